From an optimization exercise on the open Yosys and OpenROAD flow, aimed at small area, a short achievable clock period and few clock cycles; shortcuts taken in it are not production practice.
Only simulation tests tie the RTL to the original design; equivalence was not proved.
Runs are listed by start time; runs that overlapped did not see each other's results, and the first one shown may already differ from the original design.
The series may have gaps, and a smaller design here may also do less where the tests do not look.
Power and IR drop assume default switching activity.

--- design/flow/design.v ---
module alu(	input wire [31:0] A, B,
			input wire [2:0] ALU_operation,
			output reg [31:0] res,
			output wire zero, overflow,
			output reg C
		);
wire sign_xor;
parameter one = 32'h00000001, zero_0 = 32'h00000000;
assign zero = (res == zero_0)? 1'b1 : 1'b0;
assign sign_xor = A[31] ^ B[31];
assign overflow = (~sign_xor) & (A[31] ^ res[31]); 
always @(A, B, ALU_operation) begin
	C = 1'b0;
	case (ALU_operation)
		3'b000: res = A & B;
		3'b001: res = A | B;
		3'b010: {C, res} = A + B ;
		3'b011: res = A ^ B;
		3'b100: res = ~(A | B);
		3'b101: res = A >> B[10:6];
		3'b110: begin res = A - B; C = (A < B)? 1'b1 : 1'b0; end
		3'b111: res = (A < B) ? one : zero_0;
		default: res = {32{1'bx}};
	endcase
end
endmodule
`timescale 1ns / 1ps
module regs(
	input wire clk, rst, WE,
	input wire [4:0] R_addr_A, R_addr_B, W_addr,
	input wire [31:0] W_data,
	output wire [31:0] rdata_A, rdata_B
    );
reg [31:0] R_array [31:0];
integer i;
assign rdata_A = R_array[R_addr_A];
assign rdata_B = R_array[R_addr_B];
always @ (posedge clk) begin
	if (rst) begin
		for (i = 0; i < 32; i = i+1) begin
			R_array[i] <= 32'h00000000;
		end
	end
	else if (WE) begin
		R_array[W_addr] <= W_data;
	end
end
endmodule
`timescale 1ns / 1ps
module REG_32(
	input wire clk, rst, EN,
	input wire [31:0] D,
	output reg [31:0] Q
    );
always @ (posedge clk) begin
	if (rst) begin
		Q <= 32'h00000000;
	end
	else if (EN) begin
		Q <= D;
	end
end
endmodule
`timescale 1ns / 1ps
module Ext_32(
	imm_16, SorZ, imm_32
    );
input wire [15:0] imm_16;
input wire SorZ;  
output reg [31:0] imm_32;
always @* begin
	case (SorZ)
		1'b0: begin  
			imm_32 <= {{16'd0}, {imm_16}};
		end
		1'b1: begin  
			imm_32 <= {{16{imm_16[15]}}, {imm_16}};
		end
	endcase
end
endmodule
`timescale 1ns / 1ps
module ctrl(	input  clk,
				input  reset,
				input  [31:0] Inst_in,
				input  zero,
				input  overflow,
				input  MIO_ready,
				output reg MemRead,
				output reg MemWrite,
				output reg[2:0]ALU_operation,
				output [4:0]state_out,				
				output reg CPU_MIO,
				output reg IorD,
				output reg IRWrite,
				output reg [1:0]RegDst,
				output reg RegWrite,
				output reg [1:0]MemtoReg,
				output reg ALUSrcA,
				output reg [1:0]ALUSrcB,
				output reg [1:0]PCSource,
				output reg PCWrite,
				output reg [1:0] Branch,
				output reg SorZ
				);
parameter ST_IF = 5'd0;  
parameter ST_ID = 5'd1;  
parameter ST_ERR = 5'd31;  
parameter ST_JP = 5'd2;  
parameter ST_JAL_WB = 5'd10;  
parameter ST_JAL_CPL = 5'd11;  
parameter ST_BEQ = 5'd3;  
parameter ST_BNE = 5'd12;  
parameter ST_R_EXE = 5'd4;  
parameter ST_R_CPL = 5'd5;  
parameter ST_R_JR = 5'd13;  
parameter ST_R_JALR = 5'd14;  
parameter ST_R_SRL = 5'd18;  
parameter ST_I_EXE = 5'd15;  
parameter ST_I_CPL = 5'd16;  
parameter ST_LUI = 5'd17;  
parameter ST_M_ADDR = 5'd6;  
parameter ST_M_SW_ACS = 5'd7;  
parameter ST_M_LW_ACS = 5'd8;  
parameter ST_M_LW_WB = 5'd9;  
parameter ALU_AND = 3'b000;
parameter ALU_OR = 3'b001;
parameter ALU_ADD = 3'b010;
parameter ALU_XOR = 3'b011;
parameter ALU_NOR = 3'b100;
parameter ALU_SRL = 3'b101;
parameter ALU_SUB = 3'b110;
parameter ALU_SLT = 3'b111;
parameter JUMP_INS_OPCD = 6'b000010;
parameter BEQ_INS_OPCD = 6'b000100;
parameter BNE_INS_OPCD = 6'b000101;  
parameter LW_INS_OPCD = 6'b100011;
parameter SW_INS_OPCD = 6'b101011;
parameter R_TYPE_OPCD = 6'b000000;
parameter JAL_INS_OPCD = 6'b000011;
parameter ADDI_INS_OPCD = 6'b001000;  
parameter ANDI_INS_OPCD = 6'b001100;  
parameter ORI_INS_OPCD = 6'b001101;  
parameter XORI_INS_OPCD = 6'b001110;  
parameter SLTI_INS_OPCD = 6'b001010;  
parameter LUI_INS_OPCD = 6'b001111;  
parameter AND_INS_FUNC = 6'b100100;  
parameter OR_INS_FUNC = 6'b100101;  
parameter ADD_INS_FUNC = 6'b100000;  
parameter XOR_INS_FUNC = 6'b100110;  
parameter NOR_INS_FUNC = 6'b100111;  
parameter SUB_INS_FUNC = 6'b100010;  
parameter SLT_INS_FUNC = 6'b101010;  
parameter SRL_INS_FUNC = 6'b000010;  
parameter JR_INS_FUNC = 6'b001000;  
parameter JALR_INS_FUNC = 6'b001001;  
reg [4:0] State;
assign state_out = State;
always @(posedge clk) begin
	if (reset == 1'b1) begin
		State <= ST_IF;
	end
	else begin
		case (State)
			ST_IF: begin
				if (MIO_ready == 1'b1) begin
					State <= ST_ID;
				end
				else begin
					State <= ST_IF;
				end;
			end
			ST_LUI: begin
				State <= ST_IF;
			end
			ST_ID: begin  
				case (Inst_in[31:26])
					LUI_INS_OPCD: begin
						State <= ST_LUI;
					end
					ANDI_INS_OPCD: begin
						State <= ST_I_EXE;
					end
					ADDI_INS_OPCD: begin
						State <= ST_I_EXE;
					end
					ORI_INS_OPCD: begin
						State <= ST_I_EXE;
					end
					XORI_INS_OPCD: begin
						State <= ST_I_EXE;
					end
					SLTI_INS_OPCD: begin
						State <= ST_I_EXE;
					end
					R_TYPE_OPCD: begin
						State <= ST_R_EXE;
					end
					JUMP_INS_OPCD: begin
						State <= ST_JP;
					end
					JAL_INS_OPCD: begin
						State <= ST_JAL_WB;
					end
					BEQ_INS_OPCD: begin
						State <= ST_BEQ;
					end
					BNE_INS_OPCD: begin
						State <= ST_BNE;
					end
					SW_INS_OPCD: begin
						State <= ST_M_ADDR;
					end
					LW_INS_OPCD: begin
						State <= ST_M_ADDR;
					end
				endcase
			end
			ST_JP: begin
				State <= ST_IF;
			end
			ST_JAL_WB: begin
				State <= ST_JAL_CPL;
			end
			ST_JAL_CPL: begin
				State <= ST_IF;
			end
			ST_BEQ: begin
				State <= ST_IF;
			end
			ST_BNE: begin
				State <= ST_IF;
			end
			ST_I_EXE: begin
				State <= ST_I_CPL;
			end
			ST_I_CPL: begin
				State <= ST_IF;
			end
			ST_R_EXE: begin
				if (Inst_in[5:0] == JR_INS_FUNC)
					State <= ST_R_JR;
				else if (Inst_in[5:0] == JALR_INS_FUNC)
					State <= ST_R_JALR;
				else
					State <= ST_R_CPL;
			end
			ST_R_JR: begin
				State <= ST_IF;
			end
			ST_R_JALR: begin
				State <= ST_IF;
			end
			ST_R_CPL: begin
				State <= ST_IF;
			end
			ST_M_ADDR: begin
				if (Inst_in[31:26] == SW_INS_OPCD) begin
					State <= ST_M_SW_ACS;
				end
				else begin  
					State <= ST_M_LW_ACS;
				end;
			end
			ST_M_SW_ACS: begin
				State <= ST_IF;
			end
			ST_M_LW_ACS: begin
				State <= ST_M_LW_WB;
			end
			ST_M_LW_WB: begin
				State <= ST_IF;
			end
			default: State <= ST_ERR;
		endcase
	end;
end;
always @* begin
	ALU_operation <= ALU_ADD;  
	if (State == ST_BEQ || State == ST_BNE) begin
		ALU_operation <= ALU_SUB;
	end
	else if (State == ST_R_EXE) begin
		case (Inst_in[5:0])  
			AND_INS_FUNC: begin
				ALU_operation <= ALU_AND;
			end
			ADD_INS_FUNC: begin
				ALU_operation <= ALU_ADD;
			end
			SUB_INS_FUNC: begin
				ALU_operation <= ALU_SUB;
			end
			OR_INS_FUNC: begin
				ALU_operation <= ALU_OR;
			end
			SLT_INS_FUNC: begin
				ALU_operation <= ALU_SLT;
			end
			NOR_INS_FUNC: begin
				ALU_operation <= ALU_NOR;
			end
		endcase
	end
	else if (State == ST_I_EXE) begin
		case (Inst_in[31:26])
			ADDI_INS_OPCD: begin
				ALU_operation <= ALU_ADD;	
			end
			ANDI_INS_OPCD: begin
				ALU_operation <= ALU_AND;
			end
			ORI_INS_OPCD: begin
				ALU_operation <= ALU_OR;
			end
			XORI_INS_OPCD: begin
				ALU_operation <= ALU_XOR;
			end
			SLTI_INS_OPCD: begin  
				ALU_operation <= ALU_SLT;
			end
		endcase
	end
end
always @* begin
	RegDst <= 2'b00;
	if (State == ST_R_CPL)
		RegDst <= 2'b01;
	else if (State == ST_JAL_WB || State == ST_R_JALR)
		RegDst <= 2'b10;
end
always @* begin
	MemtoReg <= 2'b00;
	if (State == ST_M_LW_WB)
		MemtoReg <= 2'b01;
	else if (State == ST_JAL_WB || State == ST_R_JALR)
		MemtoReg <= 2'b11;
	else if (State == ST_LUI) 
		MemtoReg <= 2'b10;
end
always @* begin
	ALUSrcB <= 2'b00;
	if (State == ST_IF)
		ALUSrcB <= 2'b01;
	else if (State == ST_ID)  
		ALUSrcB <= 2'b11;
	else if (State == ST_M_ADDR || State == ST_I_EXE)  
		ALUSrcB <= 2'b10;
end
always @* begin
	PCSource <= 2'b00;
	if (State == ST_BEQ || State == ST_BNE)
		PCSource <= 2'b01;
	else if (State == ST_JP || State == ST_JAL_CPL)
		PCSource <= 2'b10;
	else if (State == ST_R_JR || State == ST_R_JALR)
		PCSource <= 2'b11;
end
always @* begin
	SorZ <= 1'b1;	 
	if (State == ST_I_EXE) begin
		case (Inst_in[31:26])
			ANDI_INS_OPCD: begin
				SorZ <= 1'b0;
			end
			ORI_INS_OPCD: begin
				SorZ <= 1'b0;
			end
			XORI_INS_OPCD: begin
				SorZ <= 1'b0;
			end
		endcase
	end
end
always @* begin
	MemRead <= (State == ST_IF) || (State == ST_M_LW_ACS);
	MemWrite <= (State == ST_M_SW_ACS);
	CPU_MIO <= 1'b0;
	IorD <= (State == ST_M_LW_ACS) || (State == ST_M_SW_ACS);
	IRWrite <= (State == ST_IF);
	RegWrite <= (State == ST_R_CPL) || (State == ST_M_LW_WB) || (State == ST_JAL_WB) || (State == ST_R_JALR) || (State == ST_LUI) || (State == ST_I_CPL);
	PCWrite <= (State == ST_IF) || (State == ST_JP) || (State == ST_JAL_CPL) || (State == ST_R_JR) || (State == ST_R_JALR);  
	ALUSrcA <= (State == ST_R_EXE) || (State == ST_M_ADDR) || (State == ST_BEQ) || (State == ST_BNE) || (State == ST_I_EXE);
	Branch[0] <= (State == ST_BEQ);
	Branch[1] <= (State == ST_BNE);
end
endmodule
`timescale 1ns / 1ps
module M_datapath(	   input clk,
					   input reset,
					   input MIO_ready,		 
					   input IorD,
					   input IRWrite,
					   input[1:0] RegDst,
					   input RegWrite,
					   input[1:0]MemtoReg,
					   input ALUSrcA,
					   input[1:0]ALUSrcB,
					   input[1:0]PCSource,
					   input PCWrite,
					   input [1:0] Branch,
					   input[2:0]ALU_operation,
					   input[31:0]data2CPU,
					   input wire SorZ,
					   output[31:0]PC_Current,  
					   output[31:0]Inst,  
					   output[31:0]data_out,  
					   output[31:0]M_addr,  
					   output zero,
					   output overflow
					  );	
wire [31:0] 
	alu_O_result,
	rf_O_A, rf_O_B,
	alu_reg_O,
	IR_O,
	DR_O,
	ext_O, ext_O_sl2,
	lui,
	jump_addr;
wire [4:0]
	rf_I_addrA, rf_I_addrB;
wire 
	alu_O_zero, alu_O_overflow, alu_O_carry;
reg 
	_PCWrite;
reg [4:0]
	rf_I_addrW;
reg [31:0]
	alu_I_opA, alu_I_opB, rf_I_data, PC_I;
assign rf_I_addrA = Inst[25:21];  
assign rf_I_addrB = Inst[20:16];  
assign ext_O_sl2 = {ext_O[29:0], 2'b00};
assign lui = {Inst[15:0], 16'h0000};
assign jump_addr = {PC_Current[31:28], Inst[25:0], 2'b00};
assign zero = alu_O_zero;
assign Inst = IR_O; 
assign overflow = alu_O_overflow;
assign data_out = rf_O_B;
assign M_addr = (IorD == 1'b0)? PC_Current : alu_reg_O;
REG_32
IR(	
	.clk(clk), .rst(reset), .EN(IRWrite), 
	.D(data2CPU), 
	.Q(IR_O)
	);
REG_32
DR(	
	.clk(clk), .rst(reset), .EN(1'b1),
	.D(data2CPU), 
	.Q(DR_O)
	);
REG_32
ALUOut(	
	.clk(clk), .rst(reset), .EN(1'b1),
	.D(alu_O_result),
	.Q(alu_reg_O)
	);
REG_32 
PC(	
	.clk(clk), .rst(reset), .EN(_PCWrite),
	.D(PC_I), 
	.Q(PC_Current)
	);
alu
alu_unit(
	.ALU_operation(ALU_operation),
	.A(alu_I_opA), .B(alu_I_opB), 
	.res(alu_O_result), .zero(alu_O_zero), .overflow(alu_O_overflow), .C(alu_O_carry)
	);
regs
register_file(
	.clk(clk), .rst(reset), .WE(RegWrite),
	.R_addr_A(rf_I_addrA), .R_addr_B(rf_I_addrB), .W_addr(rf_I_addrW), .W_data(rf_I_data),
	.rdata_A(rf_O_A), .rdata_B(rf_O_B)
	);
Ext_32
ext(
	.imm_16(Inst[15:0]), .SorZ(SorZ),
	.imm_32(ext_O)
		);
always @* begin
	if (MIO_ready == 1'b0) begin
		_PCWrite <= 1'b0;
	end
	else if (PCWrite == 1'b1) begin
		_PCWrite <= 1'b1;
	end
	else begin
		_PCWrite <= (Branch[0] && alu_O_zero) || (Branch[1] && (!alu_O_zero));  
	end
end
always @* begin
	case (PCSource)
		2'b00: begin
			PC_I <= alu_O_result;
		end
		2'b01: begin
			PC_I <= alu_reg_O;
		end
		2'b10: begin
			PC_I <= jump_addr;
		end
		2'b11: begin
			PC_I <= alu_reg_O;
		end
	endcase
end
always @* begin
	case (ALUSrcA) 
		1'b0: begin
			alu_I_opA <= PC_Current;
		end
		1'b1: begin
			alu_I_opA <= rf_O_A;
		end
	endcase
end
always @* begin
	case (ALUSrcB) 
		2'b00: begin
			alu_I_opB <= rf_O_B;
		end
		2'b01: begin
			alu_I_opB <= 32'd4;
		end
		2'b10: begin
			alu_I_opB <= ext_O;
		end
		2'b11: begin
			alu_I_opB <= ext_O_sl2;
		end
	endcase
end
always @* begin
	case (RegDst)
		2'b00: begin  
			rf_I_addrW <= Inst[20:16];
		end
		2'b01: begin  
			rf_I_addrW <= Inst[15:11];
		end
		2'b10: begin  
			rf_I_addrW <= 5'b11111;
		end
		2'b11: begin  
			rf_I_addrW <= 5'd0;
		end
	endcase
end
always @* begin 
	case(MemtoReg)
		2'b00: begin  
			rf_I_data <= alu_reg_O;
		end
		2'b01: begin  
			rf_I_data <= DR_O;
		end
		2'b10: begin  
			rf_I_data <= lui; 
		end
		2'b11: begin  
			rf_I_data <= PC_Current;
		end
	endcase
end
endmodule
`timescale 1ns / 1ps
module Multi_CPU(
	input wire clk, reset,
	input wire [31:0] Data_in, 
	output wire mem_w,
	output wire [31:0] Data_out, Addr_out
    );
wire MIO_ready = 1'b1;
wire CPU_MIO;
wire [31:0] PC_out, inst_out;
wire [4:0] state;
wire zero, overflow, MemRead, MemWrite, IorD, IRWrite, RegWrite, ALUSrcA, PCWrite, SorZ;
wire [1:0] RegDst, MemtoReg, ALUSrcB, PCSource, Branch;
wire [2:0] ALU_operation;
assign mem_w = MemWrite & (~MemRead);
ctrl
ctrl_multi_cycle(.clk(clk), .reset(reset), .zero(zero), .overflow(overflow), .MIO_ready(MIO_ready), .Inst_in(inst_out),
				.MemRead(MemRead), .MemWrite(MemWrite), .CPU_MIO(CPU_MIO), .IorD(IorD), .IRWrite(IRWrite), .RegWrite(RegWrite), .ALUSrcA(ALUSrcA),
				.PCWrite(PCWrite), .Branch(Branch), .RegDst(RegDst), .MemtoReg(MemtoReg), .ALUSrcB(ALUSrcB), .PCSource(PCSource), .SorZ(SorZ),
				.ALU_operation(ALU_operation), .state_out(state));
M_datapath
M_datapath_multi_cycle(.clk(clk), .reset(reset), .MIO_ready(MIO_ready), .IorD(IorD), .IRWrite(IRWrite), .RegWrite(RegWrite), .ALUSrcA(ALUSrcA),
				.PCWrite(PCWrite), .Branch(Branch), .RegDst(RegDst), .MemtoReg(MemtoReg) , .ALUSrcB(ALUSrcB), .PCSource(PCSource),
				.ALU_operation(ALU_operation), .data2CPU(Data_in), .SorZ(SorZ),
				.zero(zero), .overflow(overflow), .PC_Current(PC_out), .Inst(inst_out), .data_out(Data_out) , .M_addr(Addr_out)) ;
endmodule
--- design/flow/run.sh ---
#!/bin/bash
# synth_recipe.tcl (not shown) runs the flow's synth.tcl, then flattens the netlist and writes it again
# the make line also repeats each setting of config.mk as NAME=value (left out here)
make -C /OpenROAD-flow-scripts/flow DESIGN_CONFIG=/design/flow/config.mk WORK_HOME=/design/flow/orfs CLKGATE_MAP_FILE= SYNTH_SCRIPT=/design/flow/synth_recipe.tcl finish
--- design/flow/config.mk ---
export PLATFORM = sky130hd
export DESIGN_NAME = Multi_CPU
export DESIGN_NICKNAME = Multi_CPU
export VERILOG_FILES = /design/flow/design.v
export SDC_FILE = /design/flow/constraint.sdc
export NUM_CORES = 4
export LEC_CHECK = 0
export CAP_MARGIN = 20
export CORE_MARGIN = 2
export CORE_UTILIZATION = 40
export SLEW_MARGIN = 20
--- design/flow/constraint.sdc ---
create_clock -name core_clock -period 9.0 [get_ports {clk}]
set_input_delay 1.8000 -clock core_clock [delete_from_list [all_inputs] [get_ports {clk}]]
set_output_delay 1.8000 -clock core_clock [all_outputs]
set_load 0.01 [all_outputs]
==> results.py, run 1 <==
metrics = {
    "die": {
        "die_y_um": 406,
        "core-area_sq_mm": 0.161,
        "row_count": 147,
        "ios": 99,
        "die_w_um": 406,
        "die_area_sq_mm": 0.165,
        "start_util_pct": 40.3,
    },
    "cells_and_area": {
        "nets": 5052,
        "syn_to_final_growth_pct": 12.1,
        "drive_gt1_share_pct": 25.0,
        "instances_no_fill": 7187,
        "nFillCells": 14200,
    },
    "timing": {
        "rsz0062_at_grt": "no",
        "tightestPinTransition_ps": 1210,
        "fin_skew_ps": 70.1,
        "hold_viol": 0,
        "min_period_over_period_pct": 97.2,
        "relSlewSlack_pct": 19.1,
        "finalSetupViolCount": 0,
        "period_minus_slack_ps": 8750,
        "tns_ps": 0,
        "drv_slew": 0,
        "fmax_mhz": 114,
    },
    "logic_synthesis": {
        "synth_edf_count": 1024,
        "yosysTopAreaCell": "edfxtp_1",
        "synth_area_sq_mm": 0.0647,
        "yosysSeqAreaShare_pct": 51.9,
        "ys_warn_count": 6,
        "ys_ff_latch": 1167,
        "synth-main-ff-cell": "edfxtp_1",
        "synth_cell_types": 95,
        "synthTopCellsByArea": "edfxtp_1 48%, mux4_2 22%, nor2_1 6.9%",
        "yosysMostFrequentCell": "nor2_1",
        "async_reset_ff_share_pct": 0,
        "syn_avg_cell_area_sq_um": 13.0,
        "synth_top_area_share_pct": 47.5,
        "synth_nets": 5112,
        "synth.top_cells.by_count": "1195 x nor2_1, 1024 x edfxtp_1, 640 x mux4_2",
        "synth_cells": 4976,
    },
    "cts": {
        "worstSkewPairLatency_ps": 790,
        "cts-buffers-inserted": 121,
        "htreeDepth": 3,
        "post_cts_buffers": 0,
        "cts_tree": "yes",
        "clock_path_buffers": 3,
        "ctsRootBufferMaster": "clkbuf_16",
        "hold_buffers": 0,
        "cts.sinks": 1167,
        "cts.clk_slew.worst_paths_ps": 60,
    },
    "run_status": {
        "outcome": "timing/DRC/antenna clean",
    },
    "placement": {
        "portBuffers": 98,
        "gp_congestion": 0.995,
        "place_hpwl_mm": 160,
        "dp.cells": 6953,
    },
    "min_path": {
        "holdCritPathClass": "register to register",
    },
    "pwr": {
        "max-vdd-ir-drop_mv": 0.226,
        "p_per_area_mw_per_mm2": 363,
        "p_leak_nw": 24.1,
    },
    "drt": {
        "vias_per_cell": 6.66,
        "initialDrtViolationCount": 8146,
        "wire_per_inst_um": 35.6,
        "vias": 47900,
        "ant_nets": 0,
        "dr.pass1.iters": 12,
        "drcViolationCount": 0,
        "wl_mm": 256,
    },
    "worst_setup_path": {
        "start_kind": "register",
        "worstSetupEndpointType": "register",
        "crit_required_ps": 9560,
        "worstSetupPathType": "register to register",
        "critPathMaxFanout": 28,
        "critPathArrivalTime_ps": 9310,
    },
    "grt": {
        "gr-total-overflow": 0,
        "grtUsageMet1_pct": 41.1,
        "met3_usage_pct": 8.03,
        "grt_pass1_vias": 46500,
        "antenna_found_initial": 6,
        "grt_max_degree": 72,
        "busiest_layer": "met2",
        "grt_pass1_wl_mm": 357,
        "grtUsageTotal_pct": 30.8,
        "grt_util_met2_pct": 46.9,
    },
    "job": {
        "maxCapViolations": 0,
    },
}
cell usage in the layout, fill, tap and decap left out, drive strengths merged, types with 12 or more instances in the layout:
cell type / synthesis / final
nor2: 1195 / 1195
o211ai: 25 / 25
edfxtp: 1024 / 1024
nand4: 16 / 16
dfxtp: 143 / 143
a222oi: 35 / 35
mux2: 71 / 71
nand3: 49 / 49
o21ai: 78 / 78
clkdlybuf4s50: 0 / 97
o31ai: 20 / 20
and2: 22 / 22
a311oi: 13 / 13
clkinv: 1 / 63
mux4: 640 / 640
a221oi: 26 / 26
buf: 110 / 213
nor2b: 54 / 54
inv: 97 / 99
nor3: 38 / 38
or3: 12 / 12
nand2: 228 / 228
a31oi: 22 / 22
nor4: 20 / 20
clkbuf: 383 / 154
ha: 100 / 100
o21a: 17 / 17
a21oi: 197 / 197
and3: 12 / 12
nand2b: 13 / 13
a21o: 23 / 23
a211oi: 45 / 45
a22oi: 14 / 14
mux2i: 57 / 57
stage by stage:
stage | hold slack [ps] | power, W | cell area, sq um | setup slack [ps] | utilization [%]
after floorplan | 451 | 0.0158 | 64700 | 1880 | -
after global placement | 526 | 0.0210 | 68600 | 466 | 42.7
after detailed placement | 528 | 0.0210 | 68600 | 364 | 42.7
after CTS | 541 | 0.0260 | 72500 | 332 | 45.2
after global routing | 580 | 0.0272 | 72500 | 67.3 | 45.2
final | 540 | 0.0264 | 72500 | 254 | 45.2
worst paths after layout:
path	start	to	slack (ps)	cells after the start
worst max-delay path	register	M_datapath_multi_cycle.PC.Q[19]	250	23
worst min-delay path	M_datapath_multi_cycle.IR.Q[30]	M_datapath_multi_cycle.IR.Q[30]	540	2
worst max register to register	register	M_datapath_multi_cycle.PC.Q[19]	250	23
worst min register to register	M_datapath_multi_cycle.IR.Q[30]	M_datapath_multi_cycle.IR.Q[30]	540	2
critical path, stage by stage, from the launching register on:
cell and delay, ps:
dfxtp_4 770, buf_4 430, mux4_2 560, mux4_2 500, mux2_2 310, and2_1 160
a221oi_1 410, ha_1 410, a211oi_1 170, o21ai_1 360, a31oi_2 250, o211ai_1 740
a2111oi_0 250, a211oi_1 440, nand3_1 210, or4_1 550, nor4_1 370, o2111ai_1 220
nor4b_2 460, buf_4 210, a21o_1 190, and2_1 220, buf_12 190, a311oi_1 100
area by class of cell:
| class | count | area, sq um | share of cell area, % |
|---|---|---|---|
| clock buffers | 154 | 3290 | 4.53 |
| clock inverters | 73 | 598 | 0.825 |
| flip-flops and latches | 1167 | 33600 | 46.4 |
| well taps | 2160 | 2700 | 3.73 |
| inverters | 98 | 368 | 0.507 |
| repair buffers | 310 | 2770 | 3.82 |
| diodes | 7 | 17.5 | 0.0242 |
| multi-input cells | 3218 | 29100 | 40.2 |
report_power, final:
group	switching [W]	leakage, nW	internal (W)
registers	0.000689	11.8	0.00630
logic	0.00892	10.4	0.00542
clock network	0.00225	1.92	0.00277
total	0.0119	24.1	0.0145
flip-flops by register name, indices dropped and copies added (netlist names), named ones only:
signal	cells
M_datapath_multi_cycle.DR.Q	32
M_datapath_multi_cycle.register_file.R_array	1024
M_datapath_multi_cycle.ALUOut.Q	32
ctrl_multi_cycle.State	5
M_datapath_multi_cycle.IR.Q	32
M_datapath_multi_cycle.PC.Q	32
per-layer routing:
layer | part of all wire [%] | vias up | routed length (um)
li1 | - | 18900 | -
met1 | 36 | 24500 | 92700
met2 | 45 | 3659 | 115000
met3 | 13 | 732 | 33500
met4 | 5.8 | 2 | 14900
met5 | 0.0051 | - | 13
timing repair:
action	in CTS	in global routing
setup endpoints to repair	0	14
hold endpoints to repair	0	0
resized for setup	0	2
kinds of logic after synthesis:
logic type | after synthesis | share of synthesized area [%]
buffers and inverters | 591 | 3.60
adder cells (fa/ha/maj) | 102 | 2.00
AO/OA/AOI/OAI | 641 | 7.03
AND/OR/NAND/NOR | 1697 | 10.9
flip-flops | 1167 | 51.9
multiplexers | 768 | 24.4
XOR/XNOR | 10 | 0.135
Testbench counts, summed over its fixed seeds: cycles 253,570.
==> run 2, diff against run 1 <==
==> design/flow/design.v (replaced) <==
`timescale 1ns / 1ps
module regs(
	input wire clk, rst, WE,
	input wire [4:0] R_addr_A, R_addr_B, W_addr,
	input wire [31:0] W_data,
	output wire [31:0] rdata_A, rdata_B
    );
wire [31:0] wd = W_data & {32{~rst}};
wire [31:0] wsel = 32'd1 << W_addr;
wire [31:0] asel = 32'd1 << R_addr_A;
wire [31:0] bsel = 32'd1 << R_addr_B;
reg [31:0] R [0:31];
wire [31:0] ta [0:32];
wire [31:0] tb [0:32];
assign ta[0] = 32'd0;
assign tb[0] = 32'd0;
genvar i;
generate for (i = 0; i < 32; i = i + 1) begin : g
	always @(posedge clk)
		if (rst | (WE & wsel[i])) R[i] <= wd;
	assign ta[i+1] = ta[i] | (R[i] & {32{asel[i]}});
	assign tb[i+1] = tb[i] | (R[i] & {32{bsel[i]}});
end endgenerate
assign rdata_A = ta[32];
assign rdata_B = tb[32];
endmodule
`timescale 1ns / 1ps
module Multi_CPU(
	input wire clk, reset,
	input wire [31:0] Data_in,
	output wire mem_w,
	output wire [31:0] Data_out, Addr_out
    );
reg  [31:0] PC, IR, maddr, sd;
reg         irv, memph, mst;
reg  [4:0]  mrt;
wire [5:0]  op = IR[31:26];
wire [5:0]  fn = IR[5:0];
wire [4:0]  rs = IR[25:21];
wire [4:0]  rt = IR[20:16];
wire [4:0]  rd = IR[15:11];
wire [15:0] imm = IR[15:0];
wire [31:0] A, B;
wire rtype = (op == 6'h00);
wire f_jr   = rtype & (fn[5:1] == 5'b00100);    
wire f_jalr = f_jr & fn[0];
wire f_alu  = rtype & fn[5];                    
wire i_alu  = (op[5:3] == 3'b001);              
wire o_j    = (op[5:1] == 5'b00001);            
wire o_jal  = o_j & op[0];
wire o_br   = (op[5:1] == 5'b00010);            
wire o_mem  = op[5];                            
wire o_sw   = op[5] & op[3];
wire is_sub = rtype ? (fn[1]) : (op[2:0] == 3'b010);
wire is_slt = rtype ? fn[3] : (op[2:0] == 3'b010);
wire [31:0] immx = (op[2] & ~o_mem) ? {16'd0, imm} : {{16{imm[15]}}, imm};
wire [31:0] opB = (rtype | o_br) ? B : immx;
wire [31:0] opBx = opB ^ {32{is_sub}};
wire [32:0] sum = {1'b0, A} + {1'b0, opBx} + {32'd0, is_sub};
reg [31:0] res;
always @* begin
	if (is_slt) res = {31'd0, ~sum[32]};
	else if (rtype ? ~fn[2] : (op[2:0] == 3'b000)) res = sum[31:0];
	else case (rtype ? fn[1:0] : op[1:0])
		2'b00: res = A & opB;
		2'b01: res = A | opB;
		2'b10: res = A ^ opB;
		default: res = rtype ? ~(A | opB) : {imm, 16'd0};
	endcase
end
wire eq = (A == B);
wire taken = o_br & (eq ^ op[0]);
wire [31:0] brt = PC + {{14{imm[15]}}, imm, 2'b00};
wire [31:0] jt = {PC[31:28], IR[25:0], 2'b00};
wire ex_we = irv & (f_alu | i_alu | f_jalr | o_jal);
wire [4:0] ex_wa = (f_jalr | o_jal) ? 5'd31 : (rtype ? rd : rt);
wire [31:0] ex_wd = (f_jalr | o_jal) ? PC : res;
wire ld_we = memph & ~mst;
wire rf_we = memph ? ld_we : ex_we;
wire [4:0] rf_wa = memph ? mrt : ex_wa;
wire [31:0] rf_wd = memph ? Data_in : ex_wd;
regs register_file(
	.clk(clk), .rst(reset), .WE(rf_we),
	.R_addr_A(rs), .R_addr_B(rt), .W_addr(rf_wa), .W_data(rf_wd),
	.rdata_A(A), .rdata_B(B)
	);
wire redirect = irv & (taken | o_j | f_jr);
always @(posedge clk) begin
	maddr <= sum[31:0];
	sd <= B;
	mrt <= rt;
	mst <= o_sw;
	if (reset) begin
		PC <= 32'd0;
		irv <= 1'b0;
		memph <= 1'b0;
	end else if (memph) begin
		memph <= 1'b0;
	end else begin
		IR <= Data_in;
		irv <= ~redirect;
		memph <= irv & o_mem;
		if (irv & taken) PC <= brt;
		else if (irv & o_j) PC <= jt;
		else if (irv & f_jr) PC <= sum[31:0];
		else PC <= PC + 32'd4;
	end
end
assign Addr_out = memph ? maddr : PC;
assign mem_w = memph & mst;
assign Data_out = sd;
endmodule
==> run 2 against run 1 <==
Net effect:
- global-route usage grew 11 points
- non-clock buffer count grew 40
- power shrank 42%
- hold slack lost 56 ps
- core utilization grew 1.5 points
- still clean
- critical path type unchanged
- clock-buffer cell count shrank 19
- sequential share of layout area grew 4.7 points
- highest routed layer unchanged
- largest power group is now sequential cells
==> results.py, run 2 <==
metrics = {
    "logic_synthesis": {
        "synth-main-ff-cell": "edfxtp_1",
        "synth_top_family_by_area": "compound AO/OA/AOI/OAI gates",
        "synthTopCellsByArea": "edfxtp_1 56%, a22oi_1 9.0%, and3_1 5.4%",
        "synth_edf_count": 1056,
        "synth_xor_xnor_area_share_pct": 2.12,
        "yosysMostFrequentCell": "edfxtp_1",
        "synthSimpleGateAreaFrac_pct": 14.2,
        "synth_area_sq_mm": 0.0570,
        "synth.top_cells.by_count": "1056 x edfxtp_1, 683 x a22oi_1, 488 x and3_1",
        "synth_top_area_share_pct": 55.6,
        "async_reset_ff_share_pct": 0,
        "yosysSeqAreaShare_pct": 59.3,
        "synth_compound_area_share_pct": 17.5,
        "syn_avg_cell_area_sq_um": 11.9,
        "ys_warn_count": 3,
        "synth_mux_area_share_pct": 0.939,
        "synth_cells": 4791,
        "synth_cell_types": 84,
        "yosysTopAreaCell": "edfxtp_1",
        "synth_nets": 4952,
        "ys_ff_latch": 1160,
        "synthAdderAreaFrac_pct": 2.81,
    },
    "timing": {
        "finalSetupViolCount": 0,
        "fmax_mhz": 122,
        "drv_slew": 0,
        "period_minus_slack_ps": 8190,
        "tns_ps": 0,
        "setup_ws_ps": 814,
        "rsz0062_at_grt": "no",
        "fin_skew_ps": 69.1,
        "relSlewSlack_pct": 6.00,
        "hold_viol": 0,
        "min_period_over_period_pct": 91.0,
        "tightestPinTransition_ps": 1400,
    },
    "pwr": {
        "power_frac_clock_pct": 35.6,
        "sequentialPowerShare_pct": 46.9,
        "p_leak_nw": 25.2,
        "max-vdd-ir-drop_mv": 0.176,
        "swShare_pct": 31.3,
        "pwr-share-comb_pct": 17.5,
        "p_per_area_mw_per_mm2": 230,
        "p_int_w": 0.0105,
        "p_switching_w": 0.00478,
    },
    "die": {
        "row_count": 138,
        "start_util_pct": 40.3,
        "die_area_sq_mm": 0.146,
        "die_w_um": 382,
        "ios": 99,
        "core-area_sq_mm": 0.142,
        "die_y_um": 382,
    },
    "placement": {
        "portBuffers": 98,
        "place_hpwl_mm": 190,
        "dp.cells": 6675,
        "pre_cts_ws_ps": 1030,
        "gp_congestion": 1.03,
        "dpl-instance-area_sq_mm": 0.0617,
    },
    "cells_and_area": {
        "layout_common_cells": "1056 x edfxtp_1, 683 x a22oi_1, 487 x and3_1",
        "instances_no_fill": 6944,
        "regMostFlops": "register_file.R",
        "fin_area_sq_mm": 0.0661,
        "nets": 5068,
        "nFillCells": 12700,
        "drive_gt1_share_pct": 13.3,
        "final_common_cell": "edfxtp_1",
        "largest_reg_flops": 1024,
        "syn_to_final_growth_pct": 15.9,
        "final_util_pct": 46.7,
    },
    "drt": {
        "dr_wl_met3_mm": 56.9,
        "ant_nets": 0,
        "initialDrtViolationCount": 12200,
        "dr.pass1.iters": 13,
        "drcViolationCount": 0,
        "met2_length_mm": 122,
        "vias_per_cell": 7.73,
        "vias": 53700,
        "wl_mm": 316,
        "wire_per_inst_um": 45.5,
        "met1Wirelength_mm": 104,
        "highest_layer": "met5",
    },
    "grt": {
        "gr-total-overflow": 0,
        "grtUsageTotal_pct": 41.7,
        "grt_max_degree": 73,
        "grt_pass1_vias": 48500,
        "grt_pass1_wl_mm": 417,
        "antenna_found_initial": 34,
    },
    "worst_setup_path": {
        "start_kind": "register",
        "r2r_setup_slack_ps": 810,
        "worstSetupEndpointType": "register",
        "crit_required_ps": 9560,
        "worstSetupPathType": "register to register",
        "critPathMaxFanout": 32,
        "critPathArrivalTime_ps": 8750,
    },
    "cts": {
        "cts-buffers-inserted": 118,
        "cts_tree": "yes",
        "worstSkewPairLatency_ps": 810,
        "hold_buffers": 0,
        "cts_resized": 0,
        "clock_path_buffers": 3,
        "cts.clk_slew.worst_paths_ps": 70,
        "post_cts_buffers": 0,
        "htreeDepth": 3,
        "ctsRootBufferMaster": "clkbuf_16",
        "cts.sinks": 1160,
    },
    "run_status": {
        "outcome": "timing/DRC/antenna clean",
    },
    "min_path": {
        "holdCritPathClass": "register to register",
    },
    "job": {
        "maxCapViolations": 0,
    },
}
-- run 2: cell families (layout without fill, tap and decap cells) --
group           after synthesis  in the layout
compound gates             1362           1362
xor+xnor                    138            138
fa+ha+maj                   127            127
buf+inv                     466            688
flops                      1160           1160
mux                          50             50
other cells                   0             41
simple gates               1488           1488
-- run 2: worst max-delay path: stages (launching register included) --
cell and delay [ps]:
edfxtp_1 1010, nand2_1 740, nor2_4 1140, buf_4 390, a32oi_1 80, nand4_1 110
or3_1 550, nand2_1 110, nand2_1 160, xnor2_1 90, ha_1 430, and3_1 220
nand4_1 140, nor4bb_1 530, o31ai_1 200, a21oi_1 340, a211oi_1 130, nor3_1 350
a21o_1 190, a21oi_1 100, xnor2_1 240, a21oi_1 120, o21ai_2 180, buf_4 340
-- run 2: power by group through the flow --
| stage | sequential (W) | clock (W) | combinational (W) |
|---|---|---|---|
| after detailed placement | 0.00720 | 0 | 0.00248 |
| after global placement | 0.00722 | 0 | 0.00246 |
| after global routing | 0.00716 | 0.00559 | 0.00268 |
| after floorplan | 0.00700 | 0 | 0.00122 |
| after CTS | 0.00710 | 0.00539 | 0.00249 |
| final | 0.00715 | 0.00542 | 0.00267 |
-- run 2: final timing paths --
check                             to   start  depth (start not counted)
min reg2reg                    PC[1]   PC[1]                          2
min                            PC[1]   PC[1]                          2
max          register_file.R[26][30]  IR[16]                         23
max reg2reg  register_file.R[26][30]  IR[16]                         23
-- run 2: metal layers --
layer,up-vias,track usage (%)
li1,19500,-
met1,25800,50.2
met2,6185,57.0
met3,2122,20.9
met4,32,30.8
met5,-,0.562
-- run 2: area by class of cell --
class,count,area (sq um),area share [%]
Multi-Input combinational cell,3165,22200,33.6
Sequential cell,1160,33800,51.1
Clock buffer,135,3180,4.81
Timing Repair Buffer,350,2970,4.50
Clock inverter,91,1040,1.57
Tap cell,1890,2360,3.58
Antenna cell,41,103,0.155
Inverter,112,420,0.636
-- run 2: through the flow --
step,hold WS (ps),power [W]
2_1_floorplan,343,0.00821
3_3_place_gp,466,0.00968
3_5_place_dp,474,0.00968
4_1_cts,483,0.0150
5_1_grt,516,0.0154
6_report,484,0.0152
Testbench counts for the RTL of run 2, summed over its fixed seeds: cycles 85,724.
==> run 3, diff against run 2 <==
==> design/flow/design.v (replaced) <==
`timescale 1ns / 1ps
module adder32(
	input wire [31:0] a, b,
	input wire cin,
	output wire [31:0] s,
	output wire cout
    );
wire [31:0] p0 = a ^ b;
wire [31:0] g0 = a & b;
wire [31:0] g [0:5];
wire [31:0] p [0:5];
assign g[0] = {g0[31:1], g0[0] | (p0[0] & cin)};
assign p[0] = p0;
genvar l, i;
generate for (l = 0; l < 5; l = l + 1) begin : lv
	for (i = 0; i < 32; i = i + 1) begin : bt
		if (((i >> l) & 1) == 1) begin : m
			localparam integer j = ((i >> l) << l) - 1;
			assign g[l+1][i] = g[l][i] | (p[l][i] & g[l][j]);
			assign p[l+1][i] = p[l][i] & p[l][j];
		end else begin : k
			assign g[l+1][i] = g[l][i];
			assign p[l+1][i] = p[l][i];
		end
	end
end endgenerate
assign s = p0 ^ {g[5][30:0], cin};
assign cout = g[5][31];
endmodule
`timescale 1ns / 1ps
module regs(
	input wire clk, rst, WE,
	input wire [31:0] asel, bsel,
	input wire [4:0] W_addr,
	input wire [31:0] W_data,
	output wire [31:0] rdata_A, rdata_B
    );
wire [31:0] wd = W_data & {32{~rst}};
wire [31:0] wsel = 32'd1 << W_addr;
reg [31:0] R [0:31];
wire [31:0] ta [0:32];
wire [31:0] tb [0:32];
assign ta[0] = 32'd0;
assign tb[0] = 32'd0;
genvar i;
generate for (i = 0; i < 32; i = i + 1) begin : g
	always @(posedge clk)
		if (rst | (WE & wsel[i])) R[i] <= wd;
	assign ta[i+1] = ta[i] | (R[i] & {32{asel[i]}});
	assign tb[i+1] = tb[i] | (R[i] & {32{bsel[i]}});
end endgenerate
assign rdata_A = ta[32];
assign rdata_B = tb[32];
endmodule
`timescale 1ns / 1ps
module Multi_CPU(
	input wire clk, reset,
	input wire [31:0] Data_in,
	output wire mem_w,
	output wire [31:0] Data_out, Addr_out
    );
reg  [31:0] PC, IR, maddr, alt;
reg  [31:0] asel, bsel;
reg         irv, memph, mst;
reg  [4:0]  mrt;
wire [5:0]  op = IR[31:26];
wire [5:0]  fn = IR[5:0];
wire [4:0]  rt = IR[20:16];
wire [4:0]  rd = IR[15:11];
wire [15:0] imm = IR[15:0];
wire [31:0] A, B;
wire rtype  = (op == 6'h00);
wire f_jr   = rtype & (fn[5:1] == 5'b00100);    
wire f_jalr = f_jr & fn[0];
wire f_alu  = rtype & fn[5];                    
wire i_alu  = (op[5:3] == 3'b001);              
wire o_j    = (op[5:1] == 5'b00001);            
wire o_jal  = o_j & op[0];
wire o_br   = (op[5:1] == 5'b00010);            
wire o_mem  = op[5];                            
wire o_sw   = op[5] & op[3];
wire o_lui  = i_alu & (op[2:0] == 3'b111);
wire is_sub = rtype ? fn[1] : (op[2:0] == 3'b010);
wire is_slt = rtype ? fn[3] : (op[2:0] == 3'b010);
wire is_add = rtype ? ~fn[2] : (op[2:0] == 3'b000) | o_mem;
wire [1:0] lop = rtype ? fn[1:0] : (o_lui ? 2'b01 : op[1:0]);    
wire [31:0] immx = o_lui ? {imm, 16'd0} :
                   (op[2] & ~o_mem) ? {16'd0, imm} : {{16{imm[15]}}, imm};
wire [31:0] opB = B | (immx & {32{~(rtype | o_br)}});
wire [31:0] sum;
wire        cout;
adder32 add_u(.a(A), .b(opB ^ {32{is_sub}}), .cin(is_sub), .s(sum), .cout(cout));
wire [31:0] lg = (lop == 2'b00) ? (A & opB) :
                 (lop == 2'b01) ? (A | opB) :
                 (lop == 2'b10) ? (A ^ opB) : ~(A | opB);
wire eq = (A == B);
wire taken = eq ^ op[0];
wire mispred = o_br & (taken ^ imm[15]);
wire ex_link = f_jalr | o_jal;
wire ex_we = irv & (f_alu | i_alu | ex_link);
wire [4:0] ex_wa = ex_link ? 5'd31 : (rtype ? rd : rt);
wire ld_we = memph & ~mst;
wire rf_we = memph ? ld_we : ex_we;
wire [4:0] rf_wa = memph ? mrt : ex_wa;
wire w_ld  = memph;
wire w_lk  = ~memph & ex_link;
wire w_sum = ~memph & ~ex_link & ~is_slt & is_add;
wire w_slt = ~memph & ~ex_link & is_slt;
wire w_lg  = ~memph & ~ex_link & ~is_slt & ~is_add;
wire [31:0] rf_wd = ({32{w_ld}} & Data_in) | ({32{w_lk}} & alt) |
                    ({32{w_sum}} & sum) | ({32{w_lg}} & lg) | {31'd0, w_slt & ~cout};
regs register_file(
	.clk(clk), .rst(reset), .WE(rf_we),
	.asel(asel), .bsel(bsel), .W_addr(rf_wa), .W_data(rf_wd),
	.rdata_A(A), .rdata_B(B)
	);
wire [31:0] pc4 = PC + 32'd4;
wire [5:0]  fop = Data_in[31:26];
wire f_j  = (fop[5:1] == 5'b00001);
wire f_br = (fop[5:1] == 5'b00010);
wire f_bt = f_br & Data_in[15];
wire [31:0] fbrt = pc4 + {{14{Data_in[15]}}, Data_in[15:0], 2'b00};
wire [31:0] fjt = {pc4[31:28], Data_in[25:0], 2'b00};
wire st_next = ~memph & irv & o_sw;
wire [31:0] nxt = memph ? IR : Data_in;
wire usesA = (nxt[31:26] != 6'h0F);                                
wire usesB = (nxt[31:26] == 6'h00) | (nxt[31:27] == 5'b00010);      
wire [31:0] adec = 32'd1 << nxt[25:21];
wire [31:0] bdec = 32'd1 << (st_next ? rt : nxt[20:16]);
wire redirect = irv & (mispred | f_jr);
always @(posedge clk) begin
	maddr <= sum;
	mrt <= rt;
	mst <= o_sw;
	asel <= adec & {32{usesA}};
	bsel <= bdec & {32{usesB | st_next}};
	if (reset) begin
		PC <= 32'd0;
		irv <= 1'b0;
		memph <= 1'b0;
	end else if (memph) begin
		memph <= 1'b0;
	end else begin
		IR <= Data_in;
		irv <= ~redirect;
		memph <= irv & o_mem;
		alt <= (f_j | f_bt | ~f_br) ? pc4 : fbrt;
		if (irv & mispred) PC <= alt;
		else if (irv & f_jr) PC <= sum;
		else if (f_j) PC <= fjt;
		else if (f_bt) PC <= fbrt;
		else PC <= pc4;
	end
end
assign Addr_out = memph ? maddr : PC;
assign mem_w = memph & mst;
assign Data_out = B;
endmodule
--- a/design/flow/config.mk
+++ b/design/flow/config.mk
@@ -10,2 +10,3 @@
 export CORE_UTILIZATION = 40
+export SETUP_SLACK_MARGIN = 4.0
 export SLEW_MARGIN = 20
==> run 3 against run 2 <==
Net effect:
- sequential power up 16%
- first-iteration DRC count up 5.1%
- cell area up 6.1%
- combinational power up 42%
- sequential cell count up 64
- largest cell class unchanged
- global-route usage down 2.9 points
- still clean on timing, DRC and antenna
- routed wire length down 6.4%
- final cell count down 1.5%
- worst setup slack better by 3100 ps
- largest power group unchanged
- synthesized area up 1.1%
==> results.py, run 3 <==
metrics = {
    "logic_synthesis": {
        "ys_warn_count": 4,
        "async_reset_ff_share_pct": 0,
        "synth-main-ff-cell": "edfxtp_1",
        "yosysTopAreaCell": "edfxtp_1",
        "yosysMostFrequentCell": "edfxtp_1",
        "synthTopCellsByArea": "edfxtp_1 57%, a22oi_1 14%, dfxtp_1 4.7%",
        "yosysSeqAreaShare_pct": 61.4,
        "synth_area_sq_mm": 0.0576,
        "synth_cells": 4485,
        "ys_ff_latch": 1224,
        "synth_cell_types": 67,
        "syn_avg_cell_area_sq_um": 12.9,
        "synth_nets": 4649,
        "synth_edf_count": 1088,
        "synth.top_cells.by_count": "1088 x edfxtp_1, 1037 x a22oi_1, 282 x nand4_1",
        "synth_top_area_share_pct": 56.7,
    },
    "drt": {
        "wire_per_inst_um": 43.3,
        "drcViolationCount": 0,
        "initialDrtViolationCount": 12800,
        "vias": 51800,
        "ant_nets": 0,
        "wl_mm": 296,
        "dr.pass1.iters": 15,
        "vias_per_cell": 7.58,
    },
    "pwr": {
        "sequentialPowerShare_pct": 46.2,
        "pwr-share-comb_pct": 21.1,
        "max-vdd-ir-drop_mv": 0.233,
        "swShare_pct": 31.7,
        "power_frac_clock_pct": 32.7,
        "p_per_area_mw_per_mm2": 255,
        "p_switching_w": 0.00567,
        "p_int_w": 0.0122,
        "p_leak_nw": 25.0,
    },
    "placement": {
        "gp_congestion": 1.02,
        "place_hpwl_mm": 172,
        "pre_cts_ws_ps": 2170,
        "portBuffers": 98,
    },
    "worst_setup_path": {
        "r2r_cells": 19,
        "worstSetupPathType": "register to register",
        "crit_required_ps": 9570,
        "cp_slowest_cell": "nor4_4",
        "r2r_start": "asel[18]",
        "critPathArrivalTime_ps": 5690,
        "critPathMaxFanout": 18,
        "worst-path-buf-inv": 5,
        "path_cells": "buf_8 -> a22oi_2 -> nand4_1 -> nor4_4 -> inv_1 -> ha_1 -> and4_4 -> nand4_1 -> a211oi_2 -> o211ai_1 -> buf_4 -> buf_12 -> a21boi_4 -> a31oi_2 -> xnor2_1 -> a21oi_2 -> o221ai_4 -> buf_12 -> and2_2",
        "reg2reg_to": "register_file.R[24][27]",
        "cp_top_family": "simple AND/OR/NAND/NOR gates",
        "r2r_setup_slack_ps": 3880,
        "worstSetupEndpointType": "register",
        "slowest_delay_ps": 510,
        "start_kind": "register",
    },
    "timing": {
        "min_period_over_period_pct": 56.9,
        "setup_ws_ps": 3880,
        "drv_slew": 0,
        "tns_ps": 0,
        "finalSetupViolCount": 0,
        "fin_skew_ps": 70.0,
        "period_minus_slack_ps": 5120,
        "hold_viol": 0,
        "rsz0062_at_grt": "yes",
        "fmax_mhz": 195,
        "tightestPinTransition_ps": 1200,
        "relSlewSlack_pct": 20.3,
    },
    "cts": {
        "cts_tree": "yes",
        "ctsRootBufferMaster": "clkbuf_16",
        "worstSkewPairLatency_ps": 840,
        "cts.sinks": 1224,
        "cts.clk_slew.worst_paths_ps": 60,
        "clock_path_buffers": 3,
        "htreeDepth": 4,
        "cts-buffers-inserted": 132,
    },
    "min_path": {
        "hold_start": "IR[20]",
        "holdPathEnd": "mrt[4]",
        "holdCritPathClass": "register to register",
        "holdPathStages": 0,
    },
    "job": {
        "maxCapViolations": 0,
    },
    "die": {
        "start_util_pct": 40.2,
        "row_count": 139,
        "die_w_um": 384,
        "ios": 99,
        "core-area_sq_mm": 0.143,
        "die_y_um": 384,
        "die_area_sq_mm": 0.147,
    },
    "grt": {
        "grtUsageTotal_pct": 38.9,
        "grt_max_degree": 66,
        "grt_pass1_vias": 46900,
        "grt_pass1_wl_mm": 392,
        "antenna_found_initial": 11,
        "gr-total-overflow": 0,
    },
    "cells_and_area": {
        "final_common_cell": "edfxtp_1",
        "syn_to_final_growth_pct": 21.6,
        "regMostFlops": "register_file.R",
        "nets": 4979,
        "layout_common_cells": "1088 x edfxtp_1, 1020 x a22oi_1, 282 x nand4_1",
        "drive_gt1_share_pct": 19.6,
        "largest_reg_flops": 1024,
        "nFillCells": 12400,
    },
    "run_status": {
        "outcome": "timing/DRC/antenna clean",
    },
}
run 3: through the flow:
| stage | util, % | hold slack [ps] | instance area (sq um) | total power (W) | instances |
|---|---|---|---|---|---|
| finish | 48.9 | 427 | 70100 | 0.0179 | 6838 |
| global route | 48.9 | 456 | 70100 | 0.0182 | 6828 |
| CTS | 47.9 | 435 | 68600 | 0.0174 | 6733 |
| detailed placement | 43.1 | 419 | 61800 | 0.0112 | 6380 |
| global placement | 43.1 | 416 | 61700 | 0.0112 | 6378 |
| floorplan | - | 392 | 57800 | 0.00957 | 4485 |
run 3: worst max path at each step:
| stage | startpoint | to | slack, ps | cells past startpoint |
|---|---|---|---|---|
| finish | asel[18] | register_file.R[24][27] | 3880 | 19 |
| global route | IR[29] | register_file.R[24][27] | 3860 | 20 |
| CTS | bsel[1] | register_file.R[11][30] | 4000 | 22 |
| detailed placement | IR[31] | register_file.R[4][27] | 2170 | 18 |
| global placement | bsel[25] | register_file.R[12][20] | 1920 | 18 |
| floorplan | IR[31] | register_file.R[22][0] | 3790 | 11 |
run 3: kinds of logic after synthesis:
family | share of synthesized area (%)
AOI/OAI and AO/OA | 18.4
xor gates and xnor gates | 2.66
adders and majority gates | 2.90
buffers and inverters | 3.42
DFF | 61.4
muxes | 1.75
and+or+nand+nor | 9.47
run 3: layer usage:
layer,vias up,GRT usage (%),part of all wire (%)
li1,18900,-,-
met1,24900,48.2,34
met2,6099,52.6,39
met3,1913,19.7,18
met4,22,25.8,9.5
met5,-,0.520,0.14
run 3: final cells by class:
cell class	instances	area (sq um)	share of cell area, %
Tap cell	1903	2380	3.40
Clock buffer	167	3580	5.11
Sequential cell	1224	35600	50.8
Multi-Input combinational cell	2823	22000	31.3
Clock inverter	77	1030	1.47
Timing Repair Buffer	483	4970	7.09
Inverter	151	579	0.826
Antenna cell	10	25.0	0.0357
run 3: power by group through the flow:
stage	clock network [W]	logic, W	registers, W
2_1_floorplan	0	0.00161	0.00795
3_3_place_gp	0	0.00283	0.00833
3_5_place_dp	0	0.00288	0.00829
4_1_cts	0.00583	0.00340	0.00817
5_1_grt	0.00604	0.00387	0.00826
6_report	0.00585	0.00378	0.00826
run 3: repair_timing:
item	in CTS	in global routing
pin swaps	60	57
setup buffers	95	90
hold buffers	0	0
gates resized for setup	233	141
setup endpoints to repair	1445	835
gates cloned	14	4
run 3: worst reg2reg max path, delay by kind of cell, from the launching register on:
family          cells  cell delay, ps
xor+xnor            1             190
compound gates      7            1390
buf+inv             5            1020
flops               1             490
simple gates        5            1420
fa+ha+maj           1             380
Testbench counts for the RTL of run 3, summed over its fixed seeds: cycles 82,021.
==> run 4, diff against run 3 <==
==> design/flow/design.v (replaced) <==
`timescale 1ns / 1ps
module adder32(input wire [31:0] a, b, input wire cin, output wire [31:0] s, output wire cout);
wire [31:0] x = a ^ b;
wire [32:0] g [0:6];
wire [32:0] p [0:6];
assign g[0] = {a & b, cin};
assign p[0] = {a | b, 1'b0};
genvar l, i;
generate for (l = 0; l < 6; l = l + 1) begin : lv
	for (i = 0; i < 33; i = i + 1) begin : bt
		if (i >= (1 << l)) begin : m
			assign g[l+1][i] = g[l][i] | (p[l][i] & g[l][i - (1 << l)]);
			assign p[l+1][i] = p[l][i] & p[l][i - (1 << l)];
		end else begin : k
			assign g[l+1][i] = g[l][i];
			assign p[l+1][i] = p[l][i];
		end
	end
end endgenerate
assign s = x ^ g[6][31:0];
assign cout = g[6][32];
endmodule
`timescale 1ns / 1ps
module regs(
	input wire clk, rst, WE,
	input wire [4:0] R_addr_A, R_addr_B, W_addr,
	input wire [31:0] W_data,
	output wire [31:0] rdata_A, rdata_B
    );
wire [31:0] wd = W_data & {32{~rst}};
wire [31:0] wsel = 32'd1 << W_addr;
wire [31:0] asel = 32'd1 << R_addr_A;
wire [31:0] bsel = 32'd1 << R_addr_B;
reg [31:0] R [0:31];
wire [31:0] ta [0:32];
wire [31:0] tb [0:32];
assign ta[0] = 32'd0;
assign tb[0] = 32'd0;
genvar i;
generate for (i = 0; i < 32; i = i + 1) begin : g
	always @(posedge clk)
		if (rst | (WE & wsel[i])) R[i] <= wd;
	assign ta[i+1] = ta[i] | (R[i] & {32{asel[i]}});
	assign tb[i+1] = tb[i] | (R[i] & {32{bsel[i]}});
end endgenerate
assign rdata_A = ta[32];
assign rdata_B = tb[32];
endmodule
`timescale 1ns / 1ps
module Multi_CPU(
	input wire clk, reset,
	input wire [31:0] Data_in,
	output wire mem_w,
	output wire [31:0] Data_out, Addr_out
    );
reg  [31:0] PC, IR, aout, alt, A_r, B_r, S_r, sd, W_r;
reg  [4:0]  W_a;
reg         W_e;
reg         irv, memph, mst;
reg  [4:0]  mrt;
wire [5:0]  op = IR[31:26];
wire [5:0]  fn = IR[5:0];
wire [4:0]  rs = IR[25:21];
wire [4:0]  rt = IR[20:16];
wire [4:0]  rd = IR[15:11];
wire [15:0] imm = IR[15:0];
reg c_rtype, c_jr, c_jalr, c_we, c_link, c_j, c_br, c_mem, c_sw, c_lui;
reg c_selB, c_sub, c_slt, c_add, c_wsum, c_wlg;
reg [1:0] c_lop;
reg [4:0] c_wa;
wire rtype = c_rtype, f_jr = c_jr, o_br = c_br, o_mem = c_mem, o_sw = c_sw, o_lui = c_lui;
wire is_sub = c_sub, is_slt = c_slt, is_add = c_add;
wire [1:0] lop = c_lop;
wire [31:0] opB = B_r;
wire [31:0] sum;
wire        cout;
adder32 add_u(.a(A_r), .b(opB ^ {32{is_sub}}), .cin(is_sub), .s(sum), .cout(cout));
wire [31:0] lg = (lop == 2'b00) ? (A_r & opB) :
                 (lop == 2'b01) ? (A_r | opB) :
                 (lop == 2'b10) ? (A_r ^ opB) : ~(A_r | opB);
wire eq = (A_r == B_r);
wire taken = eq ^ op[0];
wire mispred = o_br & (taken ^ imm[15]);
wire ex_we = irv & ~memph & c_we;
wire [4:0] ex_wa = c_wa;
wire w_lk  = c_link;
wire w_sum = c_wsum;
wire w_slt = c_slt;
wire w_lg  = c_wlg;
wire [31:0] ex_wd = ({32{w_lk}} & alt) | ({32{w_sum}} & sum) |
                    ({32{w_lg}} & lg) | {31'd0, w_slt & ~cout};
wire ld_we = memph & ~mst;
wire rf_we = memph ? ld_we : ex_we;
wire [4:0] rf_wa = memph ? mrt : ex_wa;
wire [31:0] rf_wd = memph ? Data_in : ex_wd;
wire [5:0] fop = Data_in[31:26];
wire [4:0] frs = Data_in[25:21];
wire [4:0] frt = Data_in[20:16];
wire f_usesA = (fop != 6'h0F);                                     
wire f_usesB = (fop == 6'h00) | (fop[5:1] == 5'b00010) | (fop == 6'h2B);  
wire [31:0] RA, RB;
wire [5:0] ffn = Data_in[5:0];
wire d_rtype = (fop == 6'h00);
wire d_jr    = d_rtype & (ffn[5:1] == 5'b00100);
wire d_jalr  = d_jr & ffn[0];
wire d_falu  = d_rtype & ffn[5];
wire d_ialu  = (fop[5:3] == 3'b001);
wire d_jal   = (fop == 6'h03);
wire d_br    = (fop[5:1] == 5'b00010);
wire d_mem   = fop[5];
wire d_sw    = fop[5] & fop[3];
wire d_lui   = (fop == 6'h0F);
wire d_link  = d_jalr | d_jal;
wire d_sub   = d_rtype ? ffn[1] : (fop[2:0] == 3'b010);
wire d_slt   = ~d_link & (d_rtype ? ffn[3] : (fop[2:0] == 3'b010));
wire d_add   = d_rtype ? ~ffn[2] : (fop[2:0] == 3'b000) | d_mem;
regs register_file(
	.clk(clk), .rst(reset), .WE(W_e),
	.R_addr_A(frs), .R_addr_B(frt), .W_addr(W_a), .W_data(W_r),
	.rdata_A(RA), .rdata_B(RB)
	);
wire fwdA = ex_we & (ex_wa == frs);
wire fwdB = ex_we & (ex_wa == frt);
wire wfA = W_e & (W_a == frs);
wire wfB = W_e & (W_a == frt);
wire [31:0] fA = fwdA ? ex_wd : (wfA ? W_r : RA);
wire [31:0] fB = fwdB ? ex_wd : (wfB ? W_r : RB);
wire usesA = ~c_lui;
wire ldA = ~mst & usesA & (rs == mrt);
wire ldB = ~mst & c_selB & (rt == mrt);
wire ldS = ~mst & c_sw & (rt == mrt);
wire [31:0] pc4 = PC + 32'd4;
wire f_j  = (fop[5:1] == 5'b00001);
wire f_br = (fop[5:1] == 5'b00010);
wire f_bt = f_br & Data_in[15];
wire [31:0] fbs;
adder32 add_b(.a({PC[31:2], 2'b11}), .b({{14{Data_in[15]}}, Data_in[15:0], 2'b01}), .cin(1'b0), .s(fbs), .cout());
wire [31:0] fbrt = {fbs[31:2], PC[1:0]};
wire [31:0] fjt = {pc4[31:28], Data_in[25:0], 2'b00};
wire d_zx = fop[2] & ~d_mem;
wire [15:0] fimm = Data_in[15:0];
wire [31:0] fimmx = d_lui ? {fimm, 16'd0} : d_zx ? {16'd0, fimm} : {{16{fimm[15]}}, fimm};
wire d_selB = d_rtype | d_br;
wire redirect = irv & (mispred | f_jr);
wire [31:0] pc_next = (irv & mispred) ? alt : (irv & f_jr) ? sum :
                      f_j ? fjt : f_bt ? fbrt : pc4;
always @(posedge clk) begin
	mrt <= rt;
	mst <= o_sw;
	sd <= S_r;
	W_r <= rf_wd;
	W_a <= rf_wa;
	W_e <= rf_we & ~reset;
	if (reset) begin
		PC <= 32'd0;
		aout <= 32'd0;
		irv <= 1'b0;
		memph <= 1'b0;
	end else if (memph) begin
		memph <= 1'b0;
		aout <= PC;
		if (ldA) A_r <= Data_in;
		if (ldB) B_r <= Data_in;
		if (ldS) S_r <= Data_in;
	end else begin
		IR <= Data_in;
		c_rtype <= d_rtype; c_jr <= d_jr; c_jalr <= d_jalr; c_j <= f_j;
		c_we <= d_falu | d_ialu | d_link; c_link <= d_link;
		c_br <= d_br; c_mem <= d_mem; c_sw <= d_sw; c_lui <= d_lui;
		c_selB <= d_selB;
		c_sub <= d_sub; c_slt <= d_slt; c_add <= d_add;
		c_wsum <= ~d_link & ~d_slt & d_add;
		c_wlg <= ~d_link & ~d_slt & ~d_add;
		c_lop <= d_rtype ? ffn[1:0] : (d_lui ? 2'b01 : fop[1:0]);
		c_wa <= d_link ? 5'd31 : (d_rtype ? Data_in[15:11] : Data_in[20:16]);
		A_r <= f_usesA ? fA : 32'd0;
		B_r <= d_selB ? fB : fimmx;
		S_r <= fB;
		irv <= ~redirect;
		memph <= irv & o_mem;
		alt <= (f_j | f_bt | ~f_br) ? pc4 : fbrt;
		PC <= pc_next;
		aout <= (irv & o_mem) ? sum : pc_next;
	end
end
assign Addr_out = aout;
assign mem_w = memph & mst;
assign Data_out = sd;
endmodule
--- a/design/flow/config.mk
+++ b/design/flow/config.mk
@@ -10,3 +10,3 @@
 export CORE_UTILIZATION = 40
-export SETUP_SLACK_MARGIN = 4.0
+export SETUP_SLACK_MARGIN = 5.0
 export SLEW_MARGIN = 20
==> run 4 against run 3 <==
Net effect:
- core utilization decreased by 0.062 points
- clock power increased by 1%
- via count increased by 14%
- final cell count increased by 18%
- largest power group unchanged
- worst setup slack improved by 960 ps
- first-iteration DRC count increased by 11%
- non-clock buffer count increased by 82
- synthesized cell count increased by 22%
- maximum frequency increased by 23%
- clock skew decreased by 23 ps
==> results.py, run 4 <==
metrics = {
    "cells_and_area": {
        "largest_reg_flops": 1024,
        "regMostFlops": "register_file.R",
        "drive_gt1_share_pct": 19.4,
        "final_util_pct": 48.9,
        "nets": 6059,
        "syn_to_final_growth_pct": 21.6,
        "nFillCells": 14000,
        "layout_common_cells": "1183 x edfxtp_1, 1027 x a22oi_1, 382 x nand2_1",
        "final_common_cell": "edfxtp_1",
    },
    "cts": {
        "hold_buffers": 0,
        "cts-buffers-inserted": 143,
        "htreeDepth": 4,
        "cts.sinks": 1325,
        "clock_path_buffers": 3,
        "cts_tree": "yes",
        "ctsRootBufferMaster": "clkbuf_16",
        "worstSkewPairLatency_ps": 860,
        "cts.clk_slew.worst_paths_ps": 70,
    },
    "run_status": {
        "outcome": "timing/DRC/antenna clean",
    },
    "logic_synthesis": {
        "ys_ff_latch": 1325,
        "synthSimpleGateAreaFrac_pct": 9.82,
        "synth_area_sq_mm": 0.0643,
        "yosysSeqAreaShare_pct": 59.7,
        "synth_edf_count": 1183,
        "synth_xor_xnor_area_share_pct": 1.95,
        "synth_nets": 5701,
        "async_reset_ff_share_pct": 0,
        "synth_cell_types": 91,
        "synth_mux_area_share_pct": 0.905,
        "synthTopCellsByArea": "edfxtp_1 55%, a22oi_1 12%, dfxtp_1 4.4%",
        "yosysTopAreaCell": "edfxtp_1",
        "yosysMostFrequentCell": "edfxtp_1",
        "synth_cells": 5477,
        "syn_avg_cell_area_sq_um": 11.7,
        "synth_compound_area_share_pct": 20.4,
        "synth-main-ff-cell": "edfxtp_1",
        "synthAdderAreaFrac_pct": 3.70,
        "synth.top_cells.by_count": "1183 x edfxtp_1, 1033 x a22oi_1, 389 x nand2_1",
        "synth_top_area_share_pct": 55.3,
        "ys_warn_count": 4,
        "synth_top_family_by_area": "compound AO/OA/AOI/OAI gates",
    },
    "worst_setup_path": {
        "critPathArrivalTime_ps": 4830,
        "r2r_start": "c_sub",
        "critPathMaxFanout": 16,
        "reg2reg_to": "A_r[23]",
        "worstSetupEndpointType": "register",
        "worstSetupPathType": "primary input to register",
        "r2r_setup_slack_ps": 4950,
        "crit_required_ps": 9660,
        "start_kind": "primary input",
        "r2r_cells": 14,
    },
    "drt": {
        "vias": 58800,
        "initialDrtViolationCount": 14300,
        "ant_nets": 0,
        "vias_per_cell": 7.32,
        "dr.pass1.iters": 13,
        "wire_per_inst_um": 40.9,
        "drcViolationCount": 0,
        "wl_mm": 329,
    },
    "pwr": {
        "p_leak_nw": 28.8,
        "max-vdd-ir-drop_mv": 0.171,
        "sequentialPowerShare_pct": 47.9,
        "p_switching_w": 0.00575,
        "p_int_w": 0.0122,
        "p_per_area_mw_per_mm2": 230,
        "swShare_pct": 32.0,
        "power_frac_clock_pct": 32.9,
        "pwr-share-comb_pct": 19.2,
    },
    "min_path": {
        "holdPathEnd": "sd[22]",
        "holdCritPathClass": "register to register",
        "hold_start": "S_r[22]",
        "holdPathStages": 0,
    },
    "timing": {
        "tightestPinTransition_ps": 1260,
        "rsz0062_at_grt": "yes",
        "setup_ws_ps": 4840,
        "finalSetupViolCount": 0,
        "fmax_mhz": 240,
        "period_minus_slack_ps": 4160,
        "min_period_over_period_pct": 46.3,
        "fin_skew_ps": 46.9,
        "drv_slew": 0,
        "hold_viol": 0,
        "relSlewSlack_pct": 15.5,
        "tns_ps": 0,
    },
    "grt": {
        "gr-total-overflow": 0,
        "grt_pass1_wl_mm": 440,
        "grt_pass1_vias": 54700,
        "grtUsageTotal_pct": 38.7,
        "grt_max_degree": 85,
        "antenna_found_initial": 11,
    },
    "die": {
        "start_util_pct": 40.2,
        "die_y_um": 405,
        "ios": 99,
        "core-area_sq_mm": 0.160,
        "die_area_sq_mm": 0.164,
        "row_count": 147,
        "die_w_um": 405,
    },
    "placement": {
        "portBuffers": 98,
        "place_hpwl_mm": 193,
        "pre_cts_ws_ps": 2630,
        "gp_congestion": 1.00,
    },
    "job": {
        "maxCapViolations": 0,
    },
}
==> run 4: how the worst max path moves through the flow <==
stage                     start       end  slack (ps)  depth (start not counted)
CTS                       c_sub   S_r[30]        4920                         15
global route         Data_in[6]  aout[23]        4860                         14
floorplan           Data_in[15]  aout[23]        4830                         10
global placement    Data_in[20]   B_r[26]        2710                         11
detailed placement  Data_in[20]   B_r[25]        2630                         11
finish              Data_in[16]   B_r[21]        4840                         12
==> run 4: timing repair <==
| action | in CTS | in global routing |
|---|---|---|
| gates resized for setup | 361 | 207 |
| setup buffers | 204 | 49 |
| pin swaps | 104 | 85 |
| gates cloned | 4 | 2 |
| setup endpoints to repair | 215 | 159 |
==> run 4: logic make-up (layout without fill, tap and decap cells) <==
family | after synthesis | in the layout
AO/OA/AOI/OAI | 1846 | 1846
XOR/XNOR | 143 | 143
adder cells (fa/ha/maj) | 190 | 190
buffers and inverters | 596 | 1064
flip-flops | 1325 | 1325
multiplexers | 56 | 56
other | 0 | 10
AND/OR/NAND/NOR | 1321 | 1324
==> run 4: metal layers <==
layer | vias to the layer above | GRT usage (%) | wire (um)
li1 | 22200 | - | -
met1 | 28000 | 46.4 | 108000
met2 | 6520 | 54.1 | 130000
met3 | 2067 | 19.4 | 58900
met4 | 27 | 26.4 | 31200
met5 | - | 0.565 | 310
==> run 4: critical path, cell delays in order <==
cell	delay [ps]
buf_2	380
or3b_2	640
nor2_4	260
buf_6	320
a22oi_1	120
nand2_1	120
nor3_2	50
nand3_1	150
o211ai_1	370
o21ai_1	260
nor2_1	70
o31ai_1	230
==> run 4: per-stage QoR <==
step	total power, W	instances	hold slack, ps	cell area, sq um
6_report	0.0180	8044	342	78200
5_1_grt	0.0183	8035	349	78200
4_1_cts	0.0176	7982	342	76800
3_5_place_dp	0.0115	7516	328	69100
3_3_place_gp	0.0115	7516	333	69100
2_1_floorplan	0.00992	5477	323	64400
==> run 4: cell type report <==
type                            instances  area (sq um)  area share [%]
Inverter                              241           963            1.23
Tap cell                             2086          2610            3.34
Clock buffer                          176          3830            4.90
Sequential cell                      1325         38400            49.1
Multi-Input combinational cell       3559         26300            33.7
Timing Repair Buffer                  565          5280            6.76
Clock inverter                         82           771           0.986
Antenna cell                           10          25.0          0.0320
==> run 4: power groups by stage <==
stage	combinational (W)	clock, W	sequential, W
5_1_grt	0.00356	0.00615	0.00863
4_1_cts	0.00311	0.00591	0.00854
3_5_place_dp	0.00287	0	0.00864
2_1_floorplan	0.00160	0	0.00832
6_report	0.00345	0.00592	0.00861
3_3_place_gp	0.00285	0	0.00867
Testbench counts for the RTL of run 4, summed over its fixed seeds: cycles 82,021.
==> run 5, diff against run 4 <==
==> design/flow/flow/run.sh (new file) <==
#!/bin/bash
# The standard layout, with two changes to how hard and with what it
# buffers:
# - the input and output ports are buffered with buf_4 cells; left to itself
#   buffer_ports picks a delay cell (clkdlybuf4s50_1) that the
#   footprint-matching repair cannot resize later;
# - timing repair aims for 5.5 ns of setup slack at the 9 ns clock.
# The whole make output goes to standard.log in the work folder; ORFS keeps
# its per-step logs under orfs/logs.
set -euo pipefail
cd "$(dirname "$0")/.."
export BUFFER_PORTS_ARGS="-buffer_cell sky130_fd_sc_hd__buf_4"
export SETUP_SLACK_MARGIN=5.5
bash standard.sh finish > standard.log 2>&1
==> design/flow/standard.sh (new file) <==
#!/bin/bash
# synth_recipe.tcl (not shown) runs the flow's synth.tcl, then flattens the netlist and writes it again
# the make line also repeats each setting of config.mk as NAME=value (left out here)
make -C /OpenROAD-flow-scripts/flow DESIGN_CONFIG=/design/flow/config.mk WORK_HOME=/design/flow/orfs CLKGATE_MAP_FILE= SYNTH_SCRIPT=/design/flow/synth_recipe.tcl "${@:-finish}"
--- a/design/flow/config.mk
+++ b/design/flow/config.mk
@@ -10,3 +10,3 @@
 export CORE_UTILIZATION = 40
-export SETUP_SLACK_MARGIN = 5.0
+export CTS_BUF_LIST = sky130_fd_sc_hd__clkbuf_8
 export SLEW_MARGIN = 20
removed: design/flow/run.sh
==> run 5 against run 4 <==
Net effect:
- via count hardly changed
- clock-buffer cell count is 53 higher
- power is 0.63% higher
- highest routed layer unchanged
==> results.py, run 5 <==
metrics = {
    "run_status": {
        "outcome": "timing/DRC/antenna clean",
    },
    "timing": {
        "rsz0062_at_grt": "yes",
        "relSlewSlack_pct": 21.1,
        "fmax_mhz": 254,
        "tns_ps": 0,
        "period_minus_slack_ps": 3940,
        "finalSetupViolCount": 0,
        "tightestPinTransition_ps": 1180,
        "drv_slew": 0,
        "fin_skew_ps": 116,
        "hold_viol": 0,
        "min_period_over_period_pct": 43.8,
    },
    "cts": {
        "clock_path_buffers": 3,
        "htreeDepth": 4,
        "cts.clk_slew.worst_paths_ps": 80,
        "worstSkewPairLatency_ps": 1050,
        "cts-buffers-inserted": 214,
        "hold_buffers": 0,
        "cts.sinks": 1325,
        "ctsRootBufferMaster": "clkbuf_8",
        "cts_tree": "yes",
    },
    "die": {
        "start_util_pct": 40.2,
        "core-area_sq_mm": 0.160,
        "die_w_um": 405,
        "ios": 99,
        "die_area_sq_mm": 0.164,
        "row_count": 147,
        "die_y_um": 405,
    },
    "grt": {
        "grt_pass1_wl_mm": 444,
        "grtUsageTotal_pct": 39.1,
        "antenna_found_initial": 16,
        "gr-total-overflow": 0,
        "grt_max_degree": 74,
        "grt_pass1_vias": 55600,
    },
    "logic_synthesis": {
        "syn_avg_cell_area_sq_um": 11.7,
        "synth_top_area_share_pct": 55.3,
        "synth_nets": 5701,
        "yosysTopAreaCell": "edfxtp_1",
        "synth_compound_area_share_pct": 20.4,
        "synth_area_sq_mm": 0.0643,
        "synth_edf_count": 1183,
        "synth_xor_xnor_area_share_pct": 1.95,
        "synthTopCellsByArea": "edfxtp_1 55%, a22oi_1 12%, dfxtp_1 4.4%",
        "yosysMostFrequentCell": "edfxtp_1",
        "synth_cell_types": 91,
        "synth.top_cells.by_count": "1183 x edfxtp_1, 1033 x a22oi_1, 389 x nand2_1",
        "synth-main-ff-cell": "edfxtp_1",
        "synth_mux_area_share_pct": 0.905,
        "ys_ff_latch": 1325,
        "ys_warn_count": 4,
        "synth_cells": 5477,
        "async_reset_ff_share_pct": 0,
        "synth_top_family_by_area": "compound AO/OA/AOI/OAI gates",
        "yosysSeqAreaShare_pct": 59.7,
        "synthAdderAreaFrac_pct": 3.70,
        "synthSimpleGateAreaFrac_pct": 9.82,
    },
    "worst_setup_path": {
        "worstSetupPathType": "primary input to register",
        "worstSetupEndpointType": "register",
        "cp_slowest_cell": "a31oi_1",
        "critPathArrivalTime_ps": 4820,
        "cp_top_family": "compound AO/OA/AOI/OAI gates",
        "worst-path-buf-inv": 3,
        "crit_required_ps": 9880,
        "critPathMaxFanout": 21,
        "slowest_delay_ps": 700,
        "start_kind": "primary input",
        "path_cells": "buf_4 -> or3b_4 -> nor2_4 -> buf_4 -> buf_12 -> a22oi_1 -> nand4_1 -> nor2_1 -> a31oi_1 -> a21oi_1 -> o21ai_1",
        "cp_common_cell": "buf_4",
    },
    "cells_and_area": {
        "regMostFlops": "register_file.R",
        "drive_gt1_share_pct": 23.5,
        "fin_area_sq_mm": 0.0785,
        "nFillCells": 14100,
        "layout_common_cells": "1183 x edfxtp_1, 964 x a22oi_1, 388 x buf_4",
        "nets": 6068,
        "largest_reg_flops": 1024,
        "syn_to_final_growth_pct": 22.2,
        "final_common_cell": "edfxtp_1",
    },
    "drt": {
        "ant_nets": 0,
        "vias": 58900,
        "wl_mm": 330,
        "wire_per_inst_um": 40.7,
        "drcViolationCount": 0,
        "initialDrtViolationCount": 12800,
        "vias_per_cell": 7.25,
        "dr.pass1.iters": 15,
    },
    "pwr": {
        "p_per_area_mw_per_mm2": 231,
        "p_switching_w": 0.00605,
        "sequentialPowerShare_pct": 47.7,
        "swShare_pct": 33.4,
        "max-vdd-ir-drop_mv": 0.168,
        "p_leak_nw": 28.9,
        "p_int_w": 0.0121,
        "power_frac_clock_pct": 30.1,
        "pwr-share-comb_pct": 22.1,
    },
    "placement": {
        "gp_congestion": 1.03,
        "place_hpwl_mm": 192,
        "portBuffers": 98,
        "dpl-instance-area_sq_mm": 0.0692,
    },
    "min_path": {
        "holdCritPathClass": "register to register",
    },
    "job": {
        "maxCapViolations": 0,
    },
}
[run 5: area by class of cell]
type	count	area, sq um	area share, %
Sequential cell	1325	38400	48.9
Multi-Input combinational cell	3558	27500	35.1
Timing Repair Buffer	504	4600	5.86
Clock buffer	229	3150	4.01
Tap cell	2086	2610	3.32
Clock inverter	158	1210	1.55
Inverter	241	981	1.25
Antenna cell	14	35.0	0.0446
[run 5: worst register-to-register path: stages (launching register included)]
cell and delay, ps:
edfxtp_1 400, buf_4 160, buf_12 140, xor2_1 180, inv_1 100, ha_4 160
inv_1 70, a221o_1 410, or4_4 470, and2_4 190, a31oi_4 200, buf_12 140
buf_6 110, xnor2_4 70, a222oi_1 260, buf_4 220, buf_4 120, nor2_1 30
a21oi_1 130, o21ai_1 90
[run 5: metal layers]
metal	part of all wire, %	up-vias	track usage, %
met5	0.14	-	1.43
met2	40	6357	55.4
met4	11	24	31.1
met3	17	2102	18.7
met1	32	28100	45.0
li1	-	22300	-
[run 5: worst paths after layout]
| check | startpoint | endpoint | slack, ps | cells after the start |
|---|---|---|---|---|
| setup / recovery | Data_in[23] | A_r[21] | 5060 | 11 |
| hold / removal | S_r[21] | sd[21] | 350 | 0 |
| setup reg to reg | c_sub | A_r[21] | 5130 | 19 |
| hold reg to reg | S_r[21] | sd[21] | 350 | 0 |
[run 5: power by group through the flow]
| stage | sequential [W] | combinational [W] | clock [W] |
|---|---|---|---|
| 5_1_grt | 0.00866 | 0.00411 | 0.00570 |
| 3_5_place_dp | 0.00868 | 0.00292 | 0 |
| 2_1_floorplan | 0.00833 | 0.00168 | 0 |
| 3_3_place_gp | 0.00869 | 0.00291 | 0 |
| 4_1_cts | 0.00856 | 0.00355 | 0.00544 |
| 6_report | 0.00864 | 0.00401 | 0.00545 |
[run 5: what timing repair did]
action	in CTS	in global routing
setup buffers	160	55
resized for setup	378	207
gates cloned	4	0
setup endpoints to repair	187	240
pin swaps	124	108
hold endpoints to repair	0	0
[run 5: cell families (layout without fill, tap and decap cells)]
logic type / count (synthesis) / count (layout)
AO/OA/AOI/OAI: 1846 / 1846
flip-flops: 1325 / 1325
AND/OR/NAND/NOR: 1321 / 1323
buffers and inverters: 596 / 1132
adder cells (fa/ha/maj): 190 / 190
XOR/XNOR: 143 / 143
multiplexers: 56 / 56
other: 0 / 14
[run 5: metrics by stage]
stage               setup slack, ps  instances  power, W  utilization, %  hold slack (ps)
floorplan                      4820       5477    0.0100               -              323
global placement               3270       7488    0.0116            43.2              328
detailed placement             3470       7491    0.0116            43.2              333
CTS                            5170       8042    0.0176            48.0              348
global route                   5080       8103    0.0185            49.0              361
finish                         5060       8115    0.0181            49.1              352
==> run 6, diff against run 5 <==
--- a/design/flow/design.v
+++ b/design/flow/design.v
@@ -76,3 +76,3 @@
 wire        cout;
-adder32 add_u(.a(A_r), .b(opB ^ {32{is_sub}}), .cin(is_sub), .s(sum), .cout(cout));
+adder32 add_u(.a(A_r), .b(opB), .cin(is_sub), .s(sum), .cout(cout));
 wire [31:0] lg = (lop == 2'b00) ? (A_r & opB) :
@@ -113,3 +113,3 @@
 wire d_link  = d_jalr | d_jal;
-wire d_sub   = d_rtype ? ffn[1] : (fop[2:0] == 3'b010);
+wire d_sub   = d_rtype ? (ffn[1:0] == 2'b10) : (fop[2:0] == 3'b010);
 wire d_slt   = ~d_link & (d_rtype ? ffn[3] : (fop[2:0] == 3'b010));
@@ -162,3 +162,3 @@
 		if (ldA) A_r <= Data_in;
-		if (ldB) B_r <= Data_in;
+		if (ldB) B_r <= Data_in ^ {32{c_sub}};
 		if (ldS) S_r <= Data_in;
@@ -176,3 +176,3 @@
 		A_r <= f_usesA ? fA : 32'd0;
-		B_r <= d_selB ? fB : fimmx;
+		B_r <= (d_selB ? fB : fimmx) ^ {32{d_sub}};
 		S_r <= fB;
==> design/flow/flow/run.sh (replaced) <==
#!/bin/bash
# The standard layout, except that the input and output ports are buffered
# with buf_4 cells: left to itself buffer_ports picks a delay cell
# (clkdlybuf4s50_1) that the footprint-matching repair cannot resize later.
# The whole make output goes to standard.log in the work folder; ORFS keeps
# its per-step logs under orfs/logs.
set -euo pipefail
cd "$(dirname "$0")/.."
export BUFFER_PORTS_ARGS="-buffer_cell sky130_fd_sc_hd__buf_4"
bash standard.sh finish > standard.log 2>&1
--- a/design/flow/config.mk
+++ b/design/flow/config.mk
@@ -11,2 +11,3 @@
 export CTS_BUF_LIST = sky130_fd_sc_hd__clkbuf_8
+export SETUP_SLACK_MARGIN = 5.0
 export SLEW_MARGIN = 20
==> run 6 against run 5 <==
Net effect:
- core utilization decreased by 1.9 points
- hold slack got worse by 32 ps
- final cell count fell by 3.1%
- via count fell by 2.0%
- maximum frequency is 6.5% lower
- cell area down 5.0%
- still clean
==> results.py, run 6 <==
metrics = {
    "worst_setup_path": {
        "worstSetupEndpointType": "register",
        "crit_required_ps": 9830,
        "worstSetupPathType": "primary input to register",
        "critPathMaxFanout": 21,
        "critPathArrivalTime_ps": 5040,
        "start_kind": "primary input",
    },
    "logic_synthesis": {
        "synth_xor_xnor_area_share_pct": 2.10,
        "synth_edf_count": 1183,
        "synth_top_area_share_pct": 55.8,
        "synth_compound_area_share_pct": 21.1,
        "synthAdderAreaFrac_pct": 2.51,
        "synth.top_cells.by_count": "1183 x edfxtp_1, 731 x a22oi_1, 343 x nor2_1",
        "ys_warn_count": 4,
        "yosysTopAreaCell": "edfxtp_1",
        "synth_top_family_by_area": "compound AO/OA/AOI/OAI gates",
        "ys_ff_latch": 1325,
        "synthTopCellsByArea": "edfxtp_1 56%, a22oi_1 8.6%, dfxtp_1 4.5%",
        "syn_avg_cell_area_sq_um": 11.8,
        "synth-main-ff-cell": "edfxtp_1",
        "yosysSeqAreaShare_pct": 60.3,
        "synth_area_sq_mm": 0.0637,
        "synth_mux_area_share_pct": 1.12,
        "synth_cell_types": 95,
        "yosysMostFrequentCell": "edfxtp_1",
        "synth_nets": 5535,
        "async_reset_ff_share_pct": 0,
        "synth_cells": 5374,
        "synthSimpleGateAreaFrac_pct": 9.54,
    },
    "pwr": {
        "p_per_area_mw_per_mm2": 230,
        "max-vdd-ir-drop_mv": 0.139,
        "p_leak_nw": 27.1,
    },
    "cts": {
        "cts-buffers-inserted": 211,
        "cts.clk_slew.worst_paths_ps": 60,
        "worstSkewPairLatency_ps": 1010,
        "clock_path_buffers": 3,
        "cts_tree": "yes",
        "htreeDepth": 4,
        "ctsRootBufferMaster": "clkbuf_8",
        "cts.sinks": 1325,
    },
    "die": {
        "die_w_um": 403,
        "row_count": 146,
        "ios": 99,
        "die_y_um": 403,
        "core-area_sq_mm": 0.158,
        "die_area_sq_mm": 0.162,
        "start_util_pct": 40.3,
    },
    "drt": {
        "wl_mm": 321,
        "ant_nets": 0,
        "drcViolationCount": 0,
        "initialDrtViolationCount": 13500,
        "vias": 57700,
        "vias_per_cell": 7.34,
        "dr.pass1.iters": 15,
        "wire_per_inst_um": 40.8,
    },
    "grt": {
        "grt_pass1_vias": 53500,
        "grt_pass1_wl_mm": 430,
        "antenna_found_initial": 10,
        "grt_max_degree": 84,
        "grtUsageTotal_pct": 38.0,
        "gr-total-overflow": 0,
    },
    "timing": {
        "min_period_over_period_pct": 46.9,
        "tightestPinTransition_ps": 1130,
        "hold_viol": 0,
        "period_minus_slack_ps": 4220,
        "fmax_mhz": 237,
        "rsz0062_at_grt": "yes",
        "fin_skew_ps": 56.6,
        "relSlewSlack_pct": 24.5,
        "tns_ps": 0,
        "finalSetupViolCount": 0,
        "drv_slew": 0,
    },
    "min_path": {
        "holdCritPathClass": "register to register",
    },
    "cells_and_area": {
        "largest_reg_flops": 1024,
        "regMostFlops": "register_file.R",
        "fin_area_sq_mm": 0.0746,
        "nets": 5769,
        "syn_to_final_growth_pct": 17.2,
        "drive_gt1_share_pct": 17.2,
        "layout_common_cells": "1183 x edfxtp_1, 729 x a22oi_1, 327 x nand2_1",
        "final_common_cell": "edfxtp_1",
    },
    "placement": {
        "portBuffers": 98,
        "place_hpwl_mm": 187,
        "dpl-instance-area_sq_mm": 0.0677,
        "gp_congestion": 1.02,
    },
    "run_status": {
        "outcome": "timing/DRC/antenna clean",
    },
    "job": {
        "maxCapViolations": 0,
    },
}
-- run 6: changes by cell type in the layout (fill, tap and decap cells not counted), moves of 25 or more --
cell      before  now
a22oi_1      964  729
a221oi_1      13  151
nand2_1      377  327
a21oi_1      179  208
a22o_1        28  159
xnor2_1       59   98
buf_6         68   34
o21ai_1       42  115
a22oi_2       69    2
ha_1         144  119
inv_1        269  229
buf_4        388  325
-- run 6: path summary, 6_finish.rpt --
path	startpoint	end	slack [ps]	cells after the start
worst max-delay path	Data_in[18]	B_r[28]	4780	13
worst min-delay path	S_r[27]	sd[27]	320	0
worst max register to register	memph	B_r[13]	4910	10
worst min register to register	S_r[27]	sd[27]	320	0
-- run 6: report_power, final --
part	internal [W]	switching [W]
Combinational	0.000964	0.00221
Clock	0.00283	0.00264
Sequential	0.00783	0.000713
Total	0.0116	0.00556
-- run 6: layout make-up --
cell class | count | area [sq um]
antenna | 5 | 12.5
clock buffer | 224 | 3080
clock inverter | 167 | 1280
fill | 14100 | 83600
inverter | 195 | 782
multi-input combinational | 3480 | 25000
sequential | 1325 | 38400
tap | 2072 | 2590
timing repair buffer | 395 | 3490
-- run 6: stage by stage --
step           total power [W]  hold slack (ps)  instances  setup WS [ps]  util, %
6_report                0.0172              320       7863           4780     47.2
5_1_grt                 0.0175              313       7860           4900     47.2
4_1_cts                 0.0168              320       7794           4880     46.4
3_5_place_dp            0.0113              327       7322           3150     42.8
3_3_place_gp            0.0113              326       7322           3160     42.8
2_1_floorplan          0.00983              323       5374           4590        -
-- run 6: timing repair --
action,4_1_cts,5_1_grt
pin swaps,39,34
gates cloned,3,2
hold buffers,0,0
endpoints found under the setup margin,122,98
setup buffers,78,62
resized for setup,114,119
endpoints found under the hold margin,0,0
-- run 6: logic make-up (layout without fill, tap and decap cells) --
kind of cell | after synthesis | after routing
multiplexers | 68 | 68
XOR/XNOR | 153 | 153
buffers and inverters | 573 | 981
adder cells (fa/ha/maj) | 127 | 127
other | 0 | 5
AND/OR/NAND/NOR | 1267 | 1271
AO/OA/AOI/OAI | 1861 | 1861
flip-flops | 1325 | 1325
-- run 6: worst max-delay path, stage by stage --
cell and delay, ps:
buf_6 260, nor3b_4 350, and2_4 450, buf_6 400, a22oi_1 180, nand4_1 130, nor2_1 60, nand3_1 400
o211ai_1 220, o221ai_1 150, nor2_1 80, or4_1 420, nand3_1 80
-- run 6: metal layers --
metal	global-route usage, %	part of all wire [%]	vias to the layer above
met5	0.684	0.11	-
met1	44.9	32	27300
met2	54.2	40	6431
met4	28.4	10	21
met3	16.8	17	2079
li1	-	-	21800
Testbench counts for the RTL of run 6, summed over its fixed seeds: cycles 82,021.

-- port drivers added, routing unchanged --
The results above use ideal ports. As a check the final layouts listed here were re-extracted and re-timed, cells and wires unchanged.
Step 1, drivers: a clkbuf_16 drives clk and a buf_2 each remaining input, both assumed.
Step 2 times the ports against the registers' clock, not the clock port: input delays grow and output delays shrink by t, the midpoint of the rising clock arrivals with the driver on.
Slacks: no drivers / after step 1 / after step 2; pairs: no drivers / after step 1.
run | t (ns) | slack for setup (ns) | worst register clock-pin slew, ns
run 1 | 0.827 | 0.254 / 0.254 / 0.254 | 0.07 / 0.07
run 2 | 0.873 | 0.814 / 0.814 / 0.814 | 0.08 / 0.08
run 3 | 0.881 | 3.878 / 3.873 / 3.224 | 0.07 / 0.07
run 4 | 0.923 | 4.836 / 4.896 / 3.973 | 0.08 / 0.08
run 5 | 1.079 | 5.058 / 5.105 / 4.025 | 0.08 / 0.08
run 6 | 1.055 | 4.782 / 4.815 / 3.760 | 0.07 / 0.07
After both steps every run listed still meets setup and hold. The setup slack of run 5, which loses most, moves by +0.047 ns with the drivers and by -1.033 ns with both steps.
